What follows belongs to an exercise in optimizing a design on an open flow for small area and a short achievable clock period; a production flow would make more cautious choices.
Where RTL was checked, it was by simulation tests only, not by an equivalence proof against the original.
Order is by start time. A run may have started before the one above it ended, and the first run may already hold edits.
The series may have gaps, and a smaller design here may also do less where the tests do not look.
Only the layout flow was run in runs 1 to 4; the RTL was not checked for function there.
Power is estimated from default activity; no workload was simulated.

<file path="flow/design.v">
`timescale 1ns / 1ps
module nand_needle_8bit (
    input  wire        clk,
    input  wire        rst_n,
    input  wire        step,
    input  wire        player_move,
    input  wire [5:0]  player_from,
    input  wire [5:0]  player_to,
    output reg  [7:0]  remainder,
    output reg  [2:0]  phase,
    output reg         slip_detected,
    output wire [7:0]  needle_mask,
    output reg  [5:0]  ai_from,
    output reg  [5:0]  ai_to,
    output reg         ai_valid
);
function [2:0] start_sq;
    input integer q;
    integer f;
    begin
        f = q % 8;
        case (q / 8)
            0: start_sq = {2'b10, (f == 2 || f == 3 || f == 5) ? 1'b1 : 1'b0};
            1: start_sq = 3'b101;
            6: start_sq = 3'b111;
            7: start_sq = {2'b11, (f == 2 || f == 3 || f == 5) ? 1'b1 : 1'b0};
            default: start_sq = 3'b000;
        endcase
    end
endfunction
function [4:0] enc_pair;
    input [2:0] a;
    input [2:0] b;
    begin
        if (a[2] & b[2])
            enc_pair = {1'b1, a[1:0], b[1:0]};
        else
            enc_pair = {1'b0, a[2], b[2], a[1:0] | b[1:0]};
    end
endfunction
function [5:0] dec_pair;    
    input [4:0] c;
    reg oa, ob;
    begin
        oa = c[4] | c[3];
        ob = c[4] | c[2];
        dec_pair = {oa, c[4] ? c[3:2] : c[1:0], ob, c[1:0]};
    end
endfunction
function [159:0] start_frame;
    input integer dummy;
    integer p;
    begin
        start_frame = 160'd0;
        for (p = 0; p < 32; p = p + 1)
            start_frame[p*5 +: 5] = enc_pair(start_sq(2*p), start_sq(2*p+1));
    end
endfunction
localparam [159:0] START = start_frame(0);
reg [159:0] slot [0:7];
reg [7:0]   fresh;
wire [159:0] cur_enc = fresh[0] ? START : slot[0];
wire [63:0] occ, col, lsb;
genvar p;
generate
    for (p = 0; p < 32; p = p + 1) begin : dec_gen
        wire [5:0] d = dec_pair(cur_enc[p*5 +: 5]);
        assign occ[2*p]   = d[5];
        assign col[2*p]   = d[4] & d[5];
        assign lsb[2*p]   = d[3] & d[5];
        assign occ[2*p+1] = d[2];
        assign col[2*p+1] = d[1] & d[2];
        assign lsb[2*p+1] = d[0] & d[2];
    end
endgenerate
wire       mv_occ = occ[player_from];
wire       mv_col = col[player_from];
wire       mv_lsb = lsb[player_from];
wire [159:0] wb;
genvar q2;
generate
    for (p = 0; p < 32; p = p + 1) begin : mv_gen
        wire [2:0] na, nb;
        wire to_a   = player_move && player_to   == 2*p;
        wire to_b   = player_move && player_to   == 2*p+1;
        wire from_a = player_move && player_from == 2*p;
        wire from_b = player_move && player_from == 2*p+1;
        assign na = to_a ? {mv_occ, mv_col, mv_lsb} : from_a ? 3'b000 :
                    {occ[2*p], col[2*p], lsb[2*p]};
        assign nb = to_b ? {mv_occ, mv_col, mv_lsb} : from_b ? 3'b000 :
                    {occ[2*p+1], col[2*p+1], lsb[2*p+1]};
        assign wb[p*5 +: 5] = enc_pair(na, nb);
    end
endgenerate
integer i;
always @(posedge clk) begin
    if (step) begin
        for (i = 0; i < 7; i = i + 1) slot[i] <= slot[i+1];
        slot[7] <= wb;
    end else begin
        slot[0] <= wb;
    end
end
always @(posedge clk or negedge rst_n) begin
    if (!rst_n) begin
        fresh <= 8'hFF;
    end else if (step) begin
        fresh <= {1'b0, fresh[7:1]};
    end else begin
        fresh[0] <= 1'b0;
    end
end
always @(posedge clk or negedge rst_n) begin
    if (!rst_n)
        phase <= 3'd0;
    else if (step)
        phase <= phase + 1'b1;
end
wire [7:0] probe = {lsb[0], lsb[9], lsb[18], lsb[27], lsb[36], lsb[45], lsb[54], lsb[63]};
reg  [6:0] ring0;
wire [7:0] ring_b = {ring0, remainder[0]};
always @(posedge clk or negedge rst_n) begin
    if (!rst_n) begin
        ring0     <= 7'd0;
        remainder <= 8'd0;
    end else if (step) begin
        ring0     <= ~(probe[6:0] & ring_b[6:0]);
        remainder <= ~(probe | ring_b);
    end
end
wire [2:0] fric [0:63];
reg        fz;
genvar s, dr, df;
generate
    for (s = 0; s < 64; s = s + 1) begin : fr_gen
        if ((((s / 8) + (s % 8)) % 2) == 0) begin : ev
            wire [8:0] n_occ, n_opp;
            for (dr = -1; dr <= 1; dr = dr + 1) begin : dr_l
                for (df = -1; df <= 1; df = df + 1) begin : df_l
                    localparam integer K  = (dr + 1) * 3 + (df + 1);
                    localparam integer NR = (s / 8) + dr;
                    localparam integer NF = (s % 8) + df;
                    if (!(dr == 0 && df == 0) && NR >= 0 && NR < 8 && NF >= 0 && NF < 8) begin : nb
                        assign n_occ[K] = occ[NR*8 + NF];
                        assign n_opp[K] = occ[NR*8 + NF] & (col[NR*8 + NF] ^ col[s]);
                    end else begin : nonb
                        assign n_occ[K] = 1'b0;
                        assign n_opp[K] = 1'b0;
                    end
                end
            end
            wire [3:0] sum = n_occ[0] + n_occ[1] + n_occ[2] + n_occ[3] + n_occ[5] +
                             n_occ[6] + n_occ[7] + n_occ[8] +
                             n_opp[0] + n_opp[1] + n_opp[2] + n_opp[3] + n_opp[5] +
                             n_opp[6] + n_opp[7] + n_opp[8];
            wire [2:0] fnew = ~occ[s] ? 3'd0 : sum[3] ? 3'd7 : sum[2:0];
            reg [2:0] fr;
            always @(posedge clk) begin
                if (step) fr <= fnew;
            end
            assign fric[s] = fr;
        end
    end
endgenerate
always @(posedge clk or negedge rst_n) begin
    if (!rst_n)     fz <= 1'b1;
    else if (step)  fz <= 1'b0;
end
wire [5:0] ray_s [0:31];
wire [3:0] ray_l [0:31];
function [5:0] smask;
    input integer m;
    begin
        smask = (1 << $clog2(7 * m + 1)) - 1;
    end
endfunction
function [3:0] lmask;
    input integer m;
    begin
        lmask = (1 << $clog2(m + 1)) - 1;
    end
endfunction
wire [5:0] U_s [0:8];
wire [3:0] U_l [0:8];
wire [5:0] D_s [0:8];
wire [3:0] D_l [0:8];
assign U_s[8] = 6'd0;
assign U_l[8] = 4'd0;
assign D_s[0] = 6'd0;
assign D_l[0] = 4'd0;
genvar k, j;
generate
    for (k = 0; k < 8; k = k + 1) begin : diag
        assign U_s[k]   = occ[9*k] ? 6'd0 : (U_s[k+1] + fric[9*k]) & smask(8 - k);
        assign U_l[k]   = occ[9*k] ? 4'd0 : (U_l[k+1] + 4'd1)      & lmask(8 - k);
        assign D_s[k+1] = occ[9*k] ? 6'd0 : (D_s[k] + fric[9*k])   & smask(k + 1);
        assign D_l[k+1] = occ[9*k] ? 4'd0 : (D_l[k] + 4'd1)        & lmask(k + 1);
        assign ray_s[0*8 + k] = U_s[k];
        assign ray_l[0*8 + k] = U_l[k];
        assign ray_s[3*8 + k] = D_s[k+1];
        assign ray_l[3*8 + k] = D_l[k+1];
    end
    for (k = 0; k < 8; k = k + 1) begin : anti
        for (dr = 1; dr <= 2; dr = dr + 1) begin : ad
            localparam integer DR = (dr == 1) ? 1 : -1;
            localparam integer DF = -DR;
            localparam integer ML = ((k < 7 - k) ? k : 7 - k) + 1;    
            wire [5:0] cs [0:ML];
            wire [3:0] cl [0:ML];
            assign cs[ML] = 6'd0;
            assign cl[ML] = 4'd0;
            for (j = 0; j < ML; j = j + 1) begin : st
                localparam integer SQ = (k + j*DR) * 8 + (k + j*DF);
                assign cs[j] = occ[SQ] ? 6'd0 : (cs[j+1] + fric[SQ]) & smask(ML - j);
                assign cl[j] = occ[SQ] ? 4'd0 : (cl[j+1] + 4'd1)     & lmask(ML - j);
            end
            assign ray_s[dr*8 + k] = cs[0];
            assign ray_l[dr*8 + k] = cl[0];
        end
    end
endgenerate
function [2:0] cdiv;
    input [5:0] sm;
    input integer c;
    begin
        cdiv = (sm >= 7*c) ? 3'd7 : (sm >= 6*c) ? 3'd6 : (sm >= 5*c) ? 3'd5 :
               (sm >= 4*c) ? 3'd4 : (sm >= 3*c) ? 3'd3 : (sm >= 2*c) ? 3'd2 :
               (sm >= c)   ? 3'd1 : 3'd0;
    end
endfunction
function [2:0] qdiv;
    input [5:0] sm;
    input [3:0] ln;
    begin
        case (ln)
            4'd1:    qdiv = sm[2:0];
            4'd2:    qdiv = sm[3:1];
            4'd3:    qdiv = cdiv(sm, 3);
            4'd4:    qdiv = sm[4:2];
            4'd5:    qdiv = cdiv(sm, 5);
            4'd6:    qdiv = cdiv(sm, 6);
            4'd7:    qdiv = cdiv(sm, 7);
            default: qdiv = sm[5:3];
        endcase
    end
endfunction
wire [31:0] rv;
wire [2:0]  rq [0:31];
genvar n;
generate
    for (n = 0; n < 32; n = n + 1) begin : qg
        assign rv[n] = ray_l[n] != 4'd0;
        assign rq[n] = qdiv(ray_s[n], ray_l[n]);
    end
endgenerate
reg [2:0]  mn;
reg [31:0] cand;
reg        anyv;
reg [3:0]  dir4;
always @(*) begin
    cand = rv;
    anyv = |rv;
    for (integer b = 2; b >= 0; b = b - 1) begin
        reg [31:0] bits;
        for (integer m = 0; m < 32; m = m + 1) bits[m] = rq[m][b];
        mn[b] = ~|(cand & ~bits);
        cand = cand & ~(bits ^ {32{mn[b]}});
    end
    if (fz) begin
        mn = 3'd0;
        cand = rv;
    end
    dir4[0] = |cand[7:0];
    dir4[1] = ~dir4[0] & |cand[15:8];
    dir4[2] = ~dir4[0] & ~dir4[1] & |cand[23:16];
    dir4[3] = ~dir4[0] & ~dir4[1] & ~dir4[2] & |cand[31:24];
end
reg [3:0] prev_e, curr_e;
reg [3:0] mask4;
wire [3:0] min_e = anyv ? {1'b0, mn} : 4'd12;
wire slip_now = ({1'b0, curr_e} + 5'd2) <= {1'b0, prev_e};
always @(posedge clk or negedge rst_n) begin
    if (!rst_n) begin
        prev_e        <= 4'd10;
        curr_e        <= 4'd10;
        slip_detected <= 1'b0;
        mask4         <= 4'd0;
    end else if (step) begin
        curr_e <= min_e;
        prev_e <= curr_e;
        if (slip_now) begin
            slip_detected <= 1'b1;
            mask4         <= dir4;
        end
    end
end
assign needle_mask = {4'd0, mask4};
always @(posedge clk or negedge rst_n) begin
    if (!rst_n) begin
        ai_from  <= 6'd0;
        ai_to    <= 6'd0;
        ai_valid <= 1'b0;
    end else if (step && slip_detected) begin
        ai_from  <= remainder[7:2];
        ai_to    <= remainder[7:2] + {2'b00, mask4};
        ai_valid <= 1'b1;
    end else begin
        ai_valid <= 1'b0;
    end
end
endmodule
</file>
<file path="flow/constraint.sdc">
create_clock -name core_clock -period 110.0 [get_ports {clk}]
set_input_delay 22.0000 -clock core_clock [delete_from_list [all_inputs] [get_ports {clk}]]
set_output_delay 22.0000 -clock core_clock [all_outputs]
set_load 0.01 [all_outputs]
</file>
<file path="flow/run.sh">
#!/bin/bash
# synth_recipe.tcl (not shown) runs the flow's synth.tcl, then flattens the netlist and writes it again
# the make line also repeats each setting of config.mk as NAME=value (left out here)
make -C /OpenROAD-flow-scripts/flow DESIGN_CONFIG=/design/flow/config.mk WORK_HOME=/design/flow/orfs CLKGATE_MAP_FILE= SYNTH_SCRIPT=/design/flow/synth_recipe.tcl finish
</file>
<file path="flow/config.mk">
export PLATFORM = sky130hd
export DESIGN_NAME = nand_needle_8bit
export DESIGN_NICKNAME = nand_needle_8bit
export VERILOG_FILES = /design/flow/design.v
export SDC_FILE = /design/flow/constraint.sdc
export NUM_CORES = 4
export LEC_CHECK = 0
export ABC_AREA = 1
export CAP_MARGIN = 20
export CORE_MARGIN = 2
export CORE_UTILIZATION = 40
export PLACE_DENSITY = 0.6
export SLEW_MARGIN = 20
</file>
==> results of run 1 <==
logic make-up (layout without fill, tap and decap cells):
| family | after synthesis | after routing | share of synthesized area |
|---|---|---|---|
| simple gates | 3037 | 3037 | 0.163 |
| buf+inv | 1568 | 1852 | 0.0762 |
| compound gates | 1446 | 1446 | 0.108 |
| flops | 1428 | 1428 | 0.520 |
| fa+ha+maj | 590 | 590 | 0.122 |
| xor+xnor | 97 | 97 | 0.0108 |
| other cells | 1 | 9 | 0.0000475 |
per-stage QoR:
| stage | util | worst slack (ns) | cell area, sq um |
|---|---|---|---|
| 2_1_floorplan | - | 85.42 | 78900 |
| 3_3_place_gp | 0.422 | 81.88 | 83000 |
| 3_5_place_dp | 0.423 | 81.75 | 83100 |
| 4_1_cts | 0.447 | 82.68 | 87900 |
| 5_1_grt | 0.447 | 82.08 | 88000 |
| 6_report | 0.447 | 82.60 | 88000 |
layout make-up:
type	instances	share of cell area
sequential	1428	0.466
antenna	5	0.000142
timing repair buffer	175	0.0168
clock inverter	96	0.0127
multi-input combinational	5174	0.363
tap	2640	0.0375
clock buffer	170	0.0427
inverter	1411	0.0603
metal layers:
metal	track usage	share of wire	vias up
li1	-	-	27700
met3	0.0518	0.075	727
met1	0.340	0.41	29300
met5	0	0.00028	-
met4	0.157	0.068	12
met2	0.411	0.45	2685
registers in the layout, indices dropped and copies added (netlist names), 3 cells and up:
signal and cells:
slot 1280, fresh 8, curr_e 4, remainder 8, prev_e 4, ai_from 6
phase 3, mask4 4, ai_to 6, ring0 7, fr_gen.ev.fr 96
layout by cell type (no fill, tap or decap), drive strengths merged, types with 105 or more instances in the layout:
master,n
nand3,294
ha,293
dfxtp,160
inv,1410
a21oi,453
fa,297
edfxtp,1216
o21ai,486
o22ai,117
nand2,1597
clkbuf,170
nor3,105
nor2,892
buf,133
power by group:
group / total (uW) / switching (uW) / internal (uW)
logic: 1580 / 1010 / 576
clock network: 501 / 218 / 282
registers: 767 / 51.1 / 716
total: 2850 / 1280 / 1570
worst max-delay path by stage:
stage	startpoint	depth (start not counted)	endpoint	slack [ns]
2_1_floorplan	player_from[1]	15	slot[7][90]	85.42
6_report	step	7	slot[5][137]	82.60
3_3_place_gp	step	7	slot[1][138]	81.88
4_1_cts	step	7	slot[3][135]	82.68
3_5_place_dp	step	7	slot[1][22]	81.75
5_1_grt	step	8	slot[0][24]	82.08
==> flow_summary.toml, run 1 <==
[power_and_ir_drop]
vdd.ir_drop.worst_uv = 20.0
total_leakage_power_uw = 0.0379
finalPower_uw = 2850
power_density_mw_per_mm2 = 32.4

[worst_setup_path]
timing.critical_path.from_type = "input port"
crit_slowest_cell = "sky130_fd_sc_hd__buf_4"
worstSetupPathType = "input port to register"
critPathBufInv = 7
crit_path_max_incr_delay_ns = 0.92
critPathRequiredTime_ns = 110.43
reg2reg_depth = 73
cp_data_arrival_time_ns = 27.83
crit_chain = "buf_16 -> buf_4 -> buf_4 -> buf_4 -> buf_12 -> buf_4 -> buf_12"
worstReg2RegStart = "fresh[0]"
setup.reg_to_reg.worst_slack_ns = 96.32
kind_of_end_point_of_the_critical_path = "register"
worst_r2r_endpoint = "mask4[2]"
critical_path.max_fanout = 181
crit_family = "buffers and inverters"
path_common_cell = "sky130_fd_sc_hd__buf_4"

[timing]
post_route_skew_ns = 0.0807
setup_viol_count_final = 0
grt_setup_unrepaired = "no"
timing_hold_violations_final = 0
finalCritPeriodShare = 0.249
layout_min_cycle_time_ns = 27.40
totalNegativeSetupSlack_ns = 0
hold_ws_ns = 0.400
worst_pin_slew_ns = 1.19
slew_viol_final = 0
clock.fmax_ghz = 0.0365
slew_headroom = 0.201

[cts]
worstSkewPairLatency_ns = 0.83
clkSlewWorstSetupHoldPaths_ns = 0.06
cts_made_buffers = 144
root_buffer = "sky130_fd_sc_hd__clkbuf_16"
htreeDepth = 4
tritoncts_clock_tree = "built"
hold_buffers = 0
cts_post_setup_buffers_inserted = 0
postCtsResizedCells = 0
cts_max_path_buffers = 3
cts_num_sinks = 1428

[synth]
netlist_area_sq_mm = 0.0789
ys_types = 74
synth_enable_flop_cells = 1216
synth.ff_latch_count = 1428
post-synth-top-count-cell = "sky130_fd_sc_hd__nand2_1"
yosysTopAreaCell = "sky130_fd_sc_hd__edfxtp_1"
ys_async_sr_fraction = 0.0364
synth_commonest_cells = "sky130_fd_sc_hd__nand2_1, sky130_fd_sc_hd__inv_1, sky130_fd_sc_hd__edfxtp_1"
synth_largest_type_area_fraction = 0.463
synthFlopType = "sky130_fd_sc_hd__edfxtp_1"
ys.warnings.count = 2
synth_top_cells_by_area = "sky130_fd_sc_hd__edfxtp_1, sky130_fd_sc_hd__fa_1, sky130_fd_sc_hd__nand2_1"
per_instance_average_area_after_synthesis_sq_um = 9.66
synthCells = 8167
proportion_of_synthesized_chip_area_in_sequential_cells = 0.520

[global_routing]
first_global_vias = 58200
grt_max_degree = 186
grt_util_all_layers = 0.263
grt_antenna_before_repair = 13
grt-ovfl-total = 0
wire_length_of_the_first_global_routing_pass_um = 387000

[finish]
share_of_cells_above_drive_strength_1 = 0.0679
layout.filler_cells = 18600
multi_input_comb_area_sq_mm = 0.0320
syn2layout_area_growth_pct = 11.5
num-nets-final = 8940
layoutNonFillerInstCount = 11100
ff_latch_area_sq_mm = 0.0410

[flow_run]
max_cap_violations = 0

[floorplanning]
dieArea_sq_mm = 0.201
io_pins = 49
initial_utilization = 0.401
die_height_um = 448
rows = 163
floorplan.core_area_sq_mm = 0.197
die_width_um = 448

[detailed_routing]
drc = 0
drt-initial-drc-count = 6074
dr_total_vias = 60400
drt-wirelength-per-cell_um = 24.0
detail_route.vias_per_cell = 5.44
ant_nets = 0
number_of_iterations_in_the_first_detailed_routing_pass = 11
total_wirelength_of_the_detailed_routed_design_um = 267000

[placement]
place.detailed.instances = 10800
buffer_ports.inserted = 44
post-dp-hpwl_um = 201000
routabilityCongestion = 1.08

[run_status]
outcome = "no timing/DRC/antenna violations"

[worst_hold_path]
min_path_cells = 0
worst_hold_path_type = "register to register"
hold_path.startpoint = "slot[5][137]"
timing.hold.worst_endpoint = "slot[4][137]"
==> inputs of run 2 (changes only) <==
--- a/flow/design.v
+++ b/flow/design.v
@@ -59,42 +59,56 @@
 localparam [159:0] START = start_frame(0);
 reg [159:0] slot [0:7];
 reg [7:0]   fresh;
-wire [159:0] cur_enc = fresh[0] ? START : slot[0];
-wire [63:0] occ, col, lsb;
+reg         st_q, mv_q;
+reg [5:0]   from_q, to_q;
+always @(posedge clk or negedge rst_n) begin
+    if (!rst_n) begin
+        st_q <= 1'b0;
+        mv_q <= 1'b0;
+    end else begin
+        st_q <= step;
+        mv_q <= player_move;
+    end
+end
+always @(posedge clk) begin
+    from_q <= player_from;
+    to_q   <= player_to;
+end
+wire [159:0] s0_enc = fresh[0] ? START : slot[0];
+wire [63:0] occ0, col0, lsb0;
 genvar p;
 generate
-    for (p = 0; p < 32; p = p + 1) begin : dec_gen
-        wire [5:0] d = dec_pair(cur_enc[p*5 +: 5]);
-        assign occ[2*p]   = d[5];
-        assign col[2*p]   = d[4] & d[5];
-        assign lsb[2*p]   = d[3] & d[5];
-        assign occ[2*p+1] = d[2];
-        assign col[2*p+1] = d[1] & d[2];
-        assign lsb[2*p+1] = d[0] & d[2];
+    for (p = 0; p < 32; p = p + 1) begin : dec0_gen
+        wire [5:0] d = dec_pair(s0_enc[p*5 +: 5]);
+        assign occ0[2*p]   = d[5];
+        assign col0[2*p]   = d[4] & d[5];
+        assign lsb0[2*p]   = d[3] & d[5];
+        assign occ0[2*p+1] = d[2];
+        assign col0[2*p+1] = d[1] & d[2];
+        assign lsb0[2*p+1] = d[0] & d[2];
     end
 endgenerate
-wire       mv_occ = occ[player_from];
-wire       mv_col = col[player_from];
-wire       mv_lsb = lsb[player_from];
+wire       mv_occ = occ0[from_q];
+wire       mv_col = col0[from_q];
+wire       mv_lsb = lsb0[from_q];
 wire [159:0] wb;
-genvar q2;
 generate
     for (p = 0; p < 32; p = p + 1) begin : mv_gen
         wire [2:0] na, nb;
-        wire to_a   = player_move && player_to   == 2*p;
-        wire to_b   = player_move && player_to   == 2*p+1;
-        wire from_a = player_move && player_from == 2*p;
-        wire from_b = player_move && player_from == 2*p+1;
+        wire to_a   = mv_q && to_q   == 2*p;
+        wire to_b   = mv_q && to_q   == 2*p+1;
+        wire from_a = mv_q && from_q == 2*p;
+        wire from_b = mv_q && from_q == 2*p+1;
         assign na = to_a ? {mv_occ, mv_col, mv_lsb} : from_a ? 3'b000 :
-                    {occ[2*p], col[2*p], lsb[2*p]};
+                    {occ0[2*p], col0[2*p], lsb0[2*p]};
         assign nb = to_b ? {mv_occ, mv_col, mv_lsb} : from_b ? 3'b000 :
-                    {occ[2*p+1], col[2*p+1], lsb[2*p+1]};
+                    {occ0[2*p+1], col0[2*p+1], lsb0[2*p+1]};
         assign wb[p*5 +: 5] = enc_pair(na, nb);
     end
 endgenerate
 integer i;
 always @(posedge clk) begin
-    if (step) begin
+    if (st_q) begin
         for (i = 0; i < 7; i = i + 1) slot[i] <= slot[i+1];
         slot[7] <= wb;
     end else begin
@@ -104,12 +118,25 @@
 always @(posedge clk or negedge rst_n) begin
     if (!rst_n) begin
         fresh <= 8'hFF;
-    end else if (step) begin
+    end else if (st_q) begin
         fresh <= {1'b0, fresh[7:1]};
     end else begin
         fresh[0] <= 1'b0;
     end
 end
+wire [159:0] cur_enc = st_q ? (fresh[1] ? START : slot[1]) : wb;
+wire [63:0] occ, col, lsb;
+generate
+    for (p = 0; p < 32; p = p + 1) begin : dec_gen
+        wire [5:0] d = dec_pair(cur_enc[p*5 +: 5]);
+        assign occ[2*p]   = d[5];
+        assign col[2*p]   = d[4] & d[5];
+        assign lsb[2*p]   = d[3] & d[5];
+        assign occ[2*p+1] = d[2];
+        assign col[2*p+1] = d[1] & d[2];
+        assign lsb[2*p+1] = d[0] & d[2];
+    end
+endgenerate
 always @(posedge clk or negedge rst_n) begin
     if (!rst_n)
         phase <= 3'd0;
==> run 2 against run 1 <==
Effect of this change:
- synthesized cell count up 7.9%
- maximum frequency up 15%
- first-iteration DRC count up 3.7%
- wire length down 5.4%
- combinational power down 21%
- sequential cell count up 15
- die area up 3.4%
- core utilization up 0.050 points
- sequential power down 2.7%
- global-route usage down 2.6 points
- highest routed layer unchanged
==> flow_summary.toml, run 2 <==
[run_status]
outcome = "no timing/DRC/antenna violations"

[synth]
proportion_of_synthesized_chip_area_in_sequential_cells = 0.506
synth_commonest_cells = "sky130_fd_sc_hd__nand2_1, sky130_fd_sc_hd__inv_1, sky130_fd_sc_hd__edfxtp_1"
synthCells = 8814
post-synth-top-count-cell = "sky130_fd_sc_hd__nand2_1"
ys.warnings.count = 2
yosysTopAreaCell = "sky130_fd_sc_hd__edfxtp_1"
synthFlopType = "sky130_fd_sc_hd__edfxtp_1"
ys_types = 76
synth_largest_type_area_fraction = 0.447
netlist_area_sq_mm = 0.0817
synth.ff_latch_count = 1443
synth_enable_flop_cells = 1216
synth_top_cells_by_area = "sky130_fd_sc_hd__edfxtp_1, sky130_fd_sc_hd__nand2_1, sky130_fd_sc_hd__fa_1"
per_instance_average_area_after_synthesis_sq_um = 9.26
ys_async_sr_fraction = 0.0381

[timing]
totalNegativeSetupSlack_ns = 0
grt_setup_unrepaired = "no"
post_route_skew_ns = 0.0881
clock.fmax_ghz = 0.0419
slew_viol_final = 0
timing_hold_violations_final = 0
setup_viol_count_final = 0
layout_min_cycle_time_ns = 23.85
worst_pin_slew_ns = 1.27
slew_headroom = 0.144
finalCritPeriodShare = 0.217

[cts]
cts_max_path_buffers = 3
hold_buffers = 0
postCtsResizedCells = 0
root_buffer = "sky130_fd_sc_hd__clkbuf_16"
cts_made_buffers = 153
clkSlewWorstSetupHoldPaths_ns = 0.06
cts_post_setup_buffers_inserted = 0
tritoncts_clock_tree = "built"
cts_num_sinks = 1443
worstSkewPairLatency_ns = 0.86
htreeDepth = 4

[power_and_ir_drop]
finalPower_uw = 2530
total_leakage_power_uw = 0.0398
vdd.ir_drop.worst_uv = 18.3
power_density_mw_per_mm2 = 27.9

[detailed_routing]
drt-initial-drc-count = 6297
drt-wirelength-per-cell_um = 21.5
dr_total_vias = 62300
detail_route.vias_per_cell = 5.31
ant_nets = 0
total_wirelength_of_the_detailed_routed_design_um = 252000
drc = 0
number_of_iterations_in_the_first_detailed_routing_pass = 7

[flow_run]
max_cap_violations = 0

[worst_hold_path]
worst_hold_path_type = "register to register"

[worst_setup_path]
kind_of_end_point_of_the_critical_path = "primary output"
crit_slowest_cell = "sky130_fd_sc_hd__clkdlybuf4s50_1"
crit_path_max_incr_delay_ns = 0.57
timing.critical_path.from_type = "register"
crit_family = "buffers and inverters"
critPathRequiredTime_ns = 88.00
critical_path.max_fanout = 4
critPathBufInv = 1
crit_chain = "clkdlybuf4s50_1"
worstSetupPathType = "register to primary output"
cp_data_arrival_time_ns = 1.85

[finish]
layout_common_cells = "sky130_fd_sc_hd__nand2_1, sky130_fd_sc_hd__inv_1, sky130_fd_sc_hd__edfxtp_1, sky130_fd_sc_hd__nor2_1, sky130_fd_sc_hd__o21ai_0"
syn2layout_area_growth_pct = 11.1
utilization = 0.448
num-nets-final = 9544
layout.cells.most_common = "sky130_fd_sc_hd__nand2_1"
largest_register_ffs = 1280
layout.filler_cells = 19300
multi_input_comb_area_sq_mm = 0.0340
ff_latch_area_sq_mm = 0.0414
share_of_cells_above_drive_strength_1 = 0.0646
top_regs = "slot: 1280 flops, fr_gen.ev.fr: 96 flops"
max_flop_register = "slot"

[global_routing]
first_global_vias = 59900
grt_antenna_before_repair = 8
grt_max_degree = 164
grt_util_all_layers = 0.238
wire_length_of_the_first_global_routing_pass_um = 374000
grt-ovfl-total = 0

[floorplanning]
die_width_um = 456
rows = 165
initial_utilization = 0.403
io_pins = 49
floorplan.core_area_sq_mm = 0.203
dieArea_sq_mm = 0.208
die_height_um = 456

[placement]
post-dp-hpwl_um = 193000
buffer_ports.inserted = 44
routabilityCongestion = 1.01
==> run 2: changes by cell type after synthesis, sizes merged, moves of 16 or more <==
cell,before,now
nor2,892,957
o21ai,486,594
o22ai,117,63
nand4,53,81
nand3,294,411
buf,60,97
nand2,1597,2039
a221oi,32,11
a21oi,453,348
xor2,63,79
nor4,34,18
==> run 2: stage by stage <==
stage                     hold WS [ns]  cell area, sq um  worst slack [ns]  std cells
final                            0.374             90700             86.15      11700
after global routing             0.379             90700             86.08      11700
after CTS                        0.357             90700             86.08      11700
after detailed placement         0.405             85400             86.14      11500
after global placement           0.400             85400             86.24      11500
after floorplan                  0.400             81700             69.07       8817
==> run 2: path summary, 6_finish.rpt <==
check / start / cells after the start / end / slack, ns
worst min register to register: slot[4][68] / 0 / slot[3][68] / 0.37
worst min-delay path: slot[4][68] / 0 / slot[3][68] / 0.37
worst max register to register: fresh[0] / 78 / mask4[2] / 91.90
min in group asynchronous: rst_n / 2 / ai_to[1] / 21.33
max in group asynchronous: rst_n / 2 / st_q / 87.92
worst max-delay path: remainder[5] / 1 / remainder[5] / 86.15
==> run 2: area by class of cell <==
class                      count  share of cell area
timing repair buffer         155              0.0143
clock buffer                 202              0.0457
multi-input combinational   5757               0.375
tap                         2672              0.0369
sequential                  1443               0.456
inverter                    1428              0.0592
clock inverter                83              0.0128
antenna                        4            0.000110
==> run 2: cell families (layout without fill, tap and decap cells) <==
logic type	Yosys count	after routing	synth area share
flip-flops	1443	1443	0.506
other	1	8	0.0000459
AND/OR/NAND/NOR	3698	3698	0.191
buffers and inverters	1617	1868	0.0772
AO/OA/AOI/OAI	1352	1352	0.0956
multiplexers	1	1	0.000138
adder cells (fa/ha/maj)	590	590	0.118
XOR/XNOR	112	112	0.0120
==> run 2: power by group <==
part | internal [uW] | switching (uW) | total [uW]
sequential | 706 | 39.8 | 746
clock | 307 | 227 | 534
combinational | 464 | 787 | 1250
==> run 2: metal layers <==
layer,up-vias,routed length (um),GRT usage
li1,29400,-,-
met1,30100,110000,0.321
met2,2221,113000,0.373
met3,537,15000,0.0307
met4,4,14400,0.126
met5,-,27,0
==> inputs of run 3 (changes only) <==
--- a/flow/design.v
+++ b/flow/design.v
@@ -258,16 +258,470 @@
 function [2:0] qdiv;
     input [5:0] sm;
     input [3:0] ln;
+    reg q2, q1, q0;
+    reg [5:0] r1;
+    reg [4:0] r2;
     begin
-        case (ln)
-            4'd1:    qdiv = sm[2:0];
-            4'd2:    qdiv = sm[3:1];
-            4'd3:    qdiv = cdiv(sm, 3);
-            4'd4:    qdiv = sm[4:2];
-            4'd5:    qdiv = cdiv(sm, 5);
-            4'd6:    qdiv = cdiv(sm, 6);
-            4'd7:    qdiv = cdiv(sm, 7);
-            default: qdiv = sm[5:3];
+        q2 = sm[5:2] >= ln;
+        r1 = q2 ? sm - {ln, 2'b00} : sm;
+        q1 = r1[4:1] >= ln;
+        r2 = q1 ? r1[4:0] - {ln, 1'b0} : r1[4:0];
+        q0 = r2[3:0] >= ln;
+        qdiv = {q2, q1, q0};
+    end
+endfunction
+function [2:0] qt2;
+    input [3:0] sm;
+    input [1:0] ln;
+    begin
+        case ({ln, sm})
+            6'd0: qt2 = 3'd7;
+            6'd16: qt2 = 3'd0;
+            6'd17: qt2 = 3'd1;
+            6'd18: qt2 = 3'd2;
+            6'd19: qt2 = 3'd3;
+            6'd20: qt2 = 3'd4;
+            6'd21: qt2 = 3'd5;
+            6'd22: qt2 = 3'd6;
+            6'd23: qt2 = 3'd7;
+            6'd32: qt2 = 3'd0;
+            6'd33: qt2 = 3'd0;
+            6'd34: qt2 = 3'd1;
+            6'd35: qt2 = 3'd1;
+            6'd36: qt2 = 3'd2;
+            6'd37: qt2 = 3'd2;
+            6'd38: qt2 = 3'd3;
+            6'd39: qt2 = 3'd3;
+            6'd40: qt2 = 3'd4;
+            6'd41: qt2 = 3'd4;
+            6'd42: qt2 = 3'd5;
+            6'd43: qt2 = 3'd5;
+            6'd44: qt2 = 3'd6;
+            6'd45: qt2 = 3'd6;
+            6'd46: qt2 = 3'd7;
+            default: qt2 = 3'bxxx;    
+        endcase
+    end
+endfunction
+function [2:0] qt3;
+    input [4:0] sm;
+    input [1:0] ln;
+    begin
+        case ({ln, sm})
+            7'd0: qt3 = 3'd7;
+            7'd32: qt3 = 3'd0;
+            7'd33: qt3 = 3'd1;
+            7'd34: qt3 = 3'd2;
+            7'd35: qt3 = 3'd3;
+            7'd36: qt3 = 3'd4;
+            7'd37: qt3 = 3'd5;
+            7'd38: qt3 = 3'd6;
+            7'd39: qt3 = 3'd7;
+            7'd64: qt3 = 3'd0;
+            7'd65: qt3 = 3'd0;
+            7'd66: qt3 = 3'd1;
+            7'd67: qt3 = 3'd1;
+            7'd68: qt3 = 3'd2;
+            7'd69: qt3 = 3'd2;
+            7'd70: qt3 = 3'd3;
+            7'd71: qt3 = 3'd3;
+            7'd72: qt3 = 3'd4;
+            7'd73: qt3 = 3'd4;
+            7'd74: qt3 = 3'd5;
+            7'd75: qt3 = 3'd5;
+            7'd76: qt3 = 3'd6;
+            7'd77: qt3 = 3'd6;
+            7'd78: qt3 = 3'd7;
+            7'd96: qt3 = 3'd0;
+            7'd97: qt3 = 3'd0;
+            7'd98: qt3 = 3'd0;
+            7'd99: qt3 = 3'd1;
+            7'd100: qt3 = 3'd1;
+            7'd101: qt3 = 3'd1;
+            7'd102: qt3 = 3'd2;
+            7'd103: qt3 = 3'd2;
+            7'd104: qt3 = 3'd2;
+            7'd105: qt3 = 3'd3;
+            7'd106: qt3 = 3'd3;
+            7'd107: qt3 = 3'd3;
+            7'd108: qt3 = 3'd4;
+            7'd109: qt3 = 3'd4;
+            7'd110: qt3 = 3'd4;
+            7'd111: qt3 = 3'd5;
+            7'd112: qt3 = 3'd5;
+            7'd113: qt3 = 3'd5;
+            7'd114: qt3 = 3'd6;
+            7'd115: qt3 = 3'd6;
+            7'd116: qt3 = 3'd6;
+            7'd117: qt3 = 3'd7;
+            default: qt3 = 3'bxxx;    
+        endcase
+    end
+endfunction
+function [2:0] qt4;
+    input [4:0] sm;
+    input [2:0] ln;
+    begin
+        case ({ln, sm})
+            8'd0: qt4 = 3'd7;
+            8'd32: qt4 = 3'd0;
+            8'd33: qt4 = 3'd1;
+            8'd34: qt4 = 3'd2;
+            8'd35: qt4 = 3'd3;
+            8'd36: qt4 = 3'd4;
+            8'd37: qt4 = 3'd5;
+            8'd38: qt4 = 3'd6;
+            8'd39: qt4 = 3'd7;
+            8'd64: qt4 = 3'd0;
+            8'd65: qt4 = 3'd0;
+            8'd66: qt4 = 3'd1;
+            8'd67: qt4 = 3'd1;
+            8'd68: qt4 = 3'd2;
+            8'd69: qt4 = 3'd2;
+            8'd70: qt4 = 3'd3;
+            8'd71: qt4 = 3'd3;
+            8'd72: qt4 = 3'd4;
+            8'd73: qt4 = 3'd4;
+            8'd74: qt4 = 3'd5;
+            8'd75: qt4 = 3'd5;
+            8'd76: qt4 = 3'd6;
+            8'd77: qt4 = 3'd6;
+            8'd78: qt4 = 3'd7;
+            8'd96: qt4 = 3'd0;
+            8'd97: qt4 = 3'd0;
+            8'd98: qt4 = 3'd0;
+            8'd99: qt4 = 3'd1;
+            8'd100: qt4 = 3'd1;
+            8'd101: qt4 = 3'd1;
+            8'd102: qt4 = 3'd2;
+            8'd103: qt4 = 3'd2;
+            8'd104: qt4 = 3'd2;
+            8'd105: qt4 = 3'd3;
+            8'd106: qt4 = 3'd3;
+            8'd107: qt4 = 3'd3;
+            8'd108: qt4 = 3'd4;
+            8'd109: qt4 = 3'd4;
+            8'd110: qt4 = 3'd4;
+            8'd111: qt4 = 3'd5;
+            8'd112: qt4 = 3'd5;
+            8'd113: qt4 = 3'd5;
+            8'd114: qt4 = 3'd6;
+            8'd115: qt4 = 3'd6;
+            8'd116: qt4 = 3'd6;
+            8'd117: qt4 = 3'd7;
+            8'd128: qt4 = 3'd0;
+            8'd129: qt4 = 3'd0;
+            8'd130: qt4 = 3'd0;
+            8'd131: qt4 = 3'd0;
+            8'd132: qt4 = 3'd1;
+            8'd133: qt4 = 3'd1;
+            8'd134: qt4 = 3'd1;
+            8'd135: qt4 = 3'd1;
+            8'd136: qt4 = 3'd2;
+            8'd137: qt4 = 3'd2;
+            8'd138: qt4 = 3'd2;
+            8'd139: qt4 = 3'd2;
+            8'd140: qt4 = 3'd3;
+            8'd141: qt4 = 3'd3;
+            8'd142: qt4 = 3'd3;
+            8'd143: qt4 = 3'd3;
+            8'd144: qt4 = 3'd4;
+            8'd145: qt4 = 3'd4;
+            8'd146: qt4 = 3'd4;
+            8'd147: qt4 = 3'd4;
+            8'd148: qt4 = 3'd5;
+            8'd149: qt4 = 3'd5;
+            8'd150: qt4 = 3'd5;
+            8'd151: qt4 = 3'd5;
+            8'd152: qt4 = 3'd6;
+            8'd153: qt4 = 3'd6;
+            8'd154: qt4 = 3'd6;
+            8'd155: qt4 = 3'd6;
+            8'd156: qt4 = 3'd7;
+            default: qt4 = 3'bxxx;    
+        endcase
+    end
+endfunction
+function [2:0] qt5;
+    input [5:0] sm;
+    input [2:0] ln;
+    begin
+        case ({ln, sm})
+            9'd0: qt5 = 3'd7;
+            9'd64: qt5 = 3'd0;
+            9'd65: qt5 = 3'd1;
+            9'd66: qt5 = 3'd2;
+            9'd67: qt5 = 3'd3;
+            9'd68: qt5 = 3'd4;
+            9'd69: qt5 = 3'd5;
+            9'd70: qt5 = 3'd6;
+            9'd71: qt5 = 3'd7;
+            9'd128: qt5 = 3'd0;
+            9'd129: qt5 = 3'd0;
+            9'd130: qt5 = 3'd1;
+            9'd131: qt5 = 3'd1;
+            9'd132: qt5 = 3'd2;
+            9'd133: qt5 = 3'd2;
+            9'd134: qt5 = 3'd3;
+            9'd135: qt5 = 3'd3;
+            9'd136: qt5 = 3'd4;
+            9'd137: qt5 = 3'd4;
+            9'd138: qt5 = 3'd5;
+            9'd139: qt5 = 3'd5;
+            9'd140: qt5 = 3'd6;
+            9'd141: qt5 = 3'd6;
+            9'd142: qt5 = 3'd7;
+            9'd192: qt5 = 3'd0;
+            9'd193: qt5 = 3'd0;
+            9'd194: qt5 = 3'd0;
+            9'd195: qt5 = 3'd1;
+            9'd196: qt5 = 3'd1;
+            9'd197: qt5 = 3'd1;
+            9'd198: qt5 = 3'd2;
+            9'd199: qt5 = 3'd2;
+            9'd200: qt5 = 3'd2;
+            9'd201: qt5 = 3'd3;
+            9'd202: qt5 = 3'd3;
+            9'd203: qt5 = 3'd3;
+            9'd204: qt5 = 3'd4;
+            9'd205: qt5 = 3'd4;
+            9'd206: qt5 = 3'd4;
+            9'd207: qt5 = 3'd5;
+            9'd208: qt5 = 3'd5;
+            9'd209: qt5 = 3'd5;
+            9'd210: qt5 = 3'd6;
+            9'd211: qt5 = 3'd6;
+            9'd212: qt5 = 3'd6;
+            9'd213: qt5 = 3'd7;
+            9'd256: qt5 = 3'd0;
+            9'd257: qt5 = 3'd0;
+            9'd258: qt5 = 3'd0;
+            9'd259: qt5 = 3'd0;
+            9'd260: qt5 = 3'd1;
+            9'd261: qt5 = 3'd1;
+            9'd262: qt5 = 3'd1;
+            9'd263: qt5 = 3'd1;
+            9'd264: qt5 = 3'd2;
+            9'd265: qt5 = 3'd2;
+            9'd266: qt5 = 3'd2;
+            9'd267: qt5 = 3'd2;
+            9'd268: qt5 = 3'd3;
+            9'd269: qt5 = 3'd3;
+            9'd270: qt5 = 3'd3;
+            9'd271: qt5 = 3'd3;
+            9'd272: qt5 = 3'd4;
+            9'd273: qt5 = 3'd4;
+            9'd274: qt5 = 3'd4;
+            9'd275: qt5 = 3'd4;
+            9'd276: qt5 = 3'd5;
+            9'd277: qt5 = 3'd5;
+            9'd278: qt5 = 3'd5;
+            9'd279: qt5 = 3'd5;
+            9'd280: qt5 = 3'd6;
+            9'd281: qt5 = 3'd6;
+            9'd282: qt5 = 3'd6;
+            9'd283: qt5 = 3'd6;
+            9'd284: qt5 = 3'd7;
+            9'd320: qt5 = 3'd0;
+            9'd321: qt5 = 3'd0;
+            9'd322: qt5 = 3'd0;
+            9'd323: qt5 = 3'd0;
+            9'd324: qt5 = 3'd0;
+            9'd325: qt5 = 3'd1;
+            9'd326: qt5 = 3'd1;
+            9'd327: qt5 = 3'd1;
+            9'd328: qt5 = 3'd1;
+            9'd329: qt5 = 3'd1;
+            9'd330: qt5 = 3'd2;
+            9'd331: qt5 = 3'd2;
+            9'd332: qt5 = 3'd2;
+            9'd333: qt5 = 3'd2;
+            9'd334: qt5 = 3'd2;
+            9'd335: qt5 = 3'd3;
+            9'd336: qt5 = 3'd3;
+            9'd337: qt5 = 3'd3;
+            9'd338: qt5 = 3'd3;
+            9'd339: qt5 = 3'd3;
+            9'd340: qt5 = 3'd4;
+            9'd341: qt5 = 3'd4;
+            9'd342: qt5 = 3'd4;
+            9'd343: qt5 = 3'd4;
+            9'd344: qt5 = 3'd4;
+            9'd345: qt5 = 3'd5;
+            9'd346: qt5 = 3'd5;
+            9'd347: qt5 = 3'd5;
+            9'd348: qt5 = 3'd5;
+            9'd349: qt5 = 3'd5;
+            9'd350: qt5 = 3'd6;
+            9'd351: qt5 = 3'd6;
+            9'd352: qt5 = 3'd6;
+            9'd353: qt5 = 3'd6;
+            9'd354: qt5 = 3'd6;
+            9'd355: qt5 = 3'd7;
+            default: qt5 = 3'bxxx;    
+        endcase
+    end
+endfunction
+function [2:0] qt6;
+    input [5:0] sm;
+    input [2:0] ln;
+    begin
+        case ({ln, sm})
+            9'd0: qt6 = 3'd7;
+            9'd64: qt6 = 3'd0;
+            9'd65: qt6 = 3'd1;
+            9'd66: qt6 = 3'd2;
+            9'd67: qt6 = 3'd3;
+            9'd68: qt6 = 3'd4;
+            9'd69: qt6 = 3'd5;
+            9'd70: qt6 = 3'd6;
+            9'd71: qt6 = 3'd7;
+            9'd128: qt6 = 3'd0;
+            9'd129: qt6 = 3'd0;
+            9'd130: qt6 = 3'd1;
+            9'd131: qt6 = 3'd1;
+            9'd132: qt6 = 3'd2;
+            9'd133: qt6 = 3'd2;
+            9'd134: qt6 = 3'd3;
+            9'd135: qt6 = 3'd3;
+            9'd136: qt6 = 3'd4;
+            9'd137: qt6 = 3'd4;
+            9'd138: qt6 = 3'd5;
+            9'd139: qt6 = 3'd5;
+            9'd140: qt6 = 3'd6;
+            9'd141: qt6 = 3'd6;
+            9'd142: qt6 = 3'd7;
+            9'd192: qt6 = 3'd0;
+            9'd193: qt6 = 3'd0;
+            9'd194: qt6 = 3'd0;
+            9'd195: qt6 = 3'd1;
+            9'd196: qt6 = 3'd1;
+            9'd197: qt6 = 3'd1;
+            9'd198: qt6 = 3'd2;
+            9'd199: qt6 = 3'd2;
+            9'd200: qt6 = 3'd2;
+            9'd201: qt6 = 3'd3;
+            9'd202: qt6 = 3'd3;
+            9'd203: qt6 = 3'd3;
+            9'd204: qt6 = 3'd4;
+            9'd205: qt6 = 3'd4;
+            9'd206: qt6 = 3'd4;
+            9'd207: qt6 = 3'd5;
+            9'd208: qt6 = 3'd5;
+            9'd209: qt6 = 3'd5;
+            9'd210: qt6 = 3'd6;
+            9'd211: qt6 = 3'd6;
+            9'd212: qt6 = 3'd6;
+            9'd213: qt6 = 3'd7;
+            9'd256: qt6 = 3'd0;
+            9'd257: qt6 = 3'd0;
+            9'd258: qt6 = 3'd0;
+            9'd259: qt6 = 3'd0;
+            9'd260: qt6 = 3'd1;
+            9'd261: qt6 = 3'd1;
+            9'd262: qt6 = 3'd1;
+            9'd263: qt6 = 3'd1;
+            9'd264: qt6 = 3'd2;
+            9'd265: qt6 = 3'd2;
+            9'd266: qt6 = 3'd2;
+            9'd267: qt6 = 3'd2;
+            9'd268: qt6 = 3'd3;
+            9'd269: qt6 = 3'd3;
+            9'd270: qt6 = 3'd3;
+            9'd271: qt6 = 3'd3;
+            9'd272: qt6 = 3'd4;
+            9'd273: qt6 = 3'd4;
+            9'd274: qt6 = 3'd4;
+            9'd275: qt6 = 3'd4;
+            9'd276: qt6 = 3'd5;
+            9'd277: qt6 = 3'd5;
+            9'd278: qt6 = 3'd5;
+            9'd279: qt6 = 3'd5;
+            9'd280: qt6 = 3'd6;
+            9'd281: qt6 = 3'd6;
+            9'd282: qt6 = 3'd6;
+            9'd283: qt6 = 3'd6;
+            9'd284: qt6 = 3'd7;
+            9'd320: qt6 = 3'd0;
+            9'd321: qt6 = 3'd0;
+            9'd322: qt6 = 3'd0;
+            9'd323: qt6 = 3'd0;
+            9'd324: qt6 = 3'd0;
+            9'd325: qt6 = 3'd1;
+            9'd326: qt6 = 3'd1;
+            9'd327: qt6 = 3'd1;
+            9'd328: qt6 = 3'd1;
+            9'd329: qt6 = 3'd1;
+            9'd330: qt6 = 3'd2;
+            9'd331: qt6 = 3'd2;
+            9'd332: qt6 = 3'd2;
+            9'd333: qt6 = 3'd2;
+            9'd334: qt6 = 3'd2;
+            9'd335: qt6 = 3'd3;
+            9'd336: qt6 = 3'd3;
+            9'd337: qt6 = 3'd3;
+            9'd338: qt6 = 3'd3;
+            9'd339: qt6 = 3'd3;
+            9'd340: qt6 = 3'd4;
+            9'd341: qt6 = 3'd4;
+            9'd342: qt6 = 3'd4;
+            9'd343: qt6 = 3'd4;
+            9'd344: qt6 = 3'd4;
+            9'd345: qt6 = 3'd5;
+            9'd346: qt6 = 3'd5;
+            9'd347: qt6 = 3'd5;
+            9'd348: qt6 = 3'd5;
+            9'd349: qt6 = 3'd5;
+            9'd350: qt6 = 3'd6;
+            9'd351: qt6 = 3'd6;
+            9'd352: qt6 = 3'd6;
+            9'd353: qt6 = 3'd6;
+            9'd354: qt6 = 3'd6;
+            9'd355: qt6 = 3'd7;
+            9'd384: qt6 = 3'd0;
+            9'd385: qt6 = 3'd0;
+            9'd386: qt6 = 3'd0;
+            9'd387: qt6 = 3'd0;
+            9'd388: qt6 = 3'd0;
+            9'd389: qt6 = 3'd0;
+            9'd390: qt6 = 3'd1;
+            9'd391: qt6 = 3'd1;
+            9'd392: qt6 = 3'd1;
+            9'd393: qt6 = 3'd1;
+            9'd394: qt6 = 3'd1;
+            9'd395: qt6 = 3'd1;
+            9'd396: qt6 = 3'd2;
+            9'd397: qt6 = 3'd2;
+            9'd398: qt6 = 3'd2;
+            9'd399: qt6 = 3'd2;
+            9'd400: qt6 = 3'd2;
+            9'd401: qt6 = 3'd2;
+            9'd402: qt6 = 3'd3;
+            9'd403: qt6 = 3'd3;
+            9'd404: qt6 = 3'd3;
+            9'd405: qt6 = 3'd3;
+            9'd406: qt6 = 3'd3;
+            9'd407: qt6 = 3'd3;
+            9'd408: qt6 = 3'd4;
+            9'd409: qt6 = 3'd4;
+            9'd410: qt6 = 3'd4;
+            9'd411: qt6 = 3'd4;
+            9'd412: qt6 = 3'd4;
+            9'd413: qt6 = 3'd4;
+            9'd414: qt6 = 3'd5;
+            9'd415: qt6 = 3'd5;
+            9'd416: qt6 = 3'd5;
+            9'd417: qt6 = 3'd5;
+            9'd418: qt6 = 3'd5;
+            9'd419: qt6 = 3'd5;
+            9'd420: qt6 = 3'd6;
+            9'd421: qt6 = 3'd6;
+            9'd422: qt6 = 3'd6;
+            9'd423: qt6 = 3'd6;
+            9'd424: qt6 = 3'd6;
+            9'd425: qt6 = 3'd6;
+            9'd426: qt6 = 3'd7;
+            default: qt6 = 3'bxxx;    
         endcase
     end
 endfunction
@@ -276,8 +730,26 @@
 genvar n;
 generate
     for (n = 0; n < 32; n = n + 1) begin : qg
+        localparam integer D  = n / 8;
+        localparam integer K  = n % 8;
+        localparam integer ML = (D == 0) ? 8 - K : (D == 3) ? K + 1 :
+                                ((K < 7 - K) ? K : 7 - K) + 1;
         assign rv[n] = ray_l[n] != 4'd0;
-        assign rq[n] = qdiv(ray_s[n], ray_l[n]);
+        if (ML == 1) begin : q1
+            assign rq[n] = ray_s[n][2:0];
+        end else if (ML == 2) begin : q2
+            assign rq[n] = qt2(ray_s[n][3:0], ray_l[n][1:0]);
+        end else if (ML == 3) begin : q3
+            assign rq[n] = qt3(ray_s[n][4:0], ray_l[n][1:0]);
+        end else if (ML == 4) begin : q4
+            assign rq[n] = qt4(ray_s[n][4:0], ray_l[n][2:0]);
+        end else if (ML == 5) begin : q5
+            assign rq[n] = qt5(ray_s[n][5:0], ray_l[n][2:0]);
+        end else if (ML == 6) begin : q6
+            assign rq[n] = qt6(ray_s[n][5:0], ray_l[n][2:0]);
+        end else begin : qr
+            assign rq[n] = qdiv(ray_s[n], ray_l[n]);
+        end
     end
 endgenerate
 reg [2:0]  mn;
--- a/flow/config.mk
+++ b/flow/config.mk
@@ -9,5 +9,6 @@
 export CAP_MARGIN = 20
 export CORE_MARGIN = 2
 export CORE_UTILIZATION = 40
+export CTS_BUF_LIST = sky130_fd_sc_hd__clkbuf_4 sky130_fd_sc_hd__clkbuf_8
 export PLACE_DENSITY = 0.6
 export SLEW_MARGIN = 20
==> run 3 against run 2 <==
Effect of this change:
- register-to-register slack lost 1.2 ns
- non-clock buffer count down 6
- core utilization down 0.11 points
- die area shrank 3.3%
- final cell count shrank 4.6%
- combinational power about the same
- critical path type unchanged
==> flow_summary.toml, run 3 <==
[detailed_routing]
number_of_iterations_in_the_first_detailed_routing_pass = 9
dr_total_vias = 58400
detail_route.vias_per_cell = 5.21
met3_length_um = 18200
drt-wirelength-per-cell_um = 21.0
drc = 0
ant_nets = 0
top_routing_layer_in_use = "met5"
total_wirelength_of_the_detailed_routed_design_um = 236000
routed-wl-met2_um = 102000
drt-initial-drc-count = 6302
route.layer.met1.wl_um = 103000

[flow_run]
max_cap_violations = 0

[floorplanning]
die_height_um = 448
io_pins = 49
rows = 163
initial_utilization = 0.401
dieArea_sq_mm = 0.201
die_width_um = 448
floorplan.core_area_sq_mm = 0.197

[cts]
tritoncts_clock_tree = "built"
cts_made_buffers = 234
hold_buffers = 0
postCtsResizedCells = 0
worstSkewPairLatency_ns = 1.05
cts_post_setup_buffers_inserted = 0
clkSlewWorstSetupHoldPaths_ns = 0.06
root_buffer = "sky130_fd_sc_hd__clkbuf_8"
cts_num_sinks = 1443
cts_max_path_buffers = 3
htreeDepth = 4

[timing]
clock.fmax_ghz = 0.0416
layout_min_cycle_time_ns = 24.04
totalNegativeSetupSlack_ns = 0
finalCritPeriodShare = 0.219
worst_pin_slew_ns = 1.29
post_route_skew_ns = 0.0755
slew_headroom = 0.132
timing_hold_violations_final = 0
setup_viol_count_final = 0
slew_viol_final = 0
grt_setup_unrepaired = "no"

[power_and_ir_drop]
comb_power_share = 0.497
total_switching_power_uw = 1040
share_seq_of_total_power = 0.297
vdd.ir_drop.worst_uv = 21.1
power_density_mw_per_mm2 = 28.6
pwr-share-clk = 0.205
cellInternalPower_uw = 1470
p_sw_frac = 0.415
finalPower_uw = 2510
total_leakage_power_uw = 0.0386

[global_routing]
grt_util_all_layers = 0.232
grt-ovfl-total = 0
grt_max_degree = 157
grt_antenna_before_repair = 7
first_global_vias = 55800
wire_length_of_the_first_global_routing_pass_um = 348000

[synth]
synth.ff_latch_count = 1443
largest_family_of_logic_cells_by_synthesized_area = "simple AND/OR/NAND/NOR gates"
proportion_of_synthesized_chip_area_in_sequential_cells = 0.524
yosysTopAreaCell = "sky130_fd_sc_hd__edfxtp_1"
simple_gate_portion_of_the_synthesized_area = 0.174
synthMuxAreaShare = 0.000380
synth_enable_flop_cells = 1216
ys_async_sr_fraction = 0.0381
ys.warnings.count = 2
synth_commonest_cells = "sky130_fd_sc_hd__nand2_1, sky130_fd_sc_hd__inv_1, sky130_fd_sc_hd__edfxtp_1"
yosys.area_share.adder = 0.125
synth_top_cells_by_area = "sky130_fd_sc_hd__edfxtp_1, sky130_fd_sc_hd__nand2_1, sky130_fd_sc_hd__fa_1"
yosys.area_share.xor_xnor = 0.0136
ys_types = 74
netlist_area_sq_mm = 0.0789
synthFlopType = "sky130_fd_sc_hd__edfxtp_1"
synth_largest_type_area_fraction = 0.463
synth_compound_area_frac = 0.0879
synthCells = 8152
per_instance_average_area_after_synthesis_sq_um = 9.68
post-synth-top-count-cell = "sky130_fd_sc_hd__nand2_1"

[finish]
multi_input_comb_area_sq_mm = 0.0317
top_regs = "slot: 1280 flops, fr_gen.ev.fr: 96 flops"
layout_common_cells = "sky130_fd_sc_hd__nand2_1, sky130_fd_sc_hd__inv_1, sky130_fd_sc_hd__edfxtp_1, sky130_fd_sc_hd__nor2_1, sky130_fd_sc_hd__o21ai_0"
syn2layout_area_growth_pct = 11.4
layout.filler_cells = 18600
share_of_cells_above_drive_strength_1 = 0.0871
num-nets-final = 8976
max_flop_register = "slot"
ff_latch_area_sq_mm = 0.0414
largest_register_ffs = 1280
layout.cells.most_common = "sky130_fd_sc_hd__nand2_1"

[worst_setup_path]
reg2reg_depth = 94
worst_path_depth = 1
crit_path_max_incr_delay_ns = 0.58
critPathRequiredTime_ns = 88.00
crit_slowest_cell = "sky130_fd_sc_hd__clkdlybuf4s50_1"
crit_family = "buffers and inverters"
critPathBufInv = 1
critical_path.max_fanout = 3
timing.critical_path.from_type = "register"
kind_of_end_point_of_the_critical_path = "primary output"
worstSetupPathType = "register to primary output"
cp_data_arrival_time_ns = 2.04
crit_chain = "clkdlybuf4s50_1"

[placement]
buffer_ports.inserted = 44
post-dp-hpwl_um = 177000
routabilityCongestion = 1.01

[worst_hold_path]
worst_hold_path_type = "register to register"
min_path_cells = 0

[run_status]
outcome = "no timing/DRC/antenna violations"
## run 3: cell count changes after synthesis, sizes merged, moves of 11 or more
| cell | before | now |
|---|---|---|
| inv | 1411 | 1321 |
| a221oi | 11 | 0 |
| xor2 | 79 | 103 |
| nand2 | 2039 | 1827 |
| a21oi | 348 | 250 |
| xnor2 | 33 | 20 |
| nor2 | 957 | 786 |
| nor3 | 115 | 78 |
| o22ai | 63 | 44 |
| o211ai | 31 | 47 |
| o21ai | 594 | 567 |
## run 3: cell type report
cell class / count / area share
timing repair buffer: 149 / 0.0144
sequential: 1443 / 0.470
clock buffer: 330 / 0.0463
inverter: 1332 / 0.0569
tap: 2640 / 0.0376
antenna: 7 / 0.000199
clock inverter: 114 / 0.0138
multi-input combinational: 5192 / 0.361
## run 3: worst reg2reg max path, delay by kind of cell (launching register included)
family | cells | cell delay, ns
AND/OR/NAND/NOR | 59 | 9.26
buffers and inverters | 14 | 3.32
adder cells (fa/ha/maj) | 8 | 2.90
AO/OA/AOI/OAI | 11 | 2.89
flip-flops | 1 | 0.51
XOR/XNOR | 2 | 0.37
## run 3: layer usage
| layer | GRT usage | vias up |
|---|---|---|
| li1 | - | 27500 |
| met1 | 0.319 | 28200 |
| met2 | 0.348 | 2220 |
| met3 | 0.0471 | 466 |
| met4 | 0.116 | 2 |
| met5 | 0 | - |
## run 3: final timing paths
path                        startpoint             end  slack (ns)
max                           mask4[2]  needle_mask[2]       85.96
max in group asynchronous        rst_n            st_q       88.18
max reg2reg                   fresh[0]        mask4[3]       90.69
min in group asynchronous        rst_n        mask4[1]       21.07
min                        slot[2][68]     slot[1][68]        0.37
min reg2reg                slot[2][68]     slot[1][68]        0.37
## run 3: cell families after synthesis
| logic type | Yosys count |
|---|---|
| compound gates | 1192 |
| xor+xnor | 123 |
| fa+ha+maj | 608 |
| buf+inv | 1520 |
| flops | 1443 |
| mux | 3 |
| other cells | 1 |
| simple gates | 3262 |
## run 3: through the flow
step / cell area [sq um] / hold WS, ns / util / cells / setup slack, ns
after global placement: 82600 / 0.400 / 0.420 / 10800 / 86.18
after CTS: 87900 / 0.363 / 0.447 / 11200 / 85.80
after detailed placement: 82600 / 0.405 / 0.420 / 10800 / 86.12
final: 88000 / 0.371 / 0.447 / 11200 / 85.96
after global routing: 87900 / 0.371 / 0.447 / 11200 / 85.83
after floorplan: 79000 / 0.400 / - / 8155 / 75.11
## run 3: power by group through the flow
stage               registers, uW  clock network [uW]  logic [uW]
finish                        748                 516        1250
global route                  754                 552        1450
floorplan                     768                   0         920
CTS                           748                 531        1250
detailed placement            758                   0        1240
global placement              756                   0        1190
==> inputs of run 4 (changes only) <==
--- a/flow/design.v
+++ b/flow/design.v
@@ -124,17 +124,21 @@
         fresh[0] <= 1'b0;
     end
 end
-wire [159:0] cur_enc = st_q ? (fresh[1] ? START : slot[1]) : wb;
+wire [63:0] occ1, col1, lsb1;
 wire [63:0] occ, col, lsb;
 generate
     for (p = 0; p < 32; p = p + 1) begin : dec_gen
-        wire [5:0] d = dec_pair(cur_enc[p*5 +: 5]);
-        assign occ[2*p]   = d[5];
-        assign col[2*p]   = d[4] & d[5];
-        assign lsb[2*p]   = d[3] & d[5];
-        assign occ[2*p+1] = d[2];
-        assign col[2*p+1] = d[1] & d[2];
-        assign lsb[2*p+1] = d[0] & d[2];
+        wire [2:0] sa = start_sq(2*p);
+        wire [2:0] sb = start_sq(2*p+1);
+        wire [5:0] d = fresh[1] ? {sa, sb} : dec_pair(slot[1][p*5 +: 5]);
+        assign occ1[2*p]   = d[5];
+        assign col1[2*p]   = d[4] & d[5];
+        assign lsb1[2*p]   = d[3] & d[5];
+        assign occ1[2*p+1] = d[2];
+        assign col1[2*p+1] = d[1] & d[2];
+        assign lsb1[2*p+1] = d[0] & d[2];
+        assign {occ[2*p], col[2*p], lsb[2*p]} = st_q ? {occ1[2*p], col1[2*p], lsb1[2*p]} : mv_gen[p].na;
+        assign {occ[2*p+1], col[2*p+1], lsb[2*p+1]} = st_q ? {occ1[2*p+1], col1[2*p+1], lsb1[2*p+1]} : mv_gen[p].nb;
     end
 endgenerate
 always @(posedge clk or negedge rst_n) begin
--- a/flow/config.mk
+++ b/flow/config.mk
@@ -8,7 +8,8 @@
 export ABC_AREA = 1
 export CAP_MARGIN = 20
 export CORE_MARGIN = 2
-export CORE_UTILIZATION = 40
-export CTS_BUF_LIST = sky130_fd_sc_hd__clkbuf_4 sky130_fd_sc_hd__clkbuf_8
-export PLACE_DENSITY = 0.6
+export CORE_UTILIZATION = 60
+export CTS_CLUSTER_DIAMETER = 100
+export CTS_CLUSTER_SIZE = 30
+export PLACE_DENSITY = 0.7
 export SLEW_MARGIN = 20
==> run 4 against run 3 <==
Effect of this change:
- still clean
- die area fell by 33%
- final cell count down 11%
- wire length down 5.0%
- power decreased by 20%
- via count down 0.16%
- final area decreased by 5.3%
- non-clock buffer count up 22
- setup slack improved by 0.30 ns
- hold slack better by 0.025 ns
==> flow_summary.toml, run 4 <==
[global_routing]
grt_antenna_before_repair = 4
grt_max_degree = 184
first_global_vias = 55200
grt_util_all_layers = 0.329
wire_length_of_the_first_global_routing_pass_um = 334000
grt-ovfl-total = 0

[floorplanning]
floorplan.core_area_sq_mm = 0.130
die_height_um = 366
io_pins = 49
initial_utilization = 0.606
dieArea_sq_mm = 0.134
die_width_um = 366
rows = 132

[cts]
cts_post_setup_buffers_inserted = 0
clkSlewWorstSetupHoldPaths_ns = 0.11
worstSkewPairLatency_ns = 0.75
htreeDepth = 2
cts_made_buffers = 58
hold_buffers = 0
cts_max_path_buffers = 3
cts_num_sinks = 1443
postCtsResizedCells = 0
root_buffer = "sky130_fd_sc_hd__clkbuf_16"
tritoncts_clock_tree = "built"

[power_and_ir_drop]
finalPower_uw = 2010
total_leakage_power_uw = 0.0361
share_seq_of_total_power = 0.365
pwr-share-clk = 0.135
comb_power_share = 0.500
vdd.ir_drop.worst_uv = 27.3
p_sw_frac = 0.412
cellInternalPower_uw = 1180
power_density_mw_per_mm2 = 24.1
total_switching_power_uw = 829

[timing]
grt_setup_unrepaired = "no"
worst_pin_slew_ns = 1.29
timing_hold_violations_final = 0
slew_headroom = 0.143
slew_viol_final = 0
layout_min_cycle_time_ns = 23.75
post_route_skew_ns = 0.0468
finalCritPeriodShare = 0.216
setup_viol_count_final = 0
totalNegativeSetupSlack_ns = 0
clock.fmax_ghz = 0.0421

[synth]
synth.ff_latch_count = 1443
synth_enable_flop_cells = 1216
synth_commonest_cells = "sky130_fd_sc_hd__nand2_1, sky130_fd_sc_hd__inv_1, sky130_fd_sc_hd__edfxtp_1"
per_instance_average_area_after_synthesis_sq_um = 9.71
ys.warnings.count = 2
yosysTopAreaCell = "sky130_fd_sc_hd__edfxtp_1"
post-synth-top-count-cell = "sky130_fd_sc_hd__nand2_1"
netlist_area_sq_mm = 0.0786
proportion_of_synthesized_chip_area_in_sequential_cells = 0.526
ys_async_sr_fraction = 0.0381
synthCells = 8098
synthFlopType = "sky130_fd_sc_hd__edfxtp_1"
ys_types = 68
synth_largest_type_area_fraction = 0.464
synth_top_cells_by_area = "sky130_fd_sc_hd__edfxtp_1, sky130_fd_sc_hd__nand2_1, sky130_fd_sc_hd__fa_1"

[worst_setup_path]
cp_data_arrival_time_ns = 1.75
crit_family = "buffers and inverters"
worstSetupPathType = "register to primary output"
crit_path_max_incr_delay_ns = 0.57
kind_of_end_point_of_the_critical_path = "primary output"
crit_chain = "clkdlybuf4s50_1"
critPathBufInv = 1
crit_slowest_cell = "sky130_fd_sc_hd__clkdlybuf4s50_1"
timing.critical_path.from_type = "register"
critical_path.max_fanout = 4
critPathRequiredTime_ns = 88.00

[run_status]
outcome = "no timing/DRC/antenna violations"

[detailed_routing]
drt-wirelength-per-cell_um = 22.5
total_wirelength_of_the_detailed_routed_design_um = 224000
ant_nets = 0
detail_route.vias_per_cell = 5.87
drt-initial-drc-count = 7023
dr_total_vias = 58300
drc = 0
number_of_iterations_in_the_first_detailed_routing_pass = 6

[placement]
buffer_ports.inserted = 44
post-dp-hpwl_um = 170000
routabilityCongestion = 1.01

[finish]
syn2layout_area_growth_pct = 5.96
max_flop_register = "slot"
share_of_cells_above_drive_strength_1 = 0.0419
num-nets-final = 8760
utilization = 0.642
top_regs = "slot: 1280 flops, fr_gen.ev.fr: 96 flops"
largest_register_ffs = 1280
layout.cells.most_common = "sky130_fd_sc_hd__nand2_1"
layout_common_cells = "sky130_fd_sc_hd__nand2_1, sky130_fd_sc_hd__inv_1, sky130_fd_sc_hd__edfxtp_1, sky130_fd_sc_hd__nor2_1, sky130_fd_sc_hd__o21ai_0"

[flow_run]
max_cap_violations = 0

[worst_hold_path]
worst_hold_path_type = "register to register"
## run 4: through the flow
| stage | hold WS [ns] | instances | instance area (sq um) | setup slack [ns] |
|---|---|---|---|---|
| 2_1_floorplan | 0.400 | 8101 | 78700 | 76.06 |
| 4_1_cts | 0.390 | 9926 | 83300 | 86.22 |
| 5_1_grt | 0.397 | 9927 | 83300 | 86.20 |
| 6_report | 0.396 | 9928 | 83300 | 86.25 |
| 3_3_place_gp | 0.400 | 9816 | 81500 | 86.27 |
| 3_5_place_dp | 0.405 | 9816 | 81500 | 86.25 |
## run 4: power groups by stage
stage | clock network, uW | registers [uW] | logic, uW
final | 272 | 734 | 1010
after global routing | 294 | 740 | 1140
after floorplan | 0 | 755 | 728
after CTS | 278 | 734 | 996
after global placement | 0 | 742 | 945
after detailed placement | 0 | 745 | 989
## run 4: routing by layer
metal / share of wire / track usage
met5: 0.00012 / 0
met4: 0.051 / 0.148
met3: 0.089 / 0.0549
met2: 0.44 / 0.503
met1: 0.42 / 0.466
## run 4: worst paths after layout
check	start	endpoint	slack (ns)	cells past startpoint
worst max-delay path	remainder[5]	remainder[5]	86.25	1
worst min-delay path	slot[3][86]	slot[2][86]	0.40	0
worst max register to register	fresh[0]	mask4[1]	92.23	86
worst min register to register	slot[3][86]	slot[2][86]	0.40	0
max in group asynchronous	rst_n	st_q	88.09	2
min in group asynchronous	rst_n	mv_q	21.04	1
## run 4: cell type report
| class | instances | area [sq um] |
|---|---|---|
| Fill cell | 10600 | 46500 |
| Sequential cell | 1443 | 41400 |
| Multi-Input combinational cell | 5119 | 31500 |
| Inverter | 1342 | 5040 |
| Tap cell | 1742 | 2180 |
| Clock buffer | 97 | 1620 |
| Timing Repair Buffer | 171 | 1440 |
| Clock inverter | 13 | 214 |
| Antenna cell | 1 | 2.50 |
## run 4: cells by family after synthesis
logic type               Yosys count  share of synthesized area
AND/OR/NAND/NOR                 2969                      0.155
buffers and inverters           1539                     0.0747
flip-flops                      1443                      0.526
AO/OA/AOI/OAI                   1416                      0.105
adder cells (fa/ha/maj)          609                      0.126
XOR/XNOR                         118                     0.0131
multiplexers                       3                   0.000382
other                              1                  0.0000477
## run 4: worst register-to-register path: cells and delay by family, from the launching register on
family	cells	cell delay [ns]
and+or+nand+nor	45	6.48
buffers and inverters	20	4.68
adders and majority gates	9	3.28
AOI/OAI and AO/OA	8	2.10
xor gates and xnor gates	4	0.76
DFF	1	0.38
==> inputs of run 5 (changes only) <==
--- a/flow/design.v
+++ b/flow/design.v
@@ -199,16 +199,25 @@
 end
 wire [5:0] ray_s [0:31];
 wire [3:0] ray_l [0:31];
+function integer nbits;    
+    input integer x;
+    integer b;
+    begin
+        nbits = 0;
+        for (b = 0; b < 31; b = b + 1)
+            if ((x >> b) != 0) nbits = b + 1;
+    end
+endfunction
 function [5:0] smask;
     input integer m;
     begin
-        smask = (1 << $clog2(7 * m + 1)) - 1;
+        smask = (1 << nbits(7 * m)) - 1;
     end
 endfunction
 function [3:0] lmask;
     input integer m;
     begin
-        lmask = (1 << $clog2(m + 1)) - 1;
+        lmask = (1 << nbits(m)) - 1;
     end
 endfunction
 wire [5:0] U_s [0:8];
@@ -236,17 +245,23 @@
             localparam integer DR = (dr == 1) ? 1 : -1;
             localparam integer DF = -DR;
             localparam integer ML = ((k < 7 - k) ? k : 7 - k) + 1;    
+            wire [ML-1:0] t;
             wire [5:0] cs [0:ML];
             wire [3:0] cl [0:ML];
-            assign cs[ML] = 6'd0;
-            assign cl[ML] = 4'd0;
+            assign cs[0] = 6'd0;
+            assign cl[0] = 4'd0;
             for (j = 0; j < ML; j = j + 1) begin : st
                 localparam integer SQ = (k + j*DR) * 8 + (k + j*DF);
-                assign cs[j] = occ[SQ] ? 6'd0 : (cs[j+1] + fric[SQ]) & smask(ML - j);
-                assign cl[j] = occ[SQ] ? 4'd0 : (cl[j+1] + 4'd1)     & lmask(ML - j);
+                if (j == 0) begin : t0
+                    assign t[j] = ~occ[SQ];
+                end else begin : tj
+                    assign t[j] = t[j-1] & ~occ[SQ];
+                end
+                assign cs[j+1] = (cs[j] + (t[j] ? fric[SQ] : 3'd0)) & smask(j + 1);
+                assign cl[j+1] = (cl[j] + t[j]) & lmask(j + 1);
             end
-            assign ray_s[dr*8 + k] = cs[0];
-            assign ray_l[dr*8 + k] = cl[0];
+            assign ray_s[dr*8 + k] = cs[ML];
+            assign ray_l[dr*8 + k] = cl[ML];
         end
     end
 endgenerate
--- a/flow/config.mk
+++ b/flow/config.mk
@@ -9,7 +9,7 @@
 export CAP_MARGIN = 20
 export CORE_MARGIN = 2
 export CORE_UTILIZATION = 60
-export CTS_CLUSTER_DIAMETER = 100
-export CTS_CLUSTER_SIZE = 30
+export CTS_CLUSTER_DIAMETER = 80
+export CTS_CLUSTER_SIZE = 20
 export PLACE_DENSITY = 0.7
 export SLEW_MARGIN = 20
==> run 5 against run 4 <==
Effect of this change:
- still clean
- hold slack improved by 0.011 ns
- clock power increased by 31%
- via count decreased by 0.51%
- final cell count decreased by 0.74%
- sequential share of layout area decreased by 0.39 points
- combinational power decreased by 4%
- area after synthesis decreased by 0.49%
- critical path depth unchanged
- critical endpoint is now remainder[3]
- largest cell class unchanged
- highest routed layer unchanged
==> flow_summary.toml, run 5 <==
[synth]
synth_largest_type_area_fraction = 0.467
ys.warnings.count = 2
per_instance_average_area_after_synthesis_sq_um = 9.84
synthCells = 7956
ys_types = 77
synth_enable_flop_cells = 1216
synthFlopType = "sky130_fd_sc_hd__edfxtp_1"
synth.ff_latch_count = 1443
synth_commonest_cells = "sky130_fd_sc_hd__nand2_1, sky130_fd_sc_hd__inv_1, sky130_fd_sc_hd__edfxtp_1"
post-synth-top-count-cell = "sky130_fd_sc_hd__nand2_1"
yosysTopAreaCell = "sky130_fd_sc_hd__edfxtp_1"
synth_top_cells_by_area = "sky130_fd_sc_hd__edfxtp_1, sky130_fd_sc_hd__fa_1, sky130_fd_sc_hd__nand2_1"
ys_async_sr_fraction = 0.0381
proportion_of_synthesized_chip_area_in_sequential_cells = 0.528
netlist_area_sq_mm = 0.0783

[floorplanning]
dieArea_sq_mm = 0.133
floorplan.core_area_sq_mm = 0.129
die_width_um = 365
io_pins = 49
die_height_um = 365
initial_utilization = 0.604
rows = 132

[finish]
layout_common_cells = "sky130_fd_sc_hd__nand2_1, sky130_fd_sc_hd__inv_1, sky130_fd_sc_hd__edfxtp_1, sky130_fd_sc_hd__nor2_1, sky130_fd_sc_hd__o21ai_0"
layout.cells.most_common = "sky130_fd_sc_hd__nand2_1"
syn2layout_area_growth_pct = 7.34
share_of_cells_above_drive_strength_1 = 0.0533
fin_area_sq_mm = 0.0840
top_regs = "slot: 1280 flops, fr_gen.ev.fr: 96 flops"
max_flop_register = "slot"
num-nets-final = 8649
layout.filler_cells = 10400
largest_register_ffs = 1280

[placement]
routabilityCongestion = 1.14
postPlaceCellArea_sq_mm = 0.0810
buffer_ports.inserted = 44
post-dp-hpwl_um = 173000

[worst_setup_path]
cp_data_arrival_time_ns = 1.71
worstSetupPathType = "register to primary output"
reg2reg_depth = 90
crit_family = "buffers and inverters"
crit_slowest_cell = "sky130_fd_sc_hd__clkdlybuf4s50_1"
timing.critical_path.from_type = "register"
setup.reg_to_reg.worst_slack_ns = 92.67
kind_of_end_point_of_the_critical_path = "primary output"
critical_path.max_fanout = 4
worst_path_depth = 1
crit_chain = "clkdlybuf4s50_1"
worstReg2RegStart = "from_q[0]"
worst_r2r_endpoint = "mask4[2]"
crit_path_max_incr_delay_ns = 0.59
critPathBufInv = 1
critPathRequiredTime_ns = 88.00

[detailed_routing]
drc = 0
ant_nets = 0
number_of_iterations_in_the_first_detailed_routing_pass = 7
total_wirelength_of_the_detailed_routed_design_um = 232000
detail_route.vias_per_cell = 5.88
drt-initial-drc-count = 7070
dr_total_vias = 58000
drt-wirelength-per-cell_um = 23.5

[cts]
tritoncts_clock_tree = "built"
clkSlewWorstSetupHoldPaths_ns = 0.09
cts_max_path_buffers = 3
cts_post_setup_buffers_inserted = 0
postCtsResizedCells = 0
hold_buffers = 0
htreeDepth = 3
cts_made_buffers = 90
cts_num_sinks = 1443
worstSkewPairLatency_ns = 0.76
root_buffer = "sky130_fd_sc_hd__clkbuf_16"

[timing]
grt_setup_unrepaired = "no"
clock.fmax_ghz = 0.0422
totalNegativeSetupSlack_ns = 0
worst_pin_slew_ns = 1.19
finalCritPeriodShare = 0.216
slew_viol_final = 0
layout_min_cycle_time_ns = 23.71
slew_headroom = 0.197
timing_hold_violations_final = 0
setup_viol_count_final = 0
post_route_skew_ns = 0.0813

[global_routing]
grt_util_all_layers = 0.346
wire_length_of_the_first_global_routing_pass_um = 340000
grt_antenna_before_repair = 5
grt-ovfl-total = 0
first_global_vias = 54600
grt_max_degree = 209

[worst_hold_path]
timing.hold.worst_endpoint = "slot[1][103]"
hold_path.startpoint = "slot[2][103]"
worst_hold_path_type = "register to register"
min_path_cells = 0

[power_and_ir_drop]
finalPower_uw = 2060
total_leakage_power_uw = 0.0367
vdd.ir_drop.worst_uv = 18.4
power_density_mw_per_mm2 = 24.5

[flow_run]
max_cap_violations = 0

[run_status]
outcome = "no timing/DRC/antenna violations"
## run 5: changes by cell type in the layout (fill, tap and decap cells not counted), moves of 14 or more
cell,previous run,this run
sky130_fd_sc_hd__fa_1,305,327
sky130_fd_sc_hd__nor3_1,59,89
sky130_fd_sc_hd__xor2_1,69,51
sky130_fd_sc_hd__nand2_1,1700,1674
sky130_fd_sc_hd__ha_1,304,274
sky130_fd_sc_hd__nand4_1,68,39
sky130_fd_sc_hd__o21ai_0,453,467
sky130_fd_sc_hd__a21oi_1,436,378
sky130_fd_sc_hd__o211ai_1,71,56
sky130_fd_sc_hd__nor2_1,697,624
sky130_fd_sc_hd__clkbuf_16,59,91
sky130_fd_sc_hd__nand2_2,9,23
## run 5: cell families after synthesis
group,share of synthesized area
xor+xnor,0.0120
other cells,0.0000479
compound gates,0.102
fa+ha+maj,0.127
mux,0.000128
flops,0.528
buf+inv,0.0750
simple gates,0.155
## run 5: area by class of cell
cell class / count / area (sq um) / area share
antenna: 3 / 7.51 / 0.0000894
timing repair buffer: 168 / 1420 / 0.0169
sequential: 1443 / 41400 / 0.492
inverter: 1340 / 5030 / 0.0599
clock inverter: 29 / 469 / 0.00559
clock buffer: 141 / 2460 / 0.0293
multi-input combinational: 4989 / 31100 / 0.370
tap: 1742 / 2180 / 0.0259
## run 5: worst max-delay path by stage
| stage | start | endpoint | slack [ns] |
|---|---|---|---|
| floorplan | st_q | mask4[2] | 75.46 |
| global placement | step | remainder[7] | 86.30 |
| detailed placement | step | remainder[7] | 86.22 |
| CTS | remainder[2] | remainder[2] | 86.23 |
| global route | remainder[2] | remainder[2] | 86.23 |
| finish | remainder[3] | remainder[3] | 86.29 |
## run 5: per-stage QoR
stage	hold WS (ns)	util	cells	worst slack [ns]
after floorplan	0.400	-	7959	75.46
after CTS	0.390	0.648	9851	86.23
after global placement	0.400	0.626	9680	86.30
after detailed placement	0.405	0.626	9681	86.22
final	0.407	0.649	9855	86.29
after global routing	0.407	0.649	9853	86.23
## run 5: layer usage
metal,track usage,share of wire
met2,0.513,0.43
met3,0.0685,0.093
met5,0,0.00011
met4,0.203,0.071
met1,0.479,0.41
## run 5: power by group
group / internal (uW) / total, uW / switching (uW)
sequential: 694 / 731 / 36.5
clock: 168 / 356 / 189
combinational: 358 / 968 / 610
total: 1220 / 2060 / 835
==> inputs of run 6 (changes only) <==
==> flow/flow/run.sh (new file) <==
#!/bin/bash
# The standard layout (standard.sh: standard synthesis and ORFS flow),
# with one change: the port buffers that buffer_ports inserts are buf_4
# cells instead of the slow delay cell it picks by default.
set -euo pipefail
export BUFFER_PORTS_ARGS="-buffer_cell sky130_fd_sc_hd__buf_4"
bash standard.sh finish > standard_flow.log 2>&1
==> flow/standard.sh (new file) <==
#!/bin/bash
# synth_recipe.tcl (not shown) runs the flow's synth.tcl, then flattens the netlist and writes it again
# the make line also repeats each setting of config.mk as NAME=value (left out here)
make -C /OpenROAD-flow-scripts/flow DESIGN_CONFIG=/design/flow/config.mk WORK_HOME=/design/flow/orfs CLKGATE_MAP_FILE= SYNTH_SCRIPT=/design/flow/synth_recipe.tcl "${@:-finish}"
removed: flow/run.sh
==> run 6 against run 5 <==
Effect of this change:
- combinational power rose by 0.9%
- setup slack improved by 0.27 ns
- sequential power barely moved
- core utilization fell by 0.21 points
==> flow_summary.toml, run 6 <==
[synth]
synth_commonest_cells = "sky130_fd_sc_hd__nand2_1, sky130_fd_sc_hd__inv_1, sky130_fd_sc_hd__edfxtp_1"
synth.ff_latch_count = 1443
per_instance_average_area_after_synthesis_sq_um = 9.84
ys_async_sr_fraction = 0.0381
netlist_area_sq_mm = 0.0783
yosysTopAreaCell = "sky130_fd_sc_hd__edfxtp_1"
synth_top_cells_by_area = "sky130_fd_sc_hd__edfxtp_1, sky130_fd_sc_hd__fa_1, sky130_fd_sc_hd__nand2_1"
ys.warnings.count = 2
proportion_of_synthesized_chip_area_in_sequential_cells = 0.528
synthFlopType = "sky130_fd_sc_hd__edfxtp_1"
synth_largest_type_area_fraction = 0.467
synthCells = 7956
ys_types = 77
post-synth-top-count-cell = "sky130_fd_sc_hd__nand2_1"
synth_enable_flop_cells = 1216

[worst_hold_path]
min_path_cells = 0
worst_hold_path_type = "register to register"
hold_path.startpoint = "slot[4][155]"
timing.hold.worst_endpoint = "slot[3][155]"

[finish]
num-nets-final = 8645
layout_common_cells = "sky130_fd_sc_hd__nand2_1, sky130_fd_sc_hd__inv_1, sky130_fd_sc_hd__edfxtp_1, sky130_fd_sc_hd__nor2_1, sky130_fd_sc_hd__o21ai_0"
max_flop_register = "slot"
syn2layout_area_growth_pct = 6.99
layout.cells.most_common = "sky130_fd_sc_hd__nand2_1"
share_of_cells_above_drive_strength_1 = 0.0574
utilization = 0.647
largest_register_ffs = 1280
top_regs = "slot: 1280 flops, fr_gen.ev.fr: 96 flops"

[floorplanning]
initial_utilization = 0.604
floorplan.core_area_sq_mm = 0.129
die_height_um = 365
dieArea_sq_mm = 0.133
rows = 132
io_pins = 49
die_width_um = 365

[worst_setup_path]
worst_r2r_endpoint = "mask4[3]"
kind_of_end_point_of_the_critical_path = "register"
critPathRequiredTime_ns = 110.63
worstReg2RegStart = "fresh[0]"
reg2reg_depth = 91
worstSetupPathType = "input port to register"
cp_data_arrival_time_ns = 24.07
setup.reg_to_reg.worst_slack_ns = 92.25
timing.critical_path.from_type = "input port"
critical_path.max_fanout = 52

[cts]
tritoncts_clock_tree = "built"
cts_num_sinks = 1443
root_buffer = "sky130_fd_sc_hd__clkbuf_16"
worstSkewPairLatency_ns = 0.75
cts_post_setup_buffers_inserted = 0
cts_max_path_buffers = 3
cts_made_buffers = 89
hold_buffers = 0
postCtsResizedCells = 0
htreeDepth = 3
clkSlewWorstSetupHoldPaths_ns = 0.08

[timing]
slew_viol_final = 0
grt_setup_unrepaired = "no"
layout_min_cycle_time_ns = 23.44
finalCritPeriodShare = 0.213
setup_viol_count_final = 0
totalNegativeSetupSlack_ns = 0
post_route_skew_ns = 0.0664
hold_ws_ns = 0.382
slew_headroom = 0.170
clock.fmax_ghz = 0.0427
worst_slack_ns = 86.56
worst_pin_slew_ns = 1.23
timing_hold_violations_final = 0

[global_routing]
grt_max_degree = 204
grt_util_all_layers = 0.346
wire_length_of_the_first_global_routing_pass_um = 339000
first_global_vias = 54800
grt_antenna_before_repair = 5
grt-ovfl-total = 0

[detailed_routing]
detail_route.vias_per_cell = 5.91
total_wirelength_of_the_detailed_routed_design_um = 231000
drc = 0
number_of_iterations_in_the_first_detailed_routing_pass = 8
drt-initial-drc-count = 7275
dr_total_vias = 58200
ant_nets = 0
drt-wirelength-per-cell_um = 23.4

[flow_run]
max_cap_violations = 0

[power_and_ir_drop]
vdd.ir_drop.worst_uv = 19.4
total_leakage_power_uw = 0.0367
power_density_mw_per_mm2 = 24.5

[placement]
place_worst_setup_slack_ns = 85.82
buffer_ports.inserted = 44
routabilityCongestion = 1.09
post-dp-hpwl_um = 174000

[run_status]
outcome = "no timing/DRC/antenna violations"
[run 6: how the worst max path moves through the flow]
| stage | from | end | slack (ns) | cells after the start |
|---|---|---|---|---|
| after floorplan | st_q | mask4[2] | 75.46 | 73 |
| after global placement | step | remainder[0] | 85.94 | 5 |
| after detailed placement | step | remainder[0] | 85.82 | 5 |
| after CTS | step | remainder[0] | 86.58 | 5 |
| after global routing | step | remainder[0] | 86.44 | 5 |
| final | step | remainder[0] | 86.56 | 5 |
[run 6: cell families (layout without fill, tap and decap cells)]
family / count (synthesis) / after routing / share of synthesized area
multiplexers: 1 / 1 / 0.000128
XOR/XNOR: 107 / 107 / 0.0120
flip-flops: 1443 / 1443 / 0.528
AO/OA/AOI/OAI: 1366 / 1366 / 0.102
adder cells (fa/ha/maj): 601 / 601 / 0.127
AND/OR/NAND/NOR: 2910 / 2910 / 0.155
other: 1 / 6 / 0.0000479
buffers and inverters: 1527 / 1671 / 0.0750
[run 6: metrics by stage]
stage | total power (uW) | instances | instance area (sq um)
2_1_floorplan | 1440 | 7959 | 78300
3_3_place_gp | 1650 | 9679 | 80900
3_5_place_dp | 1700 | 9679 | 80900
4_1_cts | 2040 | 9845 | 83700
5_1_grt | 2200 | 9845 | 83700
6_report | 2050 | 9847 | 83700
[run 6: critical path: stages]
cell and delay (ns):
sky130_fd_sc_hd__buf_6 0.28, sky130_fd_sc_hd__buf_4 0.60, sky130_fd_sc_hd__buf_4 0.61, sky130_fd_sc_hd__o311ai_0 0.32
sky130_fd_sc_hd__mux2i_1 0.20
[run 6: area by class of cell]
cell class / count / area, sq um
fill: 10400 / 45800
sequential: 1443 / 41400
timing repair buffer: 165 / 1290
tap: 1742 / 2180
clock inverter: 22 / 297
clock buffer: 144 / 2500
antenna: 2 / 5.00
inverter: 1340 / 5030
multi-input combinational: 4989 / 31100
[run 6: power by group]
group	internal (uW)	total, uW	switching, uW	leakage (uW)
sequential	694	731	37.0	0.0141
combinational	360	977	617	0.0212
clock	161	344	183	0.00133
[run 6: per-layer routing]
metal | up-vias | track usage | share of wire
met5 | - | 0 | 0.00025
met4 | 10 | 0.217 | 0.075
met3 | 670 | 0.0523 | 0.090
met2 | 3064 | 0.515 | 0.43
met1 | 27800 | 0.479 | 0.41
li1 | 26700 | - | -
==> inputs of run 7 (changes only) <==
--- a/flow/design.v
+++ b/flow/design.v
@@ -220,6 +220,48 @@
         lmask = (1 << nbits(m)) - 1;
     end
 endfunction
+function [5:0] radd;
+    input [5:0] a;
+    input [2:0] b;
+    reg c;
+    reg [5:0] bb;
+    integer t;
+    begin
+        bb = {3'b000, b};
+        c = 1'b0;
+        for (t = 0; t < 6; t = t + 1) begin
+            radd[t] = a[t] ^ bb[t] ^ c;
+            c = (a[t] & bb[t]) | (c & (a[t] ^ bb[t]));
+        end
+    end
+endfunction
+function [3:0] rinc;
+    input [3:0] a;
+    input t;
+    reg c;
+    integer u;
+    begin
+        c = t;
+        for (u = 0; u < 4; u = u + 1) begin
+            rinc[u] = a[u] ^ c;
+            c = a[u] & c;
+        end
+    end
+endfunction
+function [4:0] rsub4;
+    input [3:0] a;
+    input [3:0] b;
+    reg w;
+    integer u;
+    begin
+        w = 1'b0;
+        for (u = 0; u < 4; u = u + 1) begin
+            rsub4[u] = a[u] ^ b[u] ^ w;
+            w = (~a[u] & b[u]) | (w & ~(a[u] ^ b[u]));
+        end
+        rsub4[4] = ~w;
+    end
+endfunction
 wire [5:0] U_s [0:8];
 wire [3:0] U_l [0:8];
 wire [5:0] D_s [0:8];
@@ -231,10 +273,10 @@
 genvar k, j;
 generate
     for (k = 0; k < 8; k = k + 1) begin : diag
-        assign U_s[k]   = occ[9*k] ? 6'd0 : (U_s[k+1] + fric[9*k]) & smask(8 - k);
-        assign U_l[k]   = occ[9*k] ? 4'd0 : (U_l[k+1] + 4'd1)      & lmask(8 - k);
-        assign D_s[k+1] = occ[9*k] ? 6'd0 : (D_s[k] + fric[9*k])   & smask(k + 1);
-        assign D_l[k+1] = occ[9*k] ? 4'd0 : (D_l[k] + 4'd1)        & lmask(k + 1);
+        assign U_s[k]   = occ[9*k] ? 6'd0 : radd(U_s[k+1], fric[9*k]) & smask(8 - k);
+        assign U_l[k]   = occ[9*k] ? 4'd0 : rinc(U_l[k+1], 1'b1)      & lmask(8 - k);
+        assign D_s[k+1] = occ[9*k] ? 6'd0 : radd(D_s[k], fric[9*k])   & smask(k + 1);
+        assign D_l[k+1] = occ[9*k] ? 4'd0 : rinc(D_l[k], 1'b1)        & lmask(k + 1);
         assign ray_s[0*8 + k] = U_s[k];
         assign ray_l[0*8 + k] = U_l[k];
         assign ray_s[3*8 + k] = D_s[k+1];
@@ -257,8 +299,8 @@
                 end else begin : tj
                     assign t[j] = t[j-1] & ~occ[SQ];
                 end
-                assign cs[j+1] = (cs[j] + (t[j] ? fric[SQ] : 3'd0)) & smask(j + 1);
-                assign cl[j+1] = (cl[j] + t[j]) & lmask(j + 1);
+                assign cs[j+1] = radd(cs[j], (t[j] ? fric[SQ] : 3'd0)) & smask(j + 1);
+                assign cl[j+1] = rinc(cl[j], t[j]) & lmask(j + 1);
             end
             assign ray_s[dr*8 + k] = cs[ML];
             assign ray_l[dr*8 + k] = cl[ML];
@@ -277,16 +319,16 @@
 function [2:0] qdiv;
     input [5:0] sm;
     input [3:0] ln;
-    reg q2, q1, q0;
-    reg [5:0] r1;
-    reg [4:0] r2;
+    reg [4:0] d1, d2, d3;
+    reg [4:0] r1;
+    reg [3:0] r2;
     begin
-        q2 = sm[5:2] >= ln;
-        r1 = q2 ? sm - {ln, 2'b00} : sm;
-        q1 = r1[4:1] >= ln;
-        r2 = q1 ? r1[4:0] - {ln, 1'b0} : r1[4:0];
-        q0 = r2[3:0] >= ln;
-        qdiv = {q2, q1, q0};
+        d1 = rsub4(sm[5:2], ln);
+        r1 = {d1[4] ? d1[2:0] : sm[4:2], sm[1:0]};
+        d2 = rsub4(r1[4:1], ln);
+        r2 = {d2[4] ? d2[2:0] : r1[3:1], r1[0]};
+        d3 = rsub4(r2, ln);
+        qdiv = {d1[4], d2[4], d3[4]};
     end
 endfunction
 function [2:0] qt2;
==> run 7 against run 6 <==
Effect of this change:
- clock power is 6.7% higher
- synthesized cell count shrank 3.5%
- register-to-register slack improved by 0.38 ns
- wire length decreased by 1.4%
- sequential power about the same
- final cell count decreased by 3.4%
- core utilization rose by 0.26 points
- combinational power fell by 9.0%
- die area fell by 1.4%
- global-route usage grew 0.092 points
- critical endpoint is now ai_to[5]
- largest cell class unchanged
- largest power group unchanged
==> flow_summary.toml, run 7 <==
[power_and_ir_drop]
vdd.ir_drop.worst_uv = 16.2
share_seq_of_total_power = 0.368
p_sw_frac = 0.396
power_density_mw_per_mm2 = 24.0
comb_power_share = 0.447
pwr-share-clk = 0.185
total_leakage_power_uw = 0.0355
total_switching_power_uw = 787
cellInternalPower_uw = 1200

[finish]
syn2layout_area_growth_pct = 7.36
layout_common_cells = "sky130_fd_sc_hd__nand2_1, sky130_fd_sc_hd__inv_1, sky130_fd_sc_hd__edfxtp_1, sky130_fd_sc_hd__nor2_1, sky130_fd_sc_hd__o21ai_0"
top_regs = "slot: 1280 flops, fr_gen.ev.fr: 96 flops"
layoutNonFillerInstCount = 9510
multi_input_comb_area_sq_mm = 0.0299
max_flop_register = "slot"
layout.filler_cells = 10000
ff_latch_area_sq_mm = 0.0414
num-nets-final = 8372
largest_register_ffs = 1280
layout.cells.most_common = "sky130_fd_sc_hd__nand2_1"
share_of_cells_above_drive_strength_1 = 0.0603

[detailed_routing]
dr_total_vias = 56200
ant_nets = 0
drt-initial-drc-count = 6629
drc = 0
drt-wirelength-per-cell_um = 23.9
total_wirelength_of_the_detailed_routed_design_um = 227000
detail_route.vias_per_cell = 5.90
number_of_iterations_in_the_first_detailed_routing_pass = 10

[worst_setup_path]
crit_chain = "buf_6 -> buf_4 -> nand2_1 -> clkinv_1 -> nand2_1 -> o211ai_1 -> nand2_1"
kind_of_end_point_of_the_critical_path = "register"
path_common_cell = "sky130_fd_sc_hd__nand2_1"
worstSetupPathType = "input port to register"
critPathRequiredTime_ns = 110.65
timing.critical_path.from_type = "input port"
crit_family = "buffers and inverters"
critical_path.max_fanout = 78
crit_slowest_cell = "sky130_fd_sc_hd__buf_4"
crit_path_max_incr_delay_ns = 0.60
cp_data_arrival_time_ns = 24.39
critPathBufInv = 3

[synth]
yosysTopAreaCell = "sky130_fd_sc_hd__edfxtp_1"
ys_types = 73
proportion_of_synthesized_chip_area_in_sequential_cells = 0.536
synth.ff_latch_count = 1443
synthFlopType = "sky130_fd_sc_hd__edfxtp_1"
synth_largest_type_area_fraction = 0.474
per_instance_average_area_after_synthesis_sq_um = 10.0
synth_top_cells_by_area = "sky130_fd_sc_hd__edfxtp_1, sky130_fd_sc_hd__fa_1, sky130_fd_sc_hd__nand2_1"
synthCells = 7678
post-synth-top-count-cell = "sky130_fd_sc_hd__nand2_1"
synth_enable_flop_cells = 1216
synth_commonest_cells = "sky130_fd_sc_hd__nand2_1, sky130_fd_sc_hd__inv_1, sky130_fd_sc_hd__edfxtp_1"
ys.warnings.count = 2
ys_async_sr_fraction = 0.0381
netlist_area_sq_mm = 0.0771

[placement]
routabilityCongestion = 1.04
post-dp-hpwl_um = 170000
buffer_ports.inserted = 44
place.detailed.instances = 9328

[timing]
post_route_skew_ns = 0.0840
grt_setup_unrepaired = "no"
slew_viol_final = 0
setup_viol_count_final = 0
timing_hold_violations_final = 0
totalNegativeSetupSlack_ns = 0
slew_headroom = 0.134
clock.fmax_ghz = 0.0421
finalCritPeriodShare = 0.216
layout_min_cycle_time_ns = 23.74
worst_pin_slew_ns = 1.29

[floorplanning]
die_height_um = 363
floorplan.core_area_sq_mm = 0.128
dieArea_sq_mm = 0.131
rows = 131
die_width_um = 363
initial_utilization = 0.605
io_pins = 49

[global_routing]
gr-usage-met1 = 0.480
groute.layer.met2.usage = 0.514
wire_length_of_the_first_global_routing_pass_um = 336000
first_global_vias = 53900
grt_util_all_layers = 0.346
groute.layer.met3.usage = 0.0654
top_usage_layer = "met2"
grt_antenna_before_repair = 8
grt-ovfl-total = 0
grt_max_degree = 176

[cts]
cts_made_buffers = 93
root_buffer = "sky130_fd_sc_hd__clkbuf_16"
htreeDepth = 3
clkSlewWorstSetupHoldPaths_ns = 0.08
cts_num_sinks = 1443
tritoncts_clock_tree = "built"
postCtsResizedCells = 0
cts_max_path_buffers = 3
cts_post_setup_buffers_inserted = 0
hold_buffers = 0
worstSkewPairLatency_ns = 0.78

[run_status]
outcome = "no timing/DRC/antenna violations"

[flow_run]
max_cap_violations = 0

[worst_hold_path]
worst_hold_path_type = "register to register"
-- run 7: changes by cell type in the layout (fill, tap and decap cells not counted), sizes merged, moves of 26 or more --
cell	before	now
nand2	1701	1534
ha	274	242
fa	327	353
nand3	338	310
a21oi	386	419
a211oi	7	41
a22oi	20	49
nor2	645	594
-- run 7: cell families (layout without fill, tap and decap cells) --
| family | count (synthesis) | in the layout | synth area share |
|---|---|---|---|
| other | 1 | 10 | 0.0000486 |
| AO/OA/AOI/OAI | 1382 | 1382 | 0.104 |
| adder cells (fa/ha/maj) | 596 | 596 | 0.131 |
| multiplexers | 6 | 6 | 0.000795 |
| buffers and inverters | 1535 | 1696 | 0.0768 |
| XOR/XNOR | 91 | 91 | 0.0103 |
| flip-flops | 1443 | 1443 | 0.536 |
| AND/OR/NAND/NOR | 2624 | 2624 | 0.141 |
-- run 7: per-stage QoR --
| stage | hold slack (ns) | worst slack, ns | instance area, sq um | util | total power (uW) |
|---|---|---|---|---|---|
| CTS | 0.362 | 86.30 | 82800 | 0.649 | 1980 |
| finish | 0.373 | 86.26 | 82800 | 0.649 | 1990 |
| detailed placement | 0.405 | 85.50 | 79700 | 0.625 | 1610 |
| global placement | 0.400 | 85.54 | 79700 | 0.625 | 1570 |
| global route | 0.378 | 86.07 | 82800 | 0.649 | 2130 |
| floorplan | 0.400 | 69.08 | 77100 | - | 1380 |
-- run 7: worst reg2reg max path, delay by kind of cell, from the launching register on --
family / cells / cell delay [ns]
flip-flops: 1 / 0.50
AO/OA/AOI/OAI: 6 / 1.76
adder cells (fa/ha/maj): 13 / 5.10
AND/OR/NAND/NOR: 37 / 7.21
buffers and inverters: 15 / 2.75
-- run 7: worst paths after layout --
path                       slack (ns)       start  depth (start not counted)    endpoint
setup reg to reg                92.63   from_q[0]                         71    mask4[3]
min in group asynchronous       21.32       rst_n                          1    ai_to[2]
hold / removal                   0.37  slot[6][8]                          0  slot[5][8]
max in group asynchronous       88.11       rst_n                          1        st_q
setup / recovery                86.26        step                          7    ai_to[5]
hold reg to reg                  0.37  slot[6][8]                          0  slot[5][8]
-- run 7: metal layers --
| metal | share of wire | routed length, um | vias up |
|---|---|---|---|
| met5 | 0.00011 | 25 | - |
| met4 | 0.070 | 15800 | 4 |
| met2 | 0.43 | 98000 | 2782 |
| li1 | - | - | 25700 |
| met3 | 0.090 | 20500 | 567 |
| met1 | 0.41 | 93000 | 27100 |
-- run 7: power by group through the flow --
stage	Sequential, uW	Combinational, uW	Clock, uW
after detailed placement	741	870	0
after CTS	731	878	375
after global routing	737	1000	391
final	731	889	367
after global placement	739	833	0
after floorplan	751	631	0
-- run 7: area by class of cell --
type                            count  area share
Tap cell                         1662      0.0251
Multi-Input combinational cell   4703       0.361
Clock inverter                     26     0.00582
Sequential cell                  1443       0.500
Antenna cell                        6    0.000181
Timing Repair Buffer              168      0.0156
Clock buffer                      150      0.0315
Inverter                         1352      0.0614
==> inputs of run 8 (changes only) <==
--- a/flow/config.mk
+++ b/flow/config.mk
@@ -6,10 +6,10 @@
 export NUM_CORES = 4
 export LEC_CHECK = 0
 export ABC_AREA = 1
-export CAP_MARGIN = 20
+export CAP_MARGIN = 60
 export CORE_MARGIN = 2
 export CORE_UTILIZATION = 60
 export CTS_CLUSTER_DIAMETER = 80
 export CTS_CLUSTER_SIZE = 20
 export PLACE_DENSITY = 0.7
-export SLEW_MARGIN = 20
+export SLEW_MARGIN = 60
==> run 8 against run 7 <==
Effect of this change:
- critical path depth is 1 higher
- combinational power is 0.7% higher
- first-iteration DRC count is 2.4% higher
- non-clock buffer count is 13 higher
- via count is 0.71% higher
- count of clock-buffer cells in the layout is 7 lower
- area after synthesis stayed put
- setup slack better by 0.29 ns
- core utilization is 0.55 points higher
- critical endpoint unchanged
- final cell count hardly changed
- power is 0.35% higher
==> flow_summary.toml, run 8 <==
[run_status]
outcome = "no timing/DRC/antenna violations"

[placement]
routabilityCongestion = 1.04
postPlaceCellArea_sq_mm = 0.0803
post-dp-hpwl_um = 171000
place_worst_setup_slack_ns = 85.59
buffer_ports.inserted = 44

[worst_hold_path]
hold_path.startpoint = "slot[4][110]"
worst_hold_path_type = "register to register"
min_path_cells = 0
timing.hold.worst_endpoint = "slot[3][110]"

[floorplanning]
rows = 131
initial_utilization = 0.605
floorplan.core_area_sq_mm = 0.128
die_width_um = 363
dieArea_sq_mm = 0.131
die_height_um = 363
io_pins = 49

[cts]
tritoncts_clock_tree = "built"
postCtsResizedCells = 0
htreeDepth = 3
root_buffer = "sky130_fd_sc_hd__clkbuf_16"
cts_num_sinks = 1443
cts_max_path_buffers = 3
worstSkewPairLatency_ns = 0.78
hold_buffers = 0
cts_post_setup_buffers_inserted = 0
cts_made_buffers = 93
clkSlewWorstSetupHoldPaths_ns = 0.08

[power_and_ir_drop]
total_leakage_power_uw = 0.0358
vdd.ir_drop.worst_uv = 19.8
power_density_mw_per_mm2 = 23.9

[synth]
largest_family_of_logic_cells_by_synthesized_area = "simple AND/OR/NAND/NOR gates"
yosysTopAreaCell = "sky130_fd_sc_hd__edfxtp_1"
netlist_area_sq_mm = 0.0771
ys.warnings.count = 2
synthFlopType = "sky130_fd_sc_hd__edfxtp_1"
yosys.area_share.xor_xnor = 0.0103
post-synth-top-count-cell = "sky130_fd_sc_hd__nand2_1"
yosys.area_share.adder = 0.131
synth_enable_flop_cells = 1216
synth_compound_area_frac = 0.104
synth.ff_latch_count = 1443
synth_largest_type_area_fraction = 0.474
synthCells = 7678
ys_async_sr_fraction = 0.0381
ys_types = 73
synth_commonest_cells = "sky130_fd_sc_hd__nand2_1, sky130_fd_sc_hd__inv_1, sky130_fd_sc_hd__edfxtp_1"
synth_top_cells_by_area = "sky130_fd_sc_hd__edfxtp_1, sky130_fd_sc_hd__fa_1, sky130_fd_sc_hd__nand2_1"
simple_gate_portion_of_the_synthesized_area = 0.141
synthMuxAreaShare = 0.000795
proportion_of_synthesized_chip_area_in_sequential_cells = 0.536
per_instance_average_area_after_synthesis_sq_um = 10.0

[worst_setup_path]
setup.reg_to_reg.worst_slack_ns = 93.27
worstReg2RegStart = "from_q[0]"
reg2reg_depth = 72
critical_path.max_fanout = 50
cp_data_arrival_time_ns = 24.07
critPathRequiredTime_ns = 110.63
worst_r2r_endpoint = "mask4[3]"
timing.critical_path.from_type = "input port"
kind_of_end_point_of_the_critical_path = "register"
worstSetupPathType = "input port to register"

[timing]
post_route_skew_ns = 0.0800
hold_ws_ns = 0.388
finalCritPeriodShare = 0.213
setup_viol_count_final = 0
clock.fmax_ghz = 0.0427
slew_headroom = 0.552
slew_viol_final = 0
layout_min_cycle_time_ns = 23.45
grt_setup_unrepaired = "no"
totalNegativeSetupSlack_ns = 0
timing_hold_violations_final = 0
worst_pin_slew_ns = 0.664
worst_slack_ns = 86.55

[detailed_routing]
detail_route.vias_per_cell = 5.94
total_wirelength_of_the_detailed_routed_design_um = 231000
ant_nets = 0
dr_total_vias = 56600
number_of_iterations_in_the_first_detailed_routing_pass = 6
drc = 0
drt-initial-drc-count = 6790
drt-wirelength-per-cell_um = 24.2

[finish]
syn2layout_area_growth_pct = 8.27
layout_common_cells = "sky130_fd_sc_hd__nand2_1, sky130_fd_sc_hd__inv_1, sky130_fd_sc_hd__edfxtp_1, sky130_fd_sc_hd__nor2_1, sky130_fd_sc_hd__o21ai_0"
share_of_cells_above_drive_strength_1 = 0.0708
utilization = 0.655
largest_register_ffs = 1280
fin_area_sq_mm = 0.0835
max_flop_register = "slot"
num-nets-final = 8385
top_regs = "slot: 1280 flops, fr_gen.ev.fr: 96 flops"
layout.cells.most_common = "sky130_fd_sc_hd__nand2_1"

[global_routing]
grt-ovfl-total = 0
grt_util_all_layers = 0.349
first_global_vias = 54100
grt_max_degree = 89
wire_length_of_the_first_global_routing_pass_um = 338000
grt_antenna_before_repair = 7

[flow_run]
max_cap_violations = 0
run 8: cell counts after synthesis:
Identical to the previous run, type by type.
run 8: worst max path at each step:
stage | slack [ns] | to | from
4_1_cts | 86.36 | ai_to[5] | step
2_1_floorplan | 69.08 | mask4[1] | st_q
5_1_grt | 86.37 | mask4[2] | step
6_report | 86.55 | ai_to[5] | step
3_5_place_dp | 85.59 | ai_to[5] | step
3_3_place_gp | 85.54 | ai_to[5] | step
run 8: layout make-up:
class	count	area, sq um
diodes	3	7.51
clock buffers	143	2550
clock inverters	30	489
fillers	9981	44000
inverters	1352	5090
multi-input cells	4703	30200
flip-flops and latches	1443	41400
well taps	1662	2080
repair buffers	181	1700
run 8: logic make-up (layout without fill, tap and decap cells):
family,after synthesis,in the layout
fa+ha+maj,596,596
compound gates,1382,1382
flops,1443,1443
xor+xnor,91,91
simple gates,2624,2624
other cells,1,7
mux,6,6
buf+inv,1535,1706
run 8: worst max-delay path, cell delays in order:
cell,delay [ns]
sky130_fd_sc_hd__buf_8,0.25
sky130_fd_sc_hd__buf_16,0.29
sky130_fd_sc_hd__buf_6,0.40
sky130_fd_sc_hd__nand2_1,0.42
sky130_fd_sc_hd__clkinv_1,0.31
sky130_fd_sc_hd__nand2_1,0.10
sky130_fd_sc_hd__o211ai_1,0.11
sky130_fd_sc_hd__nand2_1,0.08
run 8: through the flow:
step	power [uW]	std cells
2_1_floorplan	1380	7681
3_3_place_gp	1570	9328
3_5_place_dp	1620	9335
4_1_cts	1990	9508
5_1_grt	2140	9514
6_report	1990	9517
run 8: per-layer routing:
metal,vias to the layer above,GRT usage,share of wire
li1,25800,-,-
met1,27400,0.480,0.40
met2,2859,0.521,0.44
met3,566,0.0698,0.093
met4,2,0.197,0.067
met5,-,0,0.000043
run 8: power by group:
part           internal, uW  total [uW]  switching, uW  leakage, uW
combinational           334         895            561       0.0202
clock                   172         367            195      0.00144
sequential              695         732           36.7       0.0141
==> inputs of run 9 (changes only) <==
--- a/flow/config.mk
+++ b/flow/config.mk
@@ -6,7 +6,7 @@
 export NUM_CORES = 4
 export LEC_CHECK = 0
 export ABC_AREA = 1
-export CAP_MARGIN = 60
+export CAP_MARGIN = 20
 export CORE_MARGIN = 2
 export CORE_UTILIZATION = 60
 export CTS_CLUSTER_DIAMETER = 80
==> run 9 against run 8 <==
Effect of this change:
- critical endpoint unchanged
- first-iteration DRC count unchanged
- area after synthesis stayed put
- largest cell class unchanged
- largest power group unchanged
- register-to-register slack about the same
- critical path depth stayed put
- sequential share of layout area is the same
- final area stayed put
==> flow_summary.toml, run 9 <==
[synth]
ys.warnings.count = 2
per_instance_average_area_after_synthesis_sq_um = 10.0
synthFlopType = "sky130_fd_sc_hd__edfxtp_1"
yosysTopAreaCell = "sky130_fd_sc_hd__edfxtp_1"
synth_enable_flop_cells = 1216
ys_types = 73
synth_top_cells_by_area = "sky130_fd_sc_hd__edfxtp_1, sky130_fd_sc_hd__fa_1, sky130_fd_sc_hd__nand2_1"
synth_commonest_cells = "sky130_fd_sc_hd__nand2_1, sky130_fd_sc_hd__inv_1, sky130_fd_sc_hd__edfxtp_1"
synth.ff_latch_count = 1443
synthCells = 7678
ys_async_sr_fraction = 0.0381
proportion_of_synthesized_chip_area_in_sequential_cells = 0.536
post-synth-top-count-cell = "sky130_fd_sc_hd__nand2_1"
netlist_area_sq_mm = 0.0771
synth_largest_type_area_fraction = 0.474

[cts]
postCtsResizedCells = 0
clkSlewWorstSetupHoldPaths_ns = 0.08
hold_buffers = 0
cts_max_path_buffers = 3
cts_made_buffers = 93
root_buffer = "sky130_fd_sc_hd__clkbuf_16"
cts_post_setup_buffers_inserted = 0
worstSkewPairLatency_ns = 0.78
tritoncts_clock_tree = "built"
htreeDepth = 3
cts_num_sinks = 1443

[run_status]
outcome = "no timing/DRC/antenna violations"

[timing]
finalCritPeriodShare = 0.213
post_route_skew_ns = 0.0800
slew_headroom = 0.552
worst_pin_slew_ns = 0.664
totalNegativeSetupSlack_ns = 0
slew_viol_final = 0
timing_hold_violations_final = 0
clock.fmax_ghz = 0.0427
setup_viol_count_final = 0
layout_min_cycle_time_ns = 23.45
grt_setup_unrepaired = "no"

[global_routing]
grt-ovfl-total = 0
wire_length_of_the_first_global_routing_pass_um = 338000
first_global_vias = 54100
grt_antenna_before_repair = 7
grt_util_all_layers = 0.349
grt_max_degree = 89

[worst_setup_path]
critPathRequiredTime_ns = 110.63
kind_of_end_point_of_the_critical_path = "register"
worstSetupPathType = "input port to register"
setup.reg_to_reg.worst_slack_ns = 93.27
cp_data_arrival_time_ns = 24.07
worstReg2RegStart = "from_q[0]"
timing.critical_path.from_type = "input port"
reg2reg_depth = 72
worst_r2r_endpoint = "mask4[3]"
critical_path.max_fanout = 50

[detailed_routing]
drt-initial-drc-count = 6790
ant_nets = 0
total_wirelength_of_the_detailed_routed_design_um = 231000
detail_route.vias_per_cell = 5.94
drc = 0
number_of_iterations_in_the_first_detailed_routing_pass = 6
dr_total_vias = 56600
drt-wirelength-per-cell_um = 24.2

[floorplanning]
rows = 131
io_pins = 49
dieArea_sq_mm = 0.131
die_width_um = 363
initial_utilization = 0.605
floorplan.core_area_sq_mm = 0.128
die_height_um = 363

[power_and_ir_drop]
total_leakage_power_uw = 0.0358
power_density_mw_per_mm2 = 23.9
vdd.ir_drop.worst_uv = 19.8

[finish]
layout.filler_cells = 9981
layoutNonFillerInstCount = 9517
num-nets-final = 8385
share_of_cells_above_drive_strength_1 = 0.0708
top_regs = "slot: 1280 flops, fr_gen.ev.fr: 96 flops"
max_flop_register = "slot"
layout_common_cells = "sky130_fd_sc_hd__nand2_1, sky130_fd_sc_hd__inv_1, sky130_fd_sc_hd__edfxtp_1, sky130_fd_sc_hd__nor2_1, sky130_fd_sc_hd__o21ai_0"
largest_register_ffs = 1280
syn2layout_area_growth_pct = 8.27
layout.cells.most_common = "sky130_fd_sc_hd__nand2_1"

[placement]
routabilityCongestion = 1.04
buffer_ports.inserted = 44
post-dp-hpwl_um = 171000
place.detailed.instances = 9335

[flow_run]
max_cap_violations = 0

[worst_hold_path]
hold_path.startpoint = "slot[4][110]"
worst_hold_path_type = "register to register"
min_path_cells = 0
timing.hold.worst_endpoint = "slot[3][110]"
==> run 9: cell counts after synthesis <==
No cell type changed its count.
==> run 9: how the worst max path moves through the flow <==
stage	startpoint	end	slack (ns)	cells past startpoint
floorplan	st_q	mask4[1]	69.08	65
global placement	step	ai_to[5]	85.54	7
detailed placement	step	ai_to[5]	85.59	8
CTS	step	ai_to[5]	86.36	8
global route	step	mask4[2]	86.37	11
finish	step	ai_to[5]	86.55	8
==> run 9: cell families after synthesis <==
group,Yosys count,synth area share
AOI/OAI and AO/OA,1382,0.104
xor gates and xnor gates,91,0.0103
adders and majority gates,596,0.131
buffers and inverters,1535,0.0768
DFF,1443,0.536
muxes,6,0.000795
other,1,0.0000486
and+or+nand+nor,2624,0.141
==> run 9: metrics by stage <==
| step | setup slack (ns) | utilization | cell area, sq um | total power (uW) | hold WS [ns] |
|---|---|---|---|---|---|
| after floorplan | 69.08 | - | 77100 | 1380 | 0.400 |
| after global placement | 85.54 | 0.625 | 79700 | 1570 | 0.400 |
| after detailed placement | 85.59 | 0.629 | 80300 | 1620 | 0.405 |
| after CTS | 86.36 | 0.653 | 83300 | 1990 | 0.386 |
| after global routing | 86.37 | 0.655 | 83500 | 2140 | 0.399 |
| final | 86.55 | 0.655 | 83500 | 1990 | 0.388 |
==> run 9: area by class of cell <==
class                   count  area, sq um  share of cell area
repair buffers            181         1700              0.0203
flip-flops and latches   1443        41400               0.495
multi-input cells        4703        30200               0.362
clock inverters            30          489             0.00586
clock buffers             143         2550              0.0305
well taps                1662         2080              0.0249
diodes                      3         7.51           0.0000899
inverters                1352         5090              0.0610
==> run 9: where the power goes <==
part	total, uW	switching (uW)	leakage, uW	internal [uW]
registers	732	36.7	0.0141	695
clock network	367	195	0.00144	172
logic	895	561	0.0202	334
==> run 9: worst max-delay path: stages <==
cell and delay (ns):
sky130_fd_sc_hd__buf_8 0.25, sky130_fd_sc_hd__buf_16 0.29, sky130_fd_sc_hd__buf_6 0.40, sky130_fd_sc_hd__nand2_1 0.42
sky130_fd_sc_hd__clkinv_1 0.31, sky130_fd_sc_hd__nand2_1 0.10, sky130_fd_sc_hd__o211ai_1 0.11, sky130_fd_sc_hd__nand2_1 0.08
==> run 9: metal layers <==
metal,GRT usage,part of all wire,vias up
li1,-,-,25800
met1,0.480,0.40,27400
met2,0.521,0.44,2859
met3,0.0698,0.093,566
met4,0.197,0.067,2
met5,0,0.000043,-
==> inputs of run 10 (changes only) <==
--- a/flow/config.mk
+++ b/flow/config.mk
@@ -12,4 +12,4 @@
 export CTS_CLUSTER_DIAMETER = 80
 export CTS_CLUSTER_SIZE = 20
 export PLACE_DENSITY = 0.7
-export SLEW_MARGIN = 60
+export SLEW_MARGIN = 80
==> run 10 against run 9 <==
Effect of this change:
- synthesized cell count did not move
- area after synthesis stayed put
- setup slack gained 0.085 ns
- sequential cell count did not move
- largest power group unchanged
- maximum frequency is 0.36% higher
- global-route usage is 1.1 points higher
- register-to-register slack gained 1.6 ns
- core utilization is 4.7 points higher
- count of clock-buffer cells in the layout grew 2
- hold slack improved by 0.0095 ns
- sequential power is 0.5% lower
==> flow_summary.toml, run 10 <==
[run_status]
outcome = "no timing/DRC/antenna violations"

[synth]
synth_top_cells_by_area = "sky130_fd_sc_hd__edfxtp_1, sky130_fd_sc_hd__fa_1, sky130_fd_sc_hd__nand2_1"
ys.warnings.count = 2
ys_async_sr_fraction = 0.0381
post-synth-top-count-cell = "sky130_fd_sc_hd__nand2_1"
netlist_area_sq_mm = 0.0771
synth_enable_flop_cells = 1216
proportion_of_synthesized_chip_area_in_sequential_cells = 0.536
synth.ff_latch_count = 1443
synth_largest_type_area_fraction = 0.474
per_instance_average_area_after_synthesis_sq_um = 10.0
yosysTopAreaCell = "sky130_fd_sc_hd__edfxtp_1"
synthFlopType = "sky130_fd_sc_hd__edfxtp_1"
synth_commonest_cells = "sky130_fd_sc_hd__nand2_1, sky130_fd_sc_hd__inv_1, sky130_fd_sc_hd__edfxtp_1"
ys_types = 73
synthCells = 7678

[cts]
hold_buffers = 0
cts_num_sinks = 1443
cts_post_setup_buffers_inserted = 0
postCtsResizedCells = 0
root_buffer = "sky130_fd_sc_hd__clkbuf_16"
worstSkewPairLatency_ns = 0.77
clkSlewWorstSetupHoldPaths_ns = 0.08
tritoncts_clock_tree = "built"
cts_made_buffers = 92
htreeDepth = 3
cts_max_path_buffers = 3

[detailed_routing]
drt-initial-drc-count = 6691
drc = 0
drt-wirelength-per-cell_um = 24.4
number_of_iterations_in_the_first_detailed_routing_pass = 7
ant_nets = 0
dr_total_vias = 58100
detail_route.vias_per_cell = 5.98
total_wirelength_of_the_detailed_routed_design_um = 237000

[timing]
timing_hold_violations_final = 0
clock.fmax_ghz = 0.0428
setup_viol_count_final = 0
totalNegativeSetupSlack_ns = 0
grt_setup_unrepaired = "no"
finalCritPeriodShare = 0.212
slew_viol_final = 0
post_route_skew_ns = 0.0712
layout_min_cycle_time_ns = 23.36

[floorplanning]
dieArea_sq_mm = 0.131
die_height_um = 363
io_pins = 49
die_width_um = 363
rows = 131
floorplan.core_area_sq_mm = 0.128
initial_utilization = 0.605

[global_routing]
first_global_vias = 56000
grt-ovfl-total = 0
grt_max_degree = 40
grt_util_all_layers = 0.359
wire_length_of_the_first_global_routing_pass_um = 349000
grt_antenna_before_repair = 5

[finish]
largest_register_ffs = 1280
top_regs = "slot: 1280 flops, fr_gen.ev.fr: 96 flops"
layout_common_cells = "sky130_fd_sc_hd__nand2_1, sky130_fd_sc_hd__inv_1, sky130_fd_sc_hd__edfxtp_1, sky130_fd_sc_hd__nor2_1, sky130_fd_sc_hd__fa_1"
num-nets-final = 8592
layout.cells.most_common = "sky130_fd_sc_hd__nand2_1"
layout.filler_cells = 9182
share_of_cells_above_drive_strength_1 = 0.154
fin_area_sq_mm = 0.0895
utilization = 0.701
syn2layout_area_growth_pct = 16.0
max_flop_register = "slot"

[power_and_ir_drop]
total_leakage_power_uw = 0.0378
vdd.ir_drop.worst_uv = 19.7
power_density_mw_per_mm2 = 23.2

[worst_setup_path]
crit_path_max_incr_delay_ns = 0.44
crit_chain = "buf_4"
crit_family = "flip-flops"
cp_data_arrival_time_ns = 1.36
critPathBufInv = 1
critPathRequiredTime_ns = 88.00
worstSetupPathType = "register to primary output"
crit_slowest_cell = "sky130_fd_sc_hd__dfrtp_1"
kind_of_end_point_of_the_critical_path = "primary output"
timing.critical_path.from_type = "register"
critical_path.max_fanout = 5

[worst_hold_path]
worst_hold_path_type = "register to register"

[flow_run]
max_cap_violations = 0

[placement]
postPlaceCellArea_sq_mm = 0.0853
buffer_ports.inserted = 44
routabilityCongestion = 1.04
post-dp-hpwl_um = 179000
[run 10: changes by cell type in the layout (fill, tap and decap cells not counted), moves of 42 or more]
cell | before | now
sky130_fd_sc_hd__a21oi_1 | 394 | 334
sky130_fd_sc_hd__o21ai_0 | 427 | 289
sky130_fd_sc_hd__o21ai_2 | 14 | 82
sky130_fd_sc_hd__o21ai_1 | 60 | 102
sky130_fd_sc_hd__buf_2 | 0 | 44
sky130_fd_sc_hd__nor2_1 | 564 | 454
sky130_fd_sc_hd__inv_1 | 1303 | 1251
sky130_fd_sc_hd__nor2_2 | 20 | 96
[run 10: path summary, 6_finish.rpt]
check                             start            to  slack, ns  cells past startpoint
hold / removal               slot[6][8]    slot[5][8]       0.40                      0
min in group asynchronous         rst_n      ai_to[2]      21.05                      1
hold reg to reg              slot[6][8]    slot[5][8]       0.40                      0
setup / recovery           remainder[6]  remainder[6]      86.64                      1
max in group asynchronous         rst_n      fresh[0]      88.49                      2
setup reg to reg               fresh[0]      mask4[3]      94.87                     80
[run 10: area by class of cell]
cell class,instances,area [sq um],share of cell area
Sequential cell,1443,41400,0.462
Multi-Input combinational cell,4703,33300,0.373
Inverter,1352,5180,0.0579
Timing Repair Buffer,389,4500,0.0503
Clock buffer,145,2540,0.0284
Tap cell,1662,2080,0.0232
Clock inverter,28,452,0.00505
Antenna cell,3,7.51,0.0000839
[run 10: where the power goes]
group          internal [uW]  switching, uW  total (uW)
Clock                    171            192         364
Combinational            381            600         981
Sequential               695           33.8         728
[run 10: cells by family after synthesis]
logic type,count (synthesis),share of synthesized area
AO/OA/AOI/OAI,1382,0.104
XOR/XNOR,91,0.0103
adder cells (fa/ha/maj),596,0.131
buffers and inverters,1535,0.0768
flip-flops,1443,0.536
multiplexers,6,0.000795
other,1,0.0000486
AND/OR/NAND/NOR,2624,0.141
[run 10: layer usage]
metal | part of all wire | up-vias | GRT usage
met4 | 0.075 | 6 | 0.226
met5 | 0.00016 | - | 0
met2 | 0.44 | 2939 | 0.536
met3 | 0.095 | 697 | 0.0711
met1 | 0.39 | 28200 | 0.487
li1 | - | 26200 | -
[run 10: per-stage QoR]
| stage | setup WS, ns | std cells | hold WS (ns) | total power [uW] |
|---|---|---|---|---|
| after global placement | 85.54 | 9328 | 0.400 | 1570 |
| final | 86.64 | 9725 | 0.398 | 2070 |
| after CTS | 86.60 | 9690 | 0.394 | 2040 |
| after global routing | 86.59 | 9722 | 0.408 | 2220 |
| after floorplan | 69.08 | 7681 | 0.400 | 1380 |
| after detailed placement | 86.07 | 9517 | 0.405 | 1670 |

==> static timing again, ports no longer ideal <==
The results above use ideal ports. As a check the final layouts listed here were re-extracted and re-timed, cells and wires unchanged. Step 1: set_driving_cell puts a clkbuf_16 on clk and a buf_2 on each other input, an assumption about the parent block. Step 2 times the ports against the registers' clock, not the clock port: input delays grow and output delays shrink by t, the midpoint of the rising clock arrivals with the driver on. Slacks: ideal ports / drivers / drivers and shift; pairs: ideal ports / drivers.
run	t (ns)	slack for setup (ns)	worst hold slack (ns)	latest minus earliest clock arrival (ns)	pins driven straight from the clock port
run 1	0.873	82.599 / 82.591 / 81.719	0.400 / 0.400 / 0.400	0.081 / 0.081	1
run 2	0.902	86.149 / 86.066 / 86.174	0.374 / 0.374 / 0.374	0.088 / 0.088	1
run 3	1.092	85.955 / 85.873 / 86.118	0.371 / 0.371 / 0.371	0.075 / 0.076	1
run 4	0.805	86.254 / 86.171 / 86.134	0.396 / 0.396 / 0.396	0.049 / 0.049	1
run 5	0.805	86.291 / 86.210 / 86.129	0.407 / 0.407 / 0.407	0.082 / 0.082	1
run 6	0.803	86.563 / 86.581 / 85.777	0.382 / 0.382 / 0.382	0.066 / 0.067	1
run 7	0.821	86.259 / 86.275 / 85.454	0.373 / 0.373 / 0.373	0.086 / 0.086	1
run 8	0.817	86.553 / 86.555 / 85.738	0.388 / 0.388 / 0.388	0.081 / 0.081	1
run 9	0.817	86.553 / 86.555 / 85.738	0.388 / 0.388 / 0.388	0.081 / 0.081	1
run 10	0.816	86.638 / 86.556 / 86.055	0.398 / 0.398 / 0.398	0.072 / 0.072	1
After both steps every run listed still meets setup and hold. The setup slack of run 1, which loses most, moves by -0.008 ns with the drivers and by -0.880 ns with both steps.
